From an optimization exercise on the open Yosys and OpenROAD flow, aimed at small area, a short achievable clock period and few clock cycles; shortcuts taken in it are not production practice. Function was checked by simulation only, so behaviour that the tests miss may differ from the original. The runs stand in the order in which they began. Some may have run side by side, so a run need not build on the results above it, and the first need not be the original design. Some runs may be left out. An edit can pass the tests and still lose a function that they never use.

==> flow/design.v <==
`timescale 1ns / 1ps
module ALU(controlSignal, dataIn, dataOut, RIn, clk, Z, zClear, rst, ZNext);  
input clk, rst;
input [2:0] controlSignal;
input [15:0] dataIn, RIn;
input zClear;
output Z;
output ZNext;  
output [15:0] dataOut;
reg [15:0] dataOut;
reg Z;
reg ZNext;
parameter NOP=2'b000, ADD=2'b001, SUB=2'b010, 
	LSHIFT=2'b011, RSHIFT=3'b100, MOVR=3'b101, INC=3'b110;
always @(controlSignal or dataIn or RIn or zClear)
	begin
		case (controlSignal)
			NOP: dataOut <= dataIn;
			ADD: dataOut <= dataIn + RIn;
			SUB: dataOut <= dataIn-RIn;
			LSHIFT: dataOut <= dataIn << RIn;
			RSHIFT: dataOut <= dataIn >> RIn;
			MOVR: dataOut <= RIn;
			INC: dataOut <= dataIn + 16'd1;
			default dataOut <= 16'b0000000000000000;
		endcase
	end
	always @(*)
	begin
		if (Z==1 && zClear)
			ZNext = 0;
		else if (controlSignal==2 && dataOut==0)
			ZNext = 1;
		else
			ZNext = Z;
	end
	always @(posedge clk)
	begin
		if (rst)
			Z <= 0;
		else
			Z <= ZNext;
	end
endmodule
`timescale 1ns / 1ps
module busAMux(select, AC, AR, PC, DR, TR, busAout, EndOperations, clk);
	input [2:0] select;
	input [15:0] AC, AR, PC,  DR, TR;
	output [15:0] busAout;
	output EndOperations;
	input clk;
	reg [15:0] busAout;
	parameter ac=3'b000, ar=3'b001, pc=3'b010, dr=3'b011, tr=3'b100;
	assign EndOperations = (select == 6) ? 1 : 0;
	always @(select or AC or AR or PC or DR or TR)
	begin
		case (select)
			ac: busAout <= AC;
			ar: busAout <= AR;
			pc: busAout <= PC;
			dr: busAout <= DR;
			tr: busAout <= TR;
			default: busAout <= 0;
		endcase
	end
endmodule
`timescale 1ns / 1ps
module writeEnableMux(select, ACWE, ARWE, DRWE, IRWE, PCWE, RWE, TRWE);
	input [2:0] select;
	output ACWE, ARWE, DRWE, IRWE, PCWE, RWE, TRWE;
	reg ACWE, ARWE, DRWE, IRWE, PCWE, RWE, TRWE;
	parameter ac=3'b000, ar=3'b001, dr=3'b010, ir=3'b011, pc=3'b100, r=3'b101, tr=3'b110, pcanddr=3'b111;
	always @(select)
		begin
			ACWE<=0; ARWE<=0; DRWE<=0; IRWE<=0; PCWE<=0; RWE<=0; TRWE<=0;
			case (select)
				ac: ACWE <= 1;
				ar: ARWE <= 1;
				dr: DRWE <= 1;
				ir: IRWE <= 1;
				pc: PCWE <= 1;
				r: RWE <= 1;
				tr: TRWE <= 1;
				pcanddr: 
					begin
						PCWE <= 1;
						DRWE <= 1;
					end
			endcase
		end
endmodule
`timescale 1ns / 1ps
module register(clk, dataIn, dataOut, writeEnable, rst);
	input clk, writeEnable, rst;
	input [15:0] dataIn;
	output [15:0] dataOut;
	reg [15:0] dataOut;
	always @(posedge clk)
		begin
			if (rst)
				dataOut <= 0;
			else if (writeEnable)
				begin
					dataOut <= dataIn;
				end
		end
endmodule
`timescale 1ns / 1ps
module IRRegister(clk, dataIn, dataOut, writeEnable, rst, dataNext);
	input clk, writeEnable, rst;
	input [5:0] dataIn;
	output [5:0] dataOut;
	reg [5:0] dataOut;
	output [5:0] dataNext;
	assign dataNext = writeEnable ? dataIn : dataOut;
	always @(posedge clk)
		begin
			if (rst)
				dataOut <= 0;
			else if (writeEnable)
				begin
					dataOut <= dataIn;
				end
		end
endmodule
`timescale 1ns / 1ps
module controlUnit(clk, Z2ControlUnit, IR2ControlUnit, instruction2processingUnit, RAMorALUOut2DRIn , opcode, select, rst, EndOperations, IRNext2ControlUnit);
	input clk, Z2ControlUnit, rst, EndOperations;
	input [5:0] IR2ControlUnit, IRNext2ControlUnit;
	output [10:0] instruction2processingUnit;
	output RAMorALUOut2DRIn;
	output [5:0] opcode;  
	output select;  
	reg [18:0] instruction;
	wire [5:0] opcode;
	wire select;
	reg RAMorALUOut2DRIn;
	wire [5:0] opcodeNext;
	assign instruction2processingUnit = instruction[17:7];
	assign select = instruction[0];
	assign opcode = (select)? IR2ControlUnit: instruction[6:1];
	assign opcodeNext = (select)? IRNext2ControlUnit: instruction[6:1];
	parameter 
	fetch1=0,
	fetch2=1,
	fetch3=2,
	fetch4=3,
	ADD1=4,
	SUB1=5,
	NOP=6,
	LDAC1=7,
	LDAC2=8,
	LDAC3=9,
	LDAC4=10,
	LDAC5=11,
	LDAC6=12,
	LDAC7=13,
	MVAC2R1=14,
	MVR2AC1=15,
	MVAC2TR1=16,
	MVTR2DR1=17,
	STAC1=18,
	STAC2=19,
	STAC3=20,
	STAC4=21,
	STAC5=22,
	STAC6=23,
	JUMP1=24,
	JUMP2=25,
	JUMP3=26,
	JUMP4=27,
	JUMPZ1=28,
	JUMPZ2=29,
	JUMPZ3=30,
	JUMPZ4=31,
	CLAC1=32,
	LSHIFT1=33,
	RSHIFT1=34,
	ENDOPS=35,
	LOAD1=36,
	LOAD2=37,
	LOAD3=38,
	LOAD4=39,
	MVTR2AC1=40;
	always @(posedge clk)
		begin
			if (rst)
				RAMorALUOut2DRIn<=0;
			else if (!(EndOperations))
			begin
				case (opcode)
					fetch2: RAMorALUOut2DRIn<=1;
					fetch3: RAMorALUOut2DRIn<=1;
					LDAC2: RAMorALUOut2DRIn<=1;
					LDAC3: RAMorALUOut2DRIn<=1;
					LDAC5: RAMorALUOut2DRIn<=1;
					LDAC6: RAMorALUOut2DRIn<=1;
					STAC2: RAMorALUOut2DRIn<=1;
					STAC3: RAMorALUOut2DRIn<=1;
					JUMP2: RAMorALUOut2DRIn<=1;
					JUMP3: RAMorALUOut2DRIn<=1;
					JUMPZ2: RAMorALUOut2DRIn<=1;
					JUMPZ3: RAMorALUOut2DRIn<=1;
					LOAD2: RAMorALUOut2DRIn<=1;
					LOAD3: RAMorALUOut2DRIn<=1;
					default: RAMorALUOut2DRIn<=0;
				endcase
			end
		end
	always @(posedge clk)
		begin
			if (rst)
				instruction<=1;
			else if (!(EndOperations))
			begin
				if (!(Z2ControlUnit))
					begin
						case (opcodeNext)
							fetch1:instruction<=8706;
							fetch2:instruction<=470532;
							fetch3:instruction<=492550;
							fetch4:instruction<=13825;
							ADD1:instruction<=32768;
							SUB1:instruction<=65536;
							NOP:instruction<=206848;
							LDAC1:instruction<=8720;
							LDAC2:instruction<=470546;
							LDAC3:instruction<=492564;
							LDAC4:instruction<=12822;
							LDAC5:instruction<=291864;
							LDAC6:instruction<=492570;
							LDAC7:instruction<=12288;
							MVAC2R1:instruction<=2560;
							MVR2AC1:instruction<=192512;
							MVAC2TR1:instruction<=3072;
							MVTR2DR1:instruction<=17408;
							STAC1:instruction<=8742;
							STAC2:instruction<=470568;
							STAC3:instruction<=492586;
							STAC4:instruction<=12844;
							STAC5:instruction<=1070;
							STAC6:instruction<=12544;
							JUMP1:instruction<=8754;
							JUMP2:instruction<=470580;
							JUMP3:instruction<=492598;
							JUMP4:instruction<=14336;
							JUMPZ1:instruction<=8762;
							JUMPZ2:instruction<=470588;
							JUMPZ3:instruction<=492606;
							JUMPZ4:instruction<=14464;
							CLAC1:instruction<=258048;
							LSHIFT1:instruction<=98304;
							RSHIFT1:instruction<=131072;
							ENDOPS:instruction<=24646;
							LOAD1:instruction<=586;
							LOAD2:instruction<=291916;
							LOAD3:instruction<=291918;
							LOAD4:instruction<=12288;
							MVTR2AC1:instruction<=16384;
						endcase
					end
				else
					begin
						case (opcodeNext)
							fetch1:instruction<=8706;
							fetch2:instruction<=470532;
							fetch3:instruction<=492550;
							fetch4:instruction<=13825;
							ADD1:instruction<=32768;
							SUB1:instruction<=65536;
							NOP:instruction<=206848;
							LDAC1:instruction<=8720;
							LDAC2:instruction<=470546;
							LDAC3:instruction<=492564;
							LDAC4:instruction<=12822;
							LDAC5:instruction<=291864;
							LDAC6:instruction<=492570;
							LDAC7:instruction<=12288;
							MVAC2R1:instruction<=2560;
							MVR2AC1:instruction<=192512;
							MVAC2TR1:instruction<=3072;
							MVTR2DR1:instruction<=17408;
							STAC1:instruction<=8742;
							STAC2:instruction<=470568;
							STAC3:instruction<=492586;
							STAC4:instruction<=12844;
							STAC5:instruction<=1070;
							STAC6:instruction<=12544;
							JUMP1:instruction<=8754;
							JUMP2:instruction<=470580;
							JUMP3:instruction<=492598;
							JUMP4:instruction<=14336;
							JUMPZ1:instruction<=206976;
							CLAC1:instruction<=258048;
							LSHIFT1:instruction<=98304;
							RSHIFT1:instruction<=131072;
							ENDOPS:instruction<=24646;
							LOAD1:instruction<=586;
							LOAD2:instruction<=291916;
							LOAD3:instruction<=291918;
							LOAD4:instruction<=12288;
							MVTR2AC1:instruction<=16384;
						endcase
					end
				end
		end
endmodule
`timescale 1ns / 1ps
module processingUnit(clk, ALUControlSignal, busAMuxSelect, writeEnableSelect, zClear,
	RAM2DR, AR2BusAMuxRAM, DR2BusAMuxRAM, Z, IROut, RAMorALUOut2DRIn , AC2BusAMux, PC2BusAMux, R2ALU, TR2BusAMux, 
	busA2ALU, ALUOut, rst, EndOperations, IRNext, ZNext);
	input [2:0] ALUControlSignal, busAMuxSelect, writeEnableSelect;
	input clk, zClear, RAMorALUOut2DRIn, rst;
	input [15:0] RAM2DR;
	output [15:0] DR2BusAMuxRAM;
	output [15:0] AR2BusAMuxRAM;
	output [5:0] IROut;
	output Z, EndOperations;
	output ZNext;
	output [5:0] IRNext;
	output [15:0] AC2BusAMux, PC2BusAMux, R2ALU, TR2BusAMux, busA2ALU, ALUOut;  
	wire clk, rst;
	wire [15:0] ALUOut, AC2BusAMux,AR2BusAMuxRAM, PC2BusAMux, DR2BusAMuxRAM, TR2BusAMux, busA2ALU, R2ALU;
	wire [5:0] IROut;
	wire [15:0] RAM2DR;
	wire [15:0] DRInput;  
	assign DRInput = (RAMorALUOut2DRIn) ? RAM2DR : ALUOut;  
	register AC(clk, ALUOut, AC2BusAMux, ACWE, rst);
	register AR(clk, ALUOut, AR2BusAMuxRAM, ARWE, rst);
	register DR(clk, DRInput, DR2BusAMuxRAM, DRWE, rst);
	IRRegister IR(clk, ALUOut[5:0], IROut, IRWE, rst, IRNext);
	register PC(clk, ALUOut, PC2BusAMux, PCWE, rst);
	register R(clk, ALUOut, R2ALU, RWE, rst);
	register TR(clk, ALUOut, TR2BusAMux, TRWE, rst);
	busAMux busAMux(busAMuxSelect, AC2BusAMux, AR2BusAMuxRAM, PC2BusAMux, DR2BusAMuxRAM, TR2BusAMux, busA2ALU, EndOperations, clk);
	writeEnableMux writeEnableMux(writeEnableSelect, ACWE, ARWE, DRWE, IRWE, PCWE, RWE, TRWE);
	ALU ALU(ALUControlSignal, busA2ALU, ALUOut, R2ALU, clk, Z, zClear, rst, ZNext);
endmodule
`timescale 1ns / 1ps
module CPU(clk, RAM2DR, AR2BusAMuxRAM, RAMWriteEnable, DR2BusAMuxRAM, RAMorALUOut2DRIn , IROut, AC2BusAMux, PC2BusAMux, R2ALU, TR2BusAMux, 
	busA2ALU, ALUOut, opcode, select, rst, EndOperations, busAMuxSelect, Z);
	output [15:0] AC2BusAMux, PC2BusAMux, R2ALU, TR2BusAMux, busA2ALU, ALUOut;  
	output [5:0] IROut, opcode;  
	output select, EndOperations;  
	output [2:0] busAMuxSelect;  
	input [15:0] RAM2DR;
	input clk, rst;
	output RAMWriteEnable, Z;
	output [15:0] AR2BusAMuxRAM, DR2BusAMuxRAM;
	output RAMorALUOut2DRIn;
	wire [2:0] ALUControlSignal, busAMuxSelect, writeEnableSelect;
	wire RAMWriteEnable, zClear;
	wire [5:0] IR2ControlUnit, IROut;
	wire [10:0] instruction2processingUnit;
	wire RAMorALUOut2DRIn;
	wire [5:0] IRNext;
	wire Z2ControlUnit, ZNext;
	assign ALUControlSignal = instruction2processingUnit[10:8];
	assign busAMuxSelect = instruction2processingUnit[7:5];
	assign writeEnableSelect = instruction2processingUnit[4:2];
	assign RAMWriteEnable = instruction2processingUnit[1];
	assign zClear = instruction2processingUnit[0];
	assign Z2ControlUnit = ZNext;  
	assign IR2ControlUnit = IROut;
	processingUnit processingUnit(clk, ALUControlSignal, busAMuxSelect, writeEnableSelect,	zClear,
		RAM2DR, AR2BusAMuxRAM, DR2BusAMuxRAM, Z, IROut, RAMorALUOut2DRIn , AC2BusAMux, PC2BusAMux, R2ALU, TR2BusAMux, 
	busA2ALU, ALUOut, rst, EndOperations, IRNext, ZNext);
	controlUnit controlUnit(clk, Z2ControlUnit, IR2ControlUnit, instruction2processingUnit, RAMorALUOut2DRIn ,
	 opcode, select, rst, EndOperations, IRNext);
	wire [5:0] opcode;  
	wire select;  
endmodule
`timescale 1ns / 1ps
module cpu16(clk, rst, mem_rdata, mem_addr, mem_wdata, mem_we, halted);
	input clk, rst;
	input [15:0] mem_rdata;
	output [15:0] mem_addr, mem_wdata;
	output mem_we, halted;
	wire [15:0] AC2BusAMux, PC2BusAMux, R2ALU, TR2BusAMux, busA2ALU, ALUOut;
	wire [5:0] IROut, opcode;
	wire select, RAMorALUOut2DRIn, Z;
	wire [2:0] busAMuxSelect;
	CPU CPU(clk, mem_rdata, mem_addr, mem_we, mem_wdata, RAMorALUOut2DRIn, IROut, AC2BusAMux, PC2BusAMux, R2ALU, TR2BusAMux,
		busA2ALU, ALUOut, opcode, select, rst, halted, busAMuxSelect, Z);
endmodule
==> flow/run.sh <==
#!/bin/bash
# synth_recipe.tcl (not shown) runs the flow's synth.tcl, then flattens the netlist and writes it again
# the make line also repeats each setting of config.mk as NAME=value (left out here)
make -C /OpenROAD-flow-scripts/flow DESIGN_CONFIG=/design/flow/config.mk WORK_HOME=/design/flow/orfs CLKGATE_MAP_FILE= SYNTH_SCRIPT=/design/flow/synth_recipe.tcl finish
==> flow/config.mk <==
export PLATFORM = sky130hd
export DESIGN_NAME = cpu16
export DESIGN_NICKNAME = cpu16
export VERILOG_FILES = /design/flow/design.v
export SDC_FILE = /design/flow/constraint.sdc
export NUM_CORES = 8
export LEC_CHECK = 0
export CAP_MARGIN = 20
export CORE_MARGIN = 2
export CORE_UTILIZATION = 40
export SLEW_MARGIN = 20
==> flow/constraint.sdc <==
create_clock -name core_clock -period 6.0 [get_ports {clk}]
set_input_delay 1.2000 -clock core_clock [delete_from_list [all_inputs] [get_ports {clk}]]
set_output_delay 1.2000 -clock core_clock [all_outputs]
set_load 0.01 [all_outputs]
==> summary.md, run 1 <==
| Metric | Value |
|---|---|
| Slowest CP cell | `dfxtp_1` |
| Max Cap Viol | `0` |
| Overflow after GRT | `0` |
| Worst-path maximum fanout | `12` |
| Post-Synth Adder-Cell Area | `0.0215` |
| Remaining DRCs | `0` |
| Req. time, crit path | `roughly 6.4 ns` |
| Post-synthesis simple-gate area fraction | `0.259` |
| Dpl hpwl | `38.1 mm` |
| Critical path class | `reg2reg` |
| Drt total wl | `50.3 mm` |
| CTS H-tree lvls | `4` |
| WHS | `between 0.4 and 0.5 ns` |
| Die height | `between 150 and 200 µm` |
| Outcome | `no timing/DRC/antenna violations` |
| Synth cell types | `95` |
| Synth Area in Compound Gates | `0.348` |
| Worst-Margin Slew | `1.04 ns` |
| Mux contribution to synthesized area | `0.0589` |
| Synthesized area per cell | `7.10 µm²` |
| Setup bufs post-CTS | `0` |
| Via Count | `12500` |
| Asr flop ratio synth | `0` |
| Max-slew violations | `0` |
| Crit-path cells | `buf_4 > or4bb_1 > o221a_2 > inv_1 > ha_1 > mux2i_1 > o21ai_0 > a221oi_1 > nor4b_1 > o311ai_1 > o31ai_2 > buf_4 > buf_4 > nand3_1 > o2111a_1 > o22ai_1 > o32a_1 > o21ai_4 > buf_4 > or4_1 > a21oi_1` |
| Net Count, Synth | `1510` |
| Yosys warns | `13` |
| Clock latency on the worst-skew pair | `0.43 ns` |
| Cells after Synth | `~1500` |
| GPL Wtd Cong | `a little over 1` |
| Worst stage delay on the critical path | `roughly 0.5 ns` |
| Detailed-route vias per instance | `6.61` |
| Cell mode on critical path | `buf_4` |
| Ys flop type | `dfxtp_1` |
| Synth Register Bits | `around 120` |
| Clk pin slew, worst setup/hold paths | `roughly 0.070 ns` |
| Post-synthesis cell area | `~10000 µm²` |
| Area Growth Syn to Fin | `19.9%` |
| Final hold vios | `0` |
| Largest net degree at the start of global routing | `88` |
| CP delay by family, top | `compound AO/OA/AOI/OAI gates` |
| Antenna viol nets, final | `0` |
| Area of the die | `27500 µm²` |
| Initial DRC Count | `between 1500 and 2000` |
| Cts bufs inserted | `17` |
| GRT Util Overall | `0.354` |
| First-pass GRT wire length | `75.3 mm` |
| Clk sinks | `122` |
| Worst path bufs/invs | `5` |
| Worst min path class | `reg2reg` |
| Tmin final | `5.76 ns` |
| Antenna cells | `0` |
| Worst setup EP type | `flip-flop` |
| Sequential area share after synthesis | `0.233` |
| Core area | `approximately 26000 µm²` |
| Initial core utilization | `0.404` |
| Final #Nets | `1582` |
| Vias in the first global route | `11600` |
| Arrival time at the worst endpoint | `6.12 ns` |
| Clock skew | `0.0186 ns` |
| Tcrit/Tclk final | `0.961` |
| XOR/XNOR Fraction of Synth Area | `0.0134` |
| Largest family of logic cells by synthesized area | `compound AO/OA/AOI/OAI gates` |
| EDFF count, synth | `0` |
| CTS tree | `yes` |
| Fmax | `0.173 GHz` |
| Maximum clock insertion buffer count | `2` |
| Floorplan row count | `about 60` |
| I/O pins | `52` |
| Slew headroom | `0.306` |
| Die width | `166 µm` |
| First-pass DRT Iterations | `6` |
| Antenna violations before repair | `1` |
| WL per Instance | `between 20 and 30 µm` |
| Buffers on Ports | `51` |
| Root Buffer | `clkbuf_16` |
| Share of post-route cells with drive strength above 1 | `0.146` |
| # setup viols final | `0` |
| Crit path launch type | `flip-flop` |
| CTS Hold Buffers Added | `0` |
## layout make-up
type	count	area [µm²]
fill	2665	13400
multi-input combinational	1190	7460
sequential	122	2440
timing repair buffer	182	1530
clock buffer	17	425
tap	335	419
clock inverter	15	150
inverter	33	124
## per-stage QoR
stage          cell area (µm²)  TNS [ns]  std cells  worst slack [ns]  utilization
2_1_floorplan            10500         0       1474             0.174            -
3_3_place_gp             11900         0       1862            0.0621        0.459
3_5_place_dp             11900         0       1862            0.0215        0.459
4_1_cts                  12500         0       1894            0.0368        0.481
5_1_grt                  12500   -0.0102       1894           -0.0102        0.484
6_report                 12500         0       1894             0.236        0.484
## kinds of logic after synthesis
kind of cell / after synthesis
AO/OA/AOI/OAI: 521
adder cells (fa/ha/maj): 18
XOR/XNOR: 16
flip-flops: 122
multiplexers: 60
buffers and inverters: 162
AND/OR/NAND/NOR: 575
## registers in the layout, indices dropped and copies added, names as in the netlist
| name | count |
|---|---|
| CPU.processingUnit.DR.dataOut | 16 |
| CPU.controlUnit.RAMorALUOut2DRIn | 1 |
| CPU.processingUnit.IR.dataOut | 6 |
| CPU.processingUnit.R.dataOut | 16 |
| CPU.processingUnit.PC.dataOut | 16 |
| CPU.processingUnit.AR.dataOut | 16 |
| CPU.processingUnit.ALU.Z | 1 |
| CPU.controlUnit.instruction | 18 |
| CPU.processingUnit.AC.dataOut | 16 |
| CPU.processingUnit.TR.dataOut | 16 |
## worst paths after layout
| kind | slack [ns] | endpoint | cells past startpoint | from |
|---|---|---|---|---|
| worst max register to register | 0.24 | CPU.controlUnit.instruction[5] | 21 | CPU.controlUnit.instruction[13] |
| worst min register to register | 0.47 | CPU.controlUnit.instruction[8] | 2 | CPU.controlUnit.instruction[8] |
| worst min-delay path | 0.47 | CPU.controlUnit.instruction[8] | 2 | CPU.controlUnit.instruction[8] |
| worst max-delay path | 0.24 | CPU.controlUnit.instruction[5] | 21 | CPU.controlUnit.instruction[13] |
## layer usage
layer | vias up | share of wire | GRT usage
met5 | - | 0 | 0
met4 | 0 | 0.058 | 0.192
met3 | 171 | 0.075 | 0.0586
met2 | 698 | 0.45 | 0.551
met1 | 5938 | 0.42 | 0.470
li1 | 5713 | - | -
## cells in the final DEF (no fill, tap or decap), types with 8 or more instances in the layout
| master | n |
|---|---|
| nand3_1 | 37 |
| nor2_1 | 239 |
| xnor2_1 | 15 |
| o32ai_1 | 9 |
| a21oi_1 | 111 |
| nor2b_1 | 10 |
| o211ai_1 | 21 |
| nor3_1 | 60 |
| nand2_1 | 111 |
| nor4_1 | 17 |
| clkbuf_16 | 17 |
| buf_4 | 129 |
| ha_1 | 18 |
| a221oi_1 | 8 |
| nor2_2 | 8 |
| o21a_1 | 8 |
| mux2i_1 | 55 |
| inv_1 | 29 |
| a211oi_1 | 117 |
| a31oi_1 | 17 |
| a2111oi_0 | 11 |
| a22oi_1 | 9 |
| a21o_1 | 10 |
| o22ai_1 | 30 |
| dfxtp_1 | 121 |
| clkdlybuf4s50_1 | 50 |
| nand2b_1 | 10 |
| o21ai_0 | 68 |
## timing repair
action                     in CTS  in global routing
setup endpoints to repair       1                 18
hold endpoints to repair        0                  0
pin swaps                       0                  0
resized for setup               2                 15
## worst register-to-register path, delay by kind of cell (launching register included)
family,cells,cell delay (ns)
compound gates,10,2.41
fa+ha+maj,1,0.28
buf+inv,5,1.04
flops,1,0.49
mux,1,0.12
simple gates,4,1.38
## Yosys cell counts (9+ instances only)
library cell / count / share of area
o21ai_0: 68 / 0.033
nor4_1: 19 / 0.011
clkbuf_1: 97 / 0.035
nand2_1: 112 / 0.040
nand2b_1: 10 / 0.0060
a31oi_1: 17 / 0.010
mux2i_1: 56 / 0.054
a211oi_1: 117 / 0.084
buf_2: 16 / 0.0077
a21o_1: 10 / 0.0072
a2111oi_0: 11 / 0.0092
nor2b_1: 10 / 0.0060
ha_1: 18 / 0.022
nor2_1: 243 / 0.087
nand3_1: 37 / 0.018
inv_1: 29 / 0.010
a22oi_1: 9 / 0.0065
o32ai_1: 10 / 0.0084
o22ai_1: 31 / 0.019
o211ai_1: 21 / 0.015
nor3_1: 62 / 0.030
dfxtp_1: 122 / 0.23
a21oi_1: 112 / 0.054
xnor2_1: 15 / 0.013
Testbench counts, summed over its fixed seeds: cycles 183,678.
Power of run 1 is not shown: the default activity estimate is doubtful for this run.
==> run 2, diff against run 1 <==
==> flow/design.v (replaced) <==
`timescale 1ns / 1ps
module cpu16(clk, rst, mem_rdata, mem_addr, mem_wdata, mem_we, halted);
	input clk, rst;
	input [15:0] mem_rdata;
	output [15:0] mem_addr, mem_wdata;
	output mem_we, halted;
	reg [15:0] P, AC, R, TR;
	reg Z;
	reg [3:0] cnt;
	reg sEX;    
	reg sOLD;   
	reg sOST;   
	reg sOJ;    
	reg sDAT;   
	reg sFET;   
	reg sLDA;   
	reg sSHL;   
	reg sSHR;   
	reg sHLT;   
	reg selD;   
	wire [5:0] op = mem_rdata[5:0];
	wire b0 = op[0], b1 = op[1], b2 = op[2], b3 = op[3], b4 = op[4], b5 = op[5];
	wire g0 = ~b5 & ~b4, g1 = ~b5 & b4, g2 = b5;
	wire dAS     = g0 & ~b3 & ~b1;           
	wire dSUB    = g0 & ~b3 & ~b1 &  b0;
	wire dNOP    = g0 & ~b3 &  b1 & ~b0;
	wire dLDAC   = g0 & ~b3 &  b1 &  b0;
	wire dMVAC2R = g0 &  b3 & ~b0;
	wire dMVR2AC = g0 &  b3 &  b0;
	wire dMVAC2TR= g1 & ~b3 & ~b1 & ~b0;
	wire dSTAC   = g1 & ~b3 &  b1;
	wire dJ      = g1 &  b3;                 
	wire dMVTR2AC= g2 &  b3;
	wire dLOAD   = g2 & ~b3 &  b2;
	wire dCLAC   = g2 & ~b3 & ~b2 & ~b1 & ~b0;
	wire dSH     = g2 & ~b3 & ~b2 & (b1 ^ b0);   
	wire dEND    = g2 & ~b3 & ~b2 &  b1 &  b0;
	wire rbig = |R[15:4];
	wire rnz = |R[3:0];
	wire rmulti = ~rbig & (R[3] | R[2] | R[1]);    
	wire shlast = (cnt == R[3:0]);
	wire shmore = sEX & dSH & rmulti;
	wire sub = b0;
	wire [15:0] Rx = R ^ {16{sub}};
	wire [16:0] sum17 = {AC, sub} + {Rx, sub};
	wire [15:0] sum = sum17[16:1];
	wire eq = ~|(AC ^ R);
	assign mem_addr = selD ? mem_rdata : sLDA ? AC : P;
	assign mem_wdata = AC;
	assign mem_we = sOST;
	assign halted = sHLT;
	wire padv = (sEX & ~dLOAD & ~shmore) | sDAT | sFET | sOJ |
		((sSHL | sSHR) & shlast);
	wire kD = sDAT;
	wire kSL = (sEX & dSH & b0 & ~rbig & rnz) | sSHL;
	wire kSR = (sEX & dSH & b1 & ~rbig & rnz) | sSHR;
	wire kS = sEX & dAS;
	wire kR = sEX & dMVR2AC;
	wire kT = sEX & dMVTR2AC;
	wire kZ = sEX & (dCLAC | (dSH & rbig));
	wire kH = ~(kD | kSL | kSR | kS | kR | kT | kZ);
	wire [15:0] acn = ({16{kD}} & mem_rdata) | ({16{kSL}} & {AC[14:0], 1'b0}) |
		({16{kSR}} & {1'b0, AC[15:1]}) | ({16{kS}} & sum) | ({16{kR}} & R) |
		({16{kT}} & TR) | ({16{kH}} & AC);
	always @(posedge clk) begin
		if (rst) begin
			P <= 16'd0;
			AC <= 16'd0;
			R <= 16'd0;
			TR <= 16'd0;
			Z <= 1'b0;
			sEX <= 1'b0; sOLD <= 1'b0; sOST <= 1'b0; sOJ <= 1'b0;
			sDAT <= 1'b0; sFET <= 1'b1; sLDA <= 1'b0; sSHL <= 1'b0; sSHR <= 1'b0;
			sHLT <= 1'b0; selD <= 1'b0;
			cnt <= 4'd2;
		end else begin
			if (padv)
				P <= mem_addr + 16'd1;
			AC <= acn;
			if (sEX & dMVAC2R) R <= AC;
			if (sEX & dMVAC2TR) TR <= AC;
			if (sEX & dSUB & eq) Z <= 1'b1;
			else if (sOJ & ~selD) Z <= 1'b0;
			cnt <= (sSHL | sSHR) ? cnt + 4'd1 : 4'd2;
			sEX <= (sEX & ~(dNOP | dLDAC | dSTAC | dJ | dLOAD | dEND | shmore))
				| sDAT | sFET | sOJ | ((sSHL | sSHR) & shlast);
			sOLD <= sEX & dLDAC;
			sOST <= sEX & dSTAC;
			sOJ <= sEX & dJ;
			selD <= sEX & (dLDAC | dSTAC | (dJ & (~b2 | ~Z)));
			sDAT <= sOLD | sLDA;
			sFET <= (sEX & dNOP) | sOST;
			sLDA <= sEX & dLOAD;
			sSHL <= (sEX & dSH & b0 & rmulti) | (sSHL & ~shlast);
			sSHR <= (sEX & dSH & b1 & rmulti) | (sSHR & ~shlast);
			sHLT <= (sEX & dEND) | sHLT;
		end
	end
endmodule
--- a/flow/config.mk
+++ b/flow/config.mk
@@ -9,3 +9,4 @@
 export CORE_MARGIN = 2
 export CORE_UTILIZATION = 40
+export SETUP_SLACK_MARGIN = 3.0
 export SLEW_MARGIN = 20
==> summary.md, run 2 <==
| Metric | Value |
|---|---|
| Routed met1 length | `7.30 mm (was 21.0 mm)` |
| Clk sinks | `80 (was 122)` |
| Drt total wl | `16.5 mm (was 50.3 mm)` |
| Dpl hpwl | `11.1 mm (was 38.1 mm)` |
| Tcrit/Tclk final | `0.500 (was 0.961)` |
| Clk pin slew, worst setup/hold paths | `0.06 ns (was 0.07 ns)` |
| Req. time, crit path | `4.80 ns (was 6.36 ns)` |
| Final hold vios | `0 (unchanged)` |
| Die width | `118 µm (was 166 µm)` |
| CTS Hold Buffers Added | `0 (unchanged)` |
| CTS tree | `yes (unchanged)` |
| Antenna viol nets, final | `0 (unchanged)` |
| Top-count cell post-synth | `nand2_1 (was nor2_1)` |
| Antenna cells | `0 (unchanged)` |
| Sum Neg Setup Slack | `0 ns (unchanged)` |
| WHS | `0.454 ns (was 0.471 ns)` |
| Sequential area share after synthesis | `0.306 (was 0.233)` |
| Crit path launch type | `primary input (was flip-flop)` |
| WL per Instance | `18.7 µm (was 26.6 µm)` |
| First-pass GRT wire length | `25.8 mm (was 75.3 mm)` |
| Fmax | `0.333 GHz (was 0.173 GHz)` |
| First-pass DRT Iterations | `5 (was 6)` |
| Worst min path class | `reg2reg (unchanged)` |
| Synth Area in Compound Gates | `0.215 (was 0.348)` |
| Pre-CTS setup slack | `1.50 ns (was 0.0215 ns)` |
| Most frequent cells in the layout | `83 x nand2_1, 79 x dfxtp_1, 56 x nor2_1, 49 x buf_4, 38 x xnor2_1 (was 239 x nor2_1, 129 x buf_4, 121 x dfxtp_1, 117 x a211oi_1)` |
| Commonest non-fill, non-tap cell in the layout | `nand2_1 (was nor2_1)` |
| Antenna violations before repair | `0 (was 1)` |
| Max Cap Viol | `0 (unchanged)` |
| Post-route worst setup slack | `3.00 ns (was 0.236 ns)` |
| Mux contribution to synthesized area | `0.0759 (was 0.0589)` |
| Via Count | `5159 (was 12500)` |
| Initial core utilization | `0.412 (was 0.404)` |
| Max-slew violations | `0 (unchanged)` |
| Vias in the first global route | `4840 (was 11600)` |
| Multi-input gate area | `3720 µm² (was 7460 µm²)` |
| Synth cell types | `62 (was 95)` |
| Detailed-route vias per instance | `5.87 (was 6.61)` |
| GRT Util Overall | `0.229 (was 0.354)` |
| Asr flop ratio synth | `0 (unchanged)` |
| Initial DRC Count | `376 (was 1571)` |
| Maximum clock insertion buffer count | `2 (unchanged)` |
| Remaining DRCs | `0 (unchanged)` |
| Area Growth Syn to Fin | `28.5% (was 19.9%)` |
| Share of the synthesized area in the top cell type | `0.306 (was 0.233)` |
| Post-Synth Adder-Cell Area | `0.0454 (was 0.0215)` |
| Worst-path maximum fanout | `6 (was 12)` |
| Commonest cells post-synth | `84 x nand2_1, 80 x dfxtp_1, 56 x nor2_1 (was 243 x nor2_1, 122 x dfxtp_1, 117 x a211oi_1)` |
| Ys flop type | `dfxtp_1 (unchanged)` |
| Worst setup EP type | `output port (was flip-flop)` |
| Largest net degree at the start of global routing | `42 (was 88)` |
| Root Buffer | `clkbuf_16 (unchanged)` |
| Post-synthesis simple-gate area fraction | `0.199 (was 0.259)` |
| Routed wire length on met3 | `1.17 mm (was 3.78 mm)` |
| Largest family of logic cells by synthesized area | `compound AO/OA/AOI/OAI gates (unchanged)` |
| Outcome | `no timing/DRC/antenna violations (unchanged)` |
| Die height | `118 µm (was 166 µm)` |
| Top sig layer | `met4 (unchanged)` |
| Area of the die | `14000 µm² (was 27500 µm²)` |
| Hold Path Depth | `2 (unchanged)` |
| I/O pins | `52 (unchanged)` |
| Arrival time at the worst endpoint | `1.80 ns (was 6.12 ns)` |
| Routed wl met2 | `7.69 mm (was 22.5 mm)` |
| Floorplan row count | `41 (was 59)` |
| Cts bufs inserted | `9 (was 17)` |
| Filler cell count | `1247 (was 2665)` |
| CTS H-tree lvls | `3 (was 4)` |
| Yosys warns | `1 (was 13)` |
| RSZ-0062 raised after global routing | `true` |
| Share of post-route cells with drive strength above 1 | `0.248 (was 0.146)` |
| GPL Wtd Cong | `0.886 (was 1.03)` |
| Worst-Margin Slew | `1.10 ns (was 1.04 ns)` |
| Area leader, netlist | `dfxtp_1 (unchanged)` |
| Reg2Reg Depth | `15 (was 21)` |
| Clock skew | `0.00795 ns (was 0.0186 ns)` |
| XOR/XNOR Fraction of Synth Area | `0.102 (was 0.0134)` |
| Post-synthesis cell area | `5240 µm² (was 10500 µm²)` |
| Slew headroom | `0.266 (was 0.306)` |
| EDFF count, synth | `0 (unchanged)` |
| Net Count, Synth | `682 (was 1510)` |
| Critical path class | `in2out (was reg2reg)` |
| Final #Nets | `739 (was 1582)` |
| Clock latency on the worst-skew pair | `0.35 ns (was 0.43 ns)` |
| Synth area leaders | `dfxtp_1 31%, xnor2_1 6.3%, mux2i_1 6.3% (was dfxtp_1 23%, nor2_1 8.7%, a211oi_1 8.4%)` |
| Buffers on Ports | `51 (unchanged)` |
| Overflow after GRT | `0 (unchanged)` |
| Synth Register Bits | `80 (was 122)` |
| Reg area | `1610 µm² (was 2440 µm²)` |
| Core area | `12700 µm² (was 25900 µm²)` |
| Synthesized area per cell | `8.13 µm² (was 7.10 µm²)` |
| # setup viols final | `0 (unchanged)` |
| Tmin final | `3.00 ns (was 5.76 ns)` |
| Cells after Synth | `645 (was 1474)` |
==> run 2: cell types whose count changed after synthesis, sizes merged, moves of 29 or more <==
cell / previous run / this run
clkbuf: 97 / 46
dfxtp: 122 / 80
a21oi: 112 / 37
nand2: 113 / 84
nor2: 247 / 56
nor3: 63 / 10
a211oi: 120 / 17
o21ai: 70 / 30
==> run 2: worst max-delay path, stage by stage <==
cell      delay, ns
buf_4          0.15
nand2b_1       0.16
o21a_1         0.15
buf_2          0.14
==> run 2: what timing repair did <==
item / in CTS / in global routing
endpoints found under the setup margin: 84 / 40
gates resized for setup: 149 / 60
gates cloned: 0 / 3
setup buffers: 25 / 16
pin swaps: 6 / 16
==> run 2: worst paths after layout <==
kind | startpoint | end | slack (ns)
setup / recovery | mem_rdata[2] | mem_addr[2] | 3.00
hold / removal | TR[6] | TR[6] | 0.45
setup reg to reg | selD | P[10] | 3.16
hold reg to reg | TR[6] | TR[6] | 0.45
==> run 2: layer usage <==
layer,global-route usage,vias up
li1,-,2453
met1,0.311,2484
met2,0.363,196
met3,0.0439,26
met4,0.0804,0
met5,0,-
==> run 2: logic make-up after synthesis <==
family                   Yosys count
AND/OR/NAND/NOR                  218
AO/OA/AOI/OAI                    158
flip-flops                        80
buffers and inverters             70
XOR/XNOR                          61
multiplexers                      39
adder cells (fa/ha/maj)           19
==> run 2: final cells by class <==
cell class                      count  area share
Multi-Input combinational cell    495       0.552
Clock buffer                       12      0.0381
Inverter                           14     0.00780
Timing Repair Buffer              102       0.128
Tap cell                          172      0.0319
Sequential cell                    80       0.238
Clock inverter                      4     0.00427
==> run 2: metrics by stage <==
stage,utilization,cells,instance area (µm²)
after floorplan,-,645,5360
after global placement,0.458,819,5830
after detailed placement,0.458,819,5830
after CTS,0.501,860,6380
after global routing,0.530,879,6740
final,0.530,879,6740
Testbench counts for the RTL of run 2, summed over its fixed seeds: cycles 48,392.
Power of run 2 is not shown: the default activity estimate is doubtful for this run.
==> run 3, diff against run 2 <==
==> flow/design.v (replaced) <==
`timescale 1ns / 1ps
module cpu16(clk, rst, mem_rdata, mem_addr, mem_wdata, mem_we, halted);
	input clk, rst;
	input [15:0] mem_rdata;
	output [15:0] mem_addr, mem_wdata;
	output mem_we, halted;
	reg [15:0] MAR, RET, AC, R, TR;
	reg [5:0] IB;
	reg Z, WE, patch;
	reg [3:0] cnt;
	reg sEX;    
	reg sLD1;   
	reg sLA1;   
	reg sDAT;   
	reg sST1;   
	reg sST2;   
	reg sSKP;   
	reg sFIL;   
	reg sSHL;   
	reg sSHR;   
	reg sHLT;   
	wire [5:0] op = IB;
	wire b0 = op[0], b1 = op[1], b2 = op[2], b3 = op[3], b4 = op[4], b5 = op[5];
	wire g0 = ~b5 & ~b4, g1 = ~b5 & b4, g2 = b5;
	wire dAS     = g0 & ~b3 & ~b1;           
	wire dSUB    = g0 & ~b3 & ~b1 &  b0;
	wire dNOP    = g0 & ~b3 &  b1 & ~b0;
	wire dLDAC   = g0 & ~b3 &  b1 &  b0;
	wire dMVAC2R = g0 &  b3 & ~b0;
	wire dMVR2AC = g0 &  b3 &  b0;
	wire dMVAC2TR= g1 & ~b3 & ~b1 & ~b0;
	wire dSTAC   = g1 & ~b3 &  b1;
	wire dJ      = g1 &  b3;                 
	wire dMVTR2AC= g2 &  b3;
	wire dLOAD   = g2 & ~b3 &  b2;
	wire dCLAC   = g2 & ~b3 & ~b2 & ~b1 & ~b0;
	wire dSH     = g2 & ~b3 & ~b2 & (b1 ^ b0);   
	wire dEND    = g2 & ~b3 & ~b2 &  b1 &  b0;
	wire jtake = dJ & (~b2 | ~Z);
	wire rbig = |R[15:4];
	wire rnz = |R[3:0];
	wire rmulti = ~rbig & (R[3] | R[2] | R[1]);    
	wire shlast = (cnt == R[3:0]);
	wire shmore = sEX & dSH & rmulti;
	wire shend = (sSHL | sSHR) & shlast;
	wire sub = b0;
	wire [15:0] Rx = R ^ {16{sub}};
	wire [16:0] sum17 = {AC, sub} + {Rx, sub};
	wire [15:0] sum = sum17[16:1];
	wire eq = &(AC ^ Rx);    
	assign mem_addr = MAR;
	assign mem_wdata = AC;
	assign mem_we = WE;
	assign halted = sHLT;
	wire [15:0] inc = MAR + 16'd1;
	wire kD = sDAT;
	wire kSL = (sEX & dSH & b0 & ~rbig & rnz) | sSHL;
	wire kSR = (sEX & dSH & b1 & ~rbig & rnz) | sSHR;
	wire kS = sEX & dAS;
	wire kR = sEX & dMVR2AC;
	wire kT = sEX & dMVTR2AC;
	wire kZ = sEX & (dCLAC | (dSH & rbig));
	wire kH = ~(kD | kSL | kSR | kS | kR | kT | kZ);
	wire nr = ~rst;
	wire [15:0] acn = ({16{kD & nr}} & mem_rdata) | ({16{kSL & nr}} & {AC[14:0], 1'b0}) |
		({16{kSR & nr}} & {1'b0, AC[15:1]}) | ({16{kS & nr}} & sum) | ({16{kR & nr}} & R) |
		({16{kT & nr}} & TR) | ({16{kH & nr}} & AC);
	wire mD = sEX & (dLDAC | dSTAC | jtake);
	wire mA = sEX & dLOAD;
	wire mR = sLD1 | sLA1 | sST1;
	wire mH = shmore | ((sSHL | sSHR) & ~shlast) | sHLT;
	wire mI = ~(mD | mA | mR | mH);
	wire [15:0] marn = ({16{mD & nr}} & mem_rdata) | ({16{mA & nr}} & AC) |
		({16{mR & nr}} & RET) | ({16{mH & nr}} & MAR) | ({16{mI & nr}} & inc);
	always @(posedge clk) begin
		MAR <= marn;
		AC <= acn;
		if (rst) begin
			R <= 16'd0;
			TR <= 16'd0;
		end else begin
			if (sEX & dMVAC2R) R <= AC;
			if (sEX & dMVAC2TR) TR <= AC;
		end
		if (rst) begin
			Z <= 1'b0;
			WE <= 1'b0;
			sEX <= 1'b0; sLD1 <= 1'b0; sLA1 <= 1'b0; sDAT <= 1'b0; sST1 <= 1'b0;
			sST2 <= 1'b0; sSKP <= 1'b1; sFIL <= 1'b0; sSHL <= 1'b0; sSHR <= 1'b0;
			sHLT <= 1'b0;
			cnt <= 4'd2;
		end else begin
			if (sEX & dSUB & eq) Z <= 1'b1;
			else if (sEX & dJ & b2 & Z) Z <= 1'b0;
			WE <= sEX & dSTAC;
			cnt <= (sSHL | sSHR) ? cnt + 4'd1 : 4'd2;
			sEX <= (sEX & ~(dNOP | dLDAC | dSTAC | dJ | dLOAD | dEND | shmore))
				| sDAT | sST2 | sFIL | shend;
			sLD1 <= sEX & dLDAC;
			sLA1 <= sEX & dLOAD;
			sDAT <= sLD1 | sLA1;
			sST1 <= sEX & dSTAC;
			sST2 <= sST1;
			sSKP <= sEX & jtake;
			sFIL <= sSKP | (sEX & (dNOP | (dJ & ~jtake)));
			sSHL <= (sEX & dSH & b0 & rmulti) | (sSHL & ~shlast);
			sSHR <= (sEX & dSH & b1 & rmulti) | (sSHR & ~shlast);
			sHLT <= (sEX & dEND) | sHLT;
		end
		RET <= dLOAD ? MAR : inc;
		if (sEX | sLD1 | sST1 | sFIL | (sST2 & patch))
			IB <= mem_rdata[5:0];
		if (sEX) patch <= (mem_rdata == MAR);
	end
endmodule
==> flow/flow/run.sh (new file) <==
#!/bin/bash
# Layout: the standard flow (standard.sh) with one change: the buffers
# that buffer_ports puts on every input and output port are
# sky130_fd_sc_hd__buf_1 rather than its default choice.
# make's output goes to standard_flow.log; ORFS keeps each step's log under orfs/logs.
set -euo pipefail
bash standard.sh "BUFFER_PORTS_ARGS=-buffer_cell sky130_fd_sc_hd__buf_1" finish > standard_flow.log 2>&1
==> flow/standard.sh (new file) <==
#!/bin/bash
# synth_recipe.tcl (not shown) runs the flow's synth.tcl, then flattens the netlist and writes it again
# the make line also repeats each setting of config.mk as NAME=value (left out here)
make -C /OpenROAD-flow-scripts/flow DESIGN_CONFIG=/design/flow/config.mk WORK_HOME=/design/flow/orfs CLKGATE_MAP_FILE= SYNTH_SCRIPT=/design/flow/synth_recipe.tcl "${@:-finish}"
--- a/flow/config.mk
+++ b/flow/config.mk
@@ -9,4 +9,4 @@
 export CORE_MARGIN = 2
 export CORE_UTILIZATION = 40
-export SETUP_SLACK_MARGIN = 3.0
+export SETUP_SLACK_MARGIN = 3.4
 export SLEW_MARGIN = 20
removed: flow/run.sh
==> summary.md, run 3 <==
| Metric | Value |
|---|---|
| Worst-path maximum fanout | `17 (was 6)` |
| Slowest CP cell | `or3_2 (was nand2b_1)` |
| CTS tree | `yes (unchanged)` |
| EDFF count, synth | `7 (was 0)` |
| Cells after Synth | `702 (was 645)` |
| Die height | `126 µm (was 118 µm)` |
| Floorplan row count | `44 (was 41)` |
| R2R Setup Slk | `3.47 ns (was 3.16 ns)` |
| Layer with the highest usage | `met2 (unchanged)` |
| Post-synthesis cell area | `5990 µm² (was 5240 µm²)` |
| Worst-Margin Slew | `0.742 ns (was 1.10 ns)` |
| Area leader, netlist | `dfxtp_1 (unchanged)` |
| Reg2reg end | `AC[15] (was P[10])` |
| Dpl hpwl | `13.5 mm (was 11.1 mm)` |
| Remaining DRCs | `0 (unchanged)` |
| Clock latency on the worst-skew pair | `0.35 ns (about the same)` |
| Die width | `126 µm (was 118 µm)` |
| Clock skew | `0.00826 ns (was 0.00795 ns)` |
| Root Buffer | `clkbuf_16 (unchanged)` |
| Synth Register Bits | `103 (was 80)` |
| Slew headroom | `0.504 (was 0.266)` |
| Share of the synthesized area in the top cell type | `0.321 (was 0.306)` |
| Vias in the first global route | `5386 (was 4840)` |
| Synth cell types | `67 (was 62)` |
| Crit path launch type | `primary input (unchanged)` |
| Net Count, Synth | `737 (was 682)` |
| Drt total wl | `19.2 mm (was 16.5 mm)` |
| Synthesized area per cell | `8.53 µm² (was 8.13 µm²)` |
| Worst setup EP type | `flip-flop (was output port)` |
| Cts bufs inserted | `9 (unchanged)` |
| Commonest cells post-synth | `96 x dfxtp_1, 93 x nand2_1, 53 x nor2_1 (was 84 x nand2_1, 80 x dfxtp_1, 56 x nor2_1)` |
| Commonest non-fill, non-tap cell in the layout | `dfxtp_1 (was nand2_1)` |
| Sequential area share after synthesis | `0.356 (was 0.306)` |
| WL per Instance | `20.6 µm (was 18.7 µm)` |
| Worst stage delay on the critical path | `0.42 ns (was 0.16 ns)` |
| WHS | `0.456 ns (was 0.454 ns)` |
| Buffers on Ports | `51 (unchanged)` |
| Tmin final | `2.53 ns (was 3.00 ns)` |
| First-pass DRT Iterations | `5 (unchanged)` |
| Via Count | `5770 (was 5159)` |
| CTS H-tree lvls | `3 (unchanged)` |
| Final hold vios | `0 (unchanged)` |
| Clk pin slew, worst setup/hold paths | `0.07 ns (was 0.06 ns)` |
| GPL Wtd Cong | `0.853 (was 0.886)` |
| Share of post-route cells with drive strength above 1 | `0.107 (was 0.248)` |
| Met3 usage | `0.0481 (was 0.0439)` |
| Worst min path class | `reg2reg (unchanged)` |
| Detailed-route vias per instance | `6.19 (was 5.87)` |
| RSZ-0062 raised after global routing | `false (was true)` |
| Hold EP | `TR[13] (was TR[6])` |
| Met2 GRT Util | `0.374 (was 0.363)` |
| Hold Path Depth | `2 (unchanged)` |
| GRT Util Overall | `0.231 (was 0.229)` |
| Critical path class | `in2reg (was in2out)` |
| Req. time, crit path | `6.27 ns (was 4.80 ns)` |
| CTS Hold Buffers Added | `0 (unchanged)` |
| Maximum clock insertion buffer count | `2 (unchanged)` |
| Most frequent cells in the layout | `96 x dfxtp_1, 92 x nand2_1, 51 x nor2_1, 50 x buf_1 (was 83 x nand2_1, 79 x dfxtp_1, 56 x nor2_1, 49 x buf_4, 38 x xnor2_1)` |
| CP delay by family, top | `simple AND/OR/NAND/NOR gates (was buffers and inverters)` |
| Fmax | `0.395 GHz (was 0.333 GHz)` |
| Yosys warns | `1 (unchanged)` |
| Initial core utilization | `0.411 (was 0.412)` |
| Largest net degree at the start of global routing | `32 (was 42)` |
| Core area | `14600 µm² (was 12700 µm²)` |
| Worst path bufs/invs | `1 (was 2)` |
| Max-slew violations | `0 (unchanged)` |
| Overflow after GRT | `0 (unchanged)` |
| FF-to-FF Start | `IB[0] (was selD)` |
| Ys flop type | `dfxtp_1 (unchanged)` |
| Synth area leaders | `dfxtp_1 32%, nand2_1 5.8%, xnor2_1 5.1% (was dfxtp_1 31%, xnor2_1 6.3%, mux2i_1 6.3%)` |
| Antenna violations before repair | `0 (unchanged)` |
| Sum Neg Setup Slack | `0 ns (unchanged)` |
| Area of the die | `16000 µm² (was 14000 µm²)` |
| Tcrit/Tclk final | `0.422 (was 0.500)` |
| Initial DRC Count | `602 (was 376)` |
| First-pass GRT wire length | `29.5 mm (was 25.8 mm)` |
| # setup viols final | `0 (unchanged)` |
| M1 GR Usage | `0.313 (was 0.311)` |
| Hold Crit Start | `TR[13] (was TR[6])` |
| Asr flop ratio synth | `0 (unchanged)` |
| Top-count cell post-synth | `dfxtp_1 (was nand2_1)` |
| Final #Nets | `778 (was 739)` |
| Max Cap Viol | `0 (unchanged)` |
| I/O pins | `52 (unchanged)` |
| Antenna cells | `0 (unchanged)` |
| Antenna viol nets, final | `0 (unchanged)` |
| Clk sinks | `103 (was 80)` |
| Arrival time at the worst endpoint | `2.80 ns (was 1.80 ns)` |
| Crit-path cells | `clkbuf_8 > nor4_4 > o2111ai_4 > or2_4 > or3_2 > o211ai_1 (was buf_4 > nand2b_1 > o21a_1 > buf_2)` |
| Outcome | `no timing/DRC/antenna violations (unchanged)` |
| Reg2Reg Depth | `9 (was 15)` |
| Area Growth Syn to Fin | `16.5% (was 28.5%)` |
==> run 3: cell types whose count changed in the layout (fill, tap and decap cells not counted), moves of 14 or more <==
cell,previous run,this run
buf_2,16,0
buf_4,49,16
dfxtp_1,79,96
a222oi_1,15,30
buf_1,0,50
o21ai_0,11,27
o211ai_1,2,16
clkdlybuf4s50_1,18,0
==> run 3: through the flow <==
stage               cells  utilization  instance area (µm²)  setup WS, ns
finish                932        0.478                 6980          3.47
global route          932        0.478                 6980          3.40
CTS                   926        0.465                 6780          3.44
detailed placement    904        0.434                 6320          2.59
global placement      904        0.433                 6320          2.73
floorplan             702            -                 6030          3.35
==> run 3: cell type report <==
cell class | instances | area (µm²)
fillers | 1405 | 7610
multi-input cells | 539 | 3770
flip-flops and latches | 103 | 2130
repair buffers | 73 | 464
clock buffers | 12 | 246
well taps | 184 | 230
clock inverters | 4 | 68.8
inverters | 17 | 63.8
==> run 3: worst min-delay path, delay by kind of cell (launching register included) <==
family / cells / cell delay [ns]
flops: 1 / 0.31
simple gates: 1 / 0.05
compound gates: 1 / 0.05
==> run 3: cell families after synthesis <==
group                    Yosys count  share of synthesized area
AND/OR/NAND/NOR                  249                      0.201
flip-flops                       103                      0.356
multiplexers                      19                     0.0320
adder cells (fa/ha/maj)           17                     0.0355
XOR/XNOR                          66                     0.0965
AO/OA/AOI/OAI                    188                      0.236
buffers and inverters             60                     0.0430
==> run 3: worst max path at each step <==
stage                         end  from  slack [ns]  depth (start not counted)
after global routing       AC[13]   rst        3.40                          8
after global placement    MAR[12]   rst        2.73                          9
after detailed placement   AC[14]   rst        2.59                          6
final                      MAR[5]   rst        3.47                          6
after CTS                  AC[10]   rst        3.44                          7
after floorplan           MAR[11]   rst        3.35                          7
==> run 3: timing repair <==
item                       in CTS  in global routing
hold endpoints to repair        0                  0
pin swaps                       2                  6
buffers inserted                5                  4
setup endpoints to repair      32                 16
gates resized for setup        15                 25
cloned                          1                  2
==> run 3: per-layer routing <==
layer,routed length (µm),part of all wire
met1,8540,0.45
met2,9010,0.47
met3,1300,0.068
met4,337,0.018
met5,0,0
Testbench counts for the RTL of run 3, summed over its fixed seeds: cycles 48,632.
Power of run 3 is not shown: the default activity estimate is doubtful for this run.
==> run 4, diff against run 3 <==
--- a/flow/design.v
+++ b/flow/design.v
@@ -1,4 +1,5 @@
 `timescale 1ns / 1ps
 module cpu16(clk, rst, mem_rdata, mem_addr, mem_wdata, mem_we, halted);
+	parameter PMB = 4;
 	input clk, rst;
 	input [15:0] mem_rdata;
@@ -7,5 +8,5 @@
 	reg [15:0] MAR, RET, AC, R, TR;
 	reg [5:0] IB;
-	reg Z, WE, patch;
+	reg Z, WE, pm;
 	reg [3:0] cnt;
 	reg sEX;    
@@ -54,4 +55,5 @@
 	assign halted = sHLT;
 	wire [15:0] inc = MAR + 16'd1;
+	wire pmn = (mem_rdata[PMB-1:0] == MAR[PMB-1:0]);
 	wire kD = sDAT;
 	wire kSL = (sEX & dSH & b0 & ~rbig & rnz) | sSHL;
@@ -96,5 +98,5 @@
 			cnt <= (sSHL | sSHR) ? cnt + 4'd1 : 4'd2;
 			sEX <= (sEX & ~(dNOP | dLDAC | dSTAC | dJ | dLOAD | dEND | shmore))
-				| sDAT | sST2 | sFIL | shend;
+				| sDAT | (sST2 & ~pm) | sFIL | shend;
 			sLD1 <= sEX & dLDAC;
 			sLA1 <= sEX & dLOAD;
@@ -103,13 +105,13 @@
 			sST2 <= sST1;
 			sSKP <= sEX & jtake;
-			sFIL <= sSKP | (sEX & (dNOP | (dJ & ~jtake)));
+			sFIL <= sSKP | (sST2 & pm) | (sEX & (dNOP | (dJ & ~jtake)));
 			sSHL <= (sEX & dSH & b0 & rmulti) | (sSHL & ~shlast);
 			sSHR <= (sEX & dSH & b1 & rmulti) | (sSHR & ~shlast);
 			sHLT <= (sEX & dEND) | sHLT;
 		end
-		RET <= dLOAD ? MAR : inc;
-		if (sEX | sLD1 | sST1 | sFIL | (sST2 & patch))
+		RET <= (dLOAD | (dSTAC & pmn)) ? MAR : inc;
+		if (sEX | sLD1 | sST1 | sFIL)
 			IB <= mem_rdata[5:0];
-		if (sEX) patch <= (mem_rdata == MAR);
+		if (sEX) pm <= pmn;
 	end
 endmodule
==> flow/flow/run.sh (replaced) <==
#!/bin/bash
# Layout: the standard flow (standard.sh) with two changes.
#  1. Synthesis is the standard flow's own script (synth_recipe.tcl) and ORFS's synth.tcl,
#     except that ORFS's abc call maps with flow/abc_area.script, an
#     area-recovering script, instead of ORFS's abc_speed.script. Registers,
#     their names and their cells are those of the standard synthesis.
#  2. The buffers that buffer_ports puts on every input and output port are
#     sky130_fd_sc_hd__buf_1 rather than its default choice.
# make's output goes to standard_flow.log; ORFS keeps each step's log under orfs/logs.
set -euo pipefail
W=$PWD
F=$W/flow
sed 's#^\(\s*\)log_cmd abc {\*}\$abc_args$#\1log_cmd abc {*}[lreplace $abc_args 0 1 -script '"$F"'/abc_area.script]#' \
  "$FLOW_HOME/scripts/synth.tcl" > "$W/synth_own.tcl"
grep -q "abc_area.script" "$W/synth_own.tcl"
sed 's#^source \$::env(SCRIPTS_DIR)/synth.tcl$#source '"$W"'/synth_own.tcl#' "$W/synth_recipe.tcl" > "$W/synth_recipe_own.tcl"
grep -q "synth_own.tcl" "$W/synth_recipe_own.tcl"
bash standard.sh "SYNTH_SCRIPT=$W/synth_recipe_own.tcl" \
  "BUFFER_PORTS_ARGS=-buffer_cell sky130_fd_sc_hd__buf_1" finish > standard_flow.log 2>&1
==> flow/flow/abc_area.script (new file) <==
&get -n
&st
&dch
&nf -R 1000
&st
&syn2
&dch
&nf -R 1000
&put
buffer -c
topo
stime -c
upsize -c
dnsize -c
--- a/flow/config.mk
+++ b/flow/config.mk
@@ -9,4 +9,5 @@
 export CORE_MARGIN = 2
 export CORE_UTILIZATION = 40
+export CTS_BUF_LIST = sky130_fd_sc_hd__clkbuf_8
 export SETUP_SLACK_MARGIN = 3.4
 export SLEW_MARGIN = 20
==> summary.md, run 4 <==
| Metric | Value |
|---|---|
| Max-slew violations | `0 (unchanged)` |
| Root Buffer | `clkbuf_8 (was clkbuf_16)` |
| Worst setup EP type | `flip-flop (unchanged)` |
| Final hold vios | `0 (unchanged)` |
| Detailed-route vias per instance | `5.80 (was 6.19)` |
| Max Cap Viol | `0 (unchanged)` |
| Synthesized area per cell | `8.48 µm² (was 8.53 µm²)` |
| First-pass DRT Iterations | `6 (was 5)` |
| FF-to-FF Start | `IB[0] (unchanged)` |
| Top-count cell post-synth | `nor2_1 (was dfxtp_1)` |
| Clk sinks | `103 (unchanged)` |
| Share of the synthesized area in the top cell type | `0.345 (was 0.321)` |
| Vias in the first global route | `4534 (was 5386)` |
| Worst path bufs/invs | `3 (was 1)` |
| Commonest cells post-synth | `102 x nor2_1, 96 x dfxtp_1, 69 x nand2_1 (was 96 x dfxtp_1, 93 x nand2_1, 53 x nor2_1)` |
| Sequential area share after synthesis | `0.382 (was 0.356)` |
| Pre-CTS setup slack | `2.69 ns (was 2.59 ns)` |
| GRT Util Overall | `0.204 (was 0.231)` |
| GPL Wtd Cong | `0.844 (was 0.853)` |
| Post-synthesis cell area | `5580 µm² (was 5990 µm²)` |
| CTS H-tree lvls | `3 (unchanged)` |
| Worst stage delay on the critical path | `0.44 ns (was 0.42 ns)` |
| CTS tree | `yes (unchanged)` |
| # setup viols final | `0 (unchanged)` |
| Worst min path class | `reg2reg (unchanged)` |
| Worst-path maximum fanout | `8 (was 17)` |
| WL per Instance | `18.1 µm (was 20.6 µm)` |
| Initial core utilization | `0.405 (was 0.411)` |
| Synth Register Bits | `103 (unchanged)` |
| Arrival time at the worst endpoint | `2.82 ns (was 2.80 ns)` |
| RSZ-0062 raised after global routing | `true (was false)` |
| Crit-path cells | `buf_12 > buf_4 > buf_4 > xor2_1 > ha_1 > a21oi_1 > o21ai_0 > a21oi_2 > o21ai_2 > xnor2_1 > o21ai_0 (was clkbuf_8 > nor4_4 > o2111ai_4 > or2_4 > or3_2 > o211ai_1)` |
| Drt total wl | `15.9 mm (was 19.2 mm)` |
| Clock skew | `0.0169 ns (was 0.00826 ns)` |
| Core area | `13800 µm² (was 14600 µm²)` |
| Antenna cells | `0 (unchanged)` |
| Cts bufs inserted | `9 (unchanged)` |
| Req. time, crit path | `6.26 ns (was 6.27 ns)` |
| EDFF count, synth | `7 (unchanged)` |
| Tmin final | `2.56 ns (was 2.53 ns)` |
| Share of post-route cells with drive strength above 1 | `0.114 (was 0.107)` |
| Commonest non-fill, non-tap cell in the layout | `nor2_1 (was dfxtp_1)` |
| Die width | `122 µm (was 126 µm)` |
| WP depth | `11 (was 6)` |
| Largest net degree at the start of global routing | `32 (unchanged)` |
| Synth cell types | `67 (unchanged)` |
| Cells after Synth | `658 (was 702)` |
| Antenna viol nets, final | `0 (unchanged)` |
| Die height | `122 µm (was 126 µm)` |
| Clk pin slew, worst setup/hold paths | `0.11 ns (was 0.07 ns)` |
| Antenna violations before repair | `0 (unchanged)` |
| Outcome | `no timing/DRC/antenna violations (unchanged)` |
| Net Count, Synth | `693 (was 737)` |
| Maximum clock insertion buffer count | `2 (unchanged)` |
| Fmax | `0.390 GHz (was 0.395 GHz)` |
| Cell Count Post-Placement | `849 (was 904)` |
| Critical path class | `reg2reg (was in2reg)` |
| Buffers on Ports | `51 (unchanged)` |
| Asr flop ratio synth | `0 (unchanged)` |
| Area leader, netlist | `dfxtp_1 (unchanged)` |
| Final #Nets | `729 (was 778)` |
| Worst-Margin Slew | `0.720 ns (was 0.742 ns)` |
| Filler cell count | `1376 (was 1405)` |
| CP delay by family, top | `compound AO/OA/AOI/OAI gates (was simple AND/OR/NAND/NOR gates)` |
| First-pass GRT wire length | `24.2 mm (was 29.5 mm)` |
| Initial DRC Count | `520 (was 602)` |
| Most frequent cells in the layout | `98 x nor2_1, 95 x dfxtp_1, 63 x nand2_1, 50 x buf_1, 33 x nor3_1 (was 96 x dfxtp_1, 92 x nand2_1, 51 x nor2_1, 50 x buf_1)` |
| Clock latency on the worst-skew pair | `0.38 ns (was 0.35 ns)` |
| Area Growth Syn to Fin | `12.6% (was 16.5%)` |
| Dpl hpwl | `11.0 mm (was 13.5 mm)` |
| Overflow after GRT | `0 (unchanged)` |
| Floorplan row count | `43 (was 44)` |
| Sum Neg Setup Slack | `0 ns (unchanged)` |
| Non-Filler Instances | `879 (was 932)` |
| Post-route worst setup slack | `3.44 ns (was 3.47 ns)` |
| Slowest CP cell | `edfxtp_1 (was or3_2)` |
| Hold Crit Start | `cnt[0] (was TR[13])` |
| Reg2Reg Depth | `11 (was 9)` |
| Synth area leaders | `dfxtp_1 34%, nor2_1 6.9%, a222oi_1 5.6% (was dfxtp_1 32%, nand2_1 5.8%, xnor2_1 5.1%)` |
| Tcrit/Tclk final | `0.427 (was 0.422)` |
| Slew headroom | `0.519 (was 0.504)` |
| Remaining DRCs | `0 (unchanged)` |
| Yosys warns | `1 (unchanged)` |
| Area of the die | `14900 µm² (was 16000 µm²)` |
| I/O pins | `52 (unchanged)` |
| Worst setup path start | `IB[0] (was rst)` |
| Hold Path Depth | `1 (was 2)` |
| Ys flop type | `dfxtp_1 (unchanged)` |
| Via Count | `5100 (was 5770)` |
| Crit path launch type | `flip-flop (was primary input)` |
-- run 4: area by class of cell --
class	count	area [µm²]	area share
clock inverter	5	80.1	0.0127
tap	180	225	0.0358
timing repair buffer	66	358	0.0570
inverter	9	33.8	0.00538
multi-input combinational	505	3300	0.525
sequential	103	2130	0.340
clock buffer	11	151	0.0241
-- run 4: timing repair --
action                     CTS  global route
buffers inserted             1            11
cloned                       0             2
hold buffers                 0             0
setup endpoints to repair   43            23
pin swaps                    1            14
gates resized for setup     17            24
-- run 4: path summary, 6_finish.rpt --
path	to	slack [ns]
setup / recovery	AC[15]	3.44
setup reg to reg	AC[15]	3.44
hold / removal	cnt[0]	0.48
hold reg to reg	cnt[0]	0.48
-- run 4: stage by stage --
stage          utilization  cell area [µm²]  hold slack, ns
6_report             0.456             6280           0.483
5_1_grt              0.456             6280           0.507
4_1_cts              0.440             6060           0.486
3_5_place_dp         0.418             5760           0.465
3_3_place_gp         0.418             5760           0.461
2_1_floorplan            -             5600           0.441
-- run 4: layer usage --
layer / vias to the layer above / wire [µm] / GRT usage
met3: 30 / 828 / 0.0332
li1: 2473 / - / -
met1: 2426 / 7480 / 0.289
met4: 0 / 405 / 0.0805
met5: - / 0 / 0
met2: 171 / 7160 / 0.311
-- run 4: cell families (layout without fill, tap and decap cells) --
| logic type | count (synthesis) | after routing | share of synthesized area |
|---|---|---|---|
| XOR/XNOR | 57 | 57 | 0.0895 |
| buffers and inverters | 51 | 91 | 0.0532 |
| multiplexers | 1 | 1 | 0.00179 |
| flip-flops | 103 | 103 | 0.382 |
| AND/OR/NAND/NOR | 290 | 291 | 0.249 |
| AO/OA/AOI/OAI | 139 | 139 | 0.186 |
| adder cells (fa/ha/maj) | 17 | 17 | 0.0381 |
Testbench counts for the RTL of run 4, summed over its fixed seeds: cycles 48,647.
Power of run 4 is not shown: the default activity estimate is doubtful for this run.
==> run 5, diff against run 4 <==
--- a/flow/flow/run.sh
+++ b/flow/flow/run.sh
@@ -7,4 +7,6 @@
 #  2. The buffers that buffer_ports puts on every input and output port are
 #     sky130_fd_sc_hd__buf_1 rather than its default choice.
+#  3. Clock tree synthesis runs with ORFS's arguments plus -dont_use_dummy_load
+#     (no dummy load cells to balance the tree).
 # make's output goes to standard_flow.log; ORFS keeps each step's log under orfs/logs.
 set -euo pipefail
@@ -17,3 +19,5 @@
 grep -q "synth_own.tcl" "$W/synth_recipe_own.tcl"
 bash standard.sh "SYNTH_SCRIPT=$W/synth_recipe_own.tcl" \
-  "BUFFER_PORTS_ARGS=-buffer_cell sky130_fd_sc_hd__buf_1" finish > standard_flow.log 2>&1
+  "BUFFER_PORTS_ARGS=-buffer_cell sky130_fd_sc_hd__buf_1" \
+  "CTS_ARGS=-sink_clustering_enable -repair_clock_nets -dont_use_dummy_load -buf_list sky130_fd_sc_hd__clkbuf_8" \
+  finish > standard_flow.log 2>&1
==> summary.md, run 5 <==
| Metric | Value |
|---|---|
| Outcome | `no timing/DRC/antenna violations (unchanged)` |
| Floorplan row count | `43 (unchanged)` |
| WL per Instance | `18.0 µm (was 18.1 µm)` |
| Hold Path Depth | `1 (unchanged)` |
| Via Count | `5084 (was 5100)` |
| Slew headroom | `0.515 (was 0.519)` |
| I/O pins | `52 (unchanged)` |
| Die width | `122 µm (unchanged)` |
| Net Count, Synth | `693 (unchanged)` |
| Fmax | `0.391 GHz (was 0.390 GHz)` |
| Remaining DRCs | `0 (unchanged)` |
| Final hold vios | `0 (unchanged)` |
| R2R Setup Slk | `3.45 ns (was 3.44 ns)` |
| Synth area leaders | `dfxtp_1 34%, nor2_1 6.9%, a222oi_1 5.6% (unchanged)` |
| Hold Crit Start | `cnt[0] (unchanged)` |
| Share of the synthesized area in the top cell type | `0.345 (unchanged)` |
| Vias in the first global route | `4519 (was 4534)` |
| Commonest non-fill, non-tap cell in the layout | `nor2_1 (unchanged)` |
| Initial core utilization | `0.405 (unchanged)` |
| Filler cell count | `1389 (was 1376)` |
| Most frequent cells in the layout | `98 x nor2_1, 95 x dfxtp_1, 63 x nand2_1, 50 x buf_1, 33 x nor3_1 (unchanged)` |
| Largest net degree at the start of global routing | `32 (unchanged)` |
| Area of the die | `14900 µm² (unchanged)` |
| Crit path launch type | `flip-flop (unchanged)` |
| Sum Neg Setup Slack | `0 ns (unchanged)` |
| First-pass GRT wire length | `24.2 mm (about the same)` |
| # setup viols final | `0 (unchanged)` |
| Clk sinks | `103 (unchanged)` |
| Final #Nets | `728 (was 729)` |
| Yosys warns | `1 (unchanged)` |
| Worst min path class | `reg2reg (unchanged)` |
| Tcrit/Tclk final | `0.426 (was 0.427)` |
| Clk pin slew, worst setup/hold paths | `0.08 ns (was 0.11 ns)` |
| Core area | `13800 µm² (unchanged)` |
| Clock latency on the worst-skew pair | `0.38 ns (about the same)` |
| Cells after Synth | `658 (unchanged)` |
| Root Buffer | `clkbuf_8 (unchanged)` |
| Worst setup EP type | `flip-flop (unchanged)` |
| Max-slew violations | `0 (unchanged)` |
| Synth cell types | `67 (unchanged)` |
| Arrival time at the worst endpoint | `2.79 ns (was 2.82 ns)` |
| Buffers on Ports | `51 (unchanged)` |
| GPL Wtd Cong | `0.844 (unchanged)` |
| Antenna viol nets, final | `0 (unchanged)` |
| Max Cap Viol | `0 (unchanged)` |
| Reg2reg end | `AC[5] (was AC[15])` |
| Die height | `122 µm (unchanged)` |
| Overflow after GRT | `0 (unchanged)` |
| Asr flop ratio synth | `0 (unchanged)` |
| Antenna cells | `0 (unchanged)` |
| First-pass DRT Iterations | `6 (unchanged)` |
| Worst-path maximum fanout | `8 (unchanged)` |
| Synthesized area per cell | `8.48 µm² (unchanged)` |
| Drt total wl | `15.7 mm (was 15.9 mm)` |
| Area Growth Syn to Fin | `10.7% (was 12.6%)` |
| Antenna violations before repair | `0 (unchanged)` |
| Ys flop type | `dfxtp_1 (unchanged)` |
| Initial DRC Count | `496 (was 520)` |
| CTS H-tree lvls | `3 (unchanged)` |
| EDFF count, synth | `7 (unchanged)` |
| Top-count cell post-synth | `nor2_1 (unchanged)` |
| Maximum clock insertion buffer count | `2 (unchanged)` |
| RSZ-0062 raised after global routing | `true (unchanged)` |
| Critical path class | `reg2reg (unchanged)` |
| Commonest cells post-synth | `102 x nor2_1, 96 x dfxtp_1, 69 x nand2_1 (unchanged)` |
| Share of post-route cells with drive strength above 1 | `0.107 (was 0.114)` |
| Worst-Margin Slew | `0.725 ns (was 0.720 ns)` |
| Cts bufs inserted | `9 (unchanged)` |
| Post-synthesis cell area | `5580 µm² (unchanged)` |
| Dpl hpwl | `11.0 mm (unchanged)` |
| Tmin final | `2.55 ns (was 2.56 ns)` |
| Detailed-route vias per instance | `5.84 (was 5.80)` |
| Hold EP | `cnt[0] (unchanged)` |
| Reg2Reg Depth | `13 (was 11)` |
| Area leader, netlist | `dfxtp_1 (unchanged)` |
| Req. time, crit path | `6.23 ns (was 6.26 ns)` |
| Sequential area share after synthesis | `0.382 (unchanged)` |
| FF-to-FF Start | `IB[0] (unchanged)` |
| Clock skew | `0.0286 ns (was 0.0169 ns)` |
| CTS tree | `yes (unchanged)` |
| GRT Util Overall | `0.204 (about the same)` |
| Synth Register Bits | `103 (unchanged)` |
-- run 5: cell counts after synthesis --
No cell type changed its count.
-- run 5: stage by stage --
stage               instance area (µm²)   util  cells  hold WS (ns)  setup slack [ns]
floorplan                          5600      -    658         0.441              3.40
global placement                   5760  0.418    849         0.461              2.74
global route                       6170  0.448    871         0.506              3.32
CTS                                5950  0.432    859         0.485              3.41
finish                             6170  0.448    871         0.479              3.45
detailed placement                 5760  0.418    849         0.465              2.69
-- run 5: area by class of cell --
class	instances	area, µm²	area share
multi-input cells	505	3310	0.536
flip-flops and latches	103	2130	0.346
repair buffers	65	350	0.0568
well taps	180	225	0.0365
clock buffers	9	124	0.0201
inverters	9	33.8	0.00547
-- run 5: critical path, cell delays in order, from the launching register on --
cell and delay (ns):
edfxtp_1 0.43, buf_12 0.17, xor2_1 0.14, ha_1 0.38
a21oi_1 0.26, o21ai_2 0.10, nand3_1 0.10, nand2_2 0.07
buf_4 0.13, buf_4 0.12, nor2_1 0.08, a211oi_1 0.07
a221oi_1 0.24, nand3_1 0.11
-- run 5: cell families (layout without fill, tap and decap cells) --
| group | after synthesis | after routing | share of synthesized area |
|---|---|---|---|
| compound gates | 139 | 139 | 0.186 |
| xor+xnor | 57 | 57 | 0.0895 |
| fa+ha+maj | 17 | 17 | 0.0381 |
| buf+inv | 51 | 83 | 0.0532 |
| flops | 103 | 103 | 0.382 |
| mux | 1 | 1 | 0.00179 |
| simple gates | 290 | 291 | 0.249 |
-- run 5: how the worst max path moves through the flow --
stage                      from  endpoint  slack [ns]  cells after the start
final                     IB[0]     AC[5]        3.45                     13
after global placement      rst     AC[3]        2.74                      7
after global routing      IB[0]    AC[14]        3.32                     13
after detailed placement    rst     AC[1]        2.69                      7
after CTS                 IB[0]    AC[15]        3.41                     13
after floorplan           IB[0]    AC[14]        3.40                     15
-- run 5: timing repair --
| action | CTS | global route |
|---|---|---|
| resized for setup | 16 | 25 |
| hold buffers | 0 | 0 |
| endpoints found under the setup margin | 43 | 22 |
| setup buffers | 1 | 10 |
| gates cloned | 0 | 2 |
| pin swaps | 1 | 13 |
-- run 5: metal layers --
| layer | wire [µm] | up-vias | share of wire | GRT usage |
|---|---|---|---|---|
| li1 | - | 2472 | - | - |
| met1 | 7290 | 2395 | 0.46 | 0.289 |
| met2 | 6950 | 189 | 0.44 | 0.308 |
| met3 | 1040 | 28 | 0.066 | 0.0370 |
| met4 | 426 | 0 | 0.027 | 0.0805 |
| met5 | 0 | - | 0 | 0 |
Power of run 5 is not shown: the default activity estimate is doubtful for this run.

## port drivers added, routing unchanged
The flow's constraints put no driver on any port. The routed layouts listed below were extracted and timed again, unchanged, in two steps.
Step 1, drivers: a clkbuf_16 drives clk and a buf_2 each remaining input, both assumed.
Step 2 moves the port delays by t, midway between the first and last clock arrival at a register: inputs arrive t later, outputs are due t later. That takes back most of the time a late clock gives input paths.
Slacks: ideal ports / drivers / drivers and shift; pairs: ideal ports / drivers.
run	shift t [ns]	setup slack, ns	worst register clock-pin slew, ns
run 1	0.473	0.236 / 0.236 / 0.236	0.08 / 0.08
run 2	0.387	2.998 / 2.869 / 2.558	0.06 / 0.06
run 3	0.383	3.466 / 3.467 / 3.095	0.07 / 0.07
run 4	0.408	3.439 / 3.439 / 3.129	0.11 / 0.11
run 5	0.400	3.445 / 3.445 / 3.143	0.10 / 0.10
After both steps setup and hold are still met in every run listed. The setup slack of run 2, which loses most, moves by -0.129 ns with the drivers and by -0.440 ns with both steps.
